Background: an optimization exercise with open tools, aiming at small area, a short achievable clock period and few clock cycles. Do not read the settings as production practice.
Where RTL was checked, it was by simulation tests only, not by an equivalence proof against the original.
Order is by start time. A run may have started before the one above it ended, and the first run may already hold edits.
The series may have gaps, and a smaller design here may also do less where the tests do not look.
For run 3, only the layout was checked, not whether the RTL still works.
Power figures rest on the tool's default switching activity, not on a simulated workload.

==> design.v <==
module s_mem (
	input  [7:0] address,
	input        clock,
	input  [7:0] data,
	input        wren,
	output [7:0] q);
	reg [7:0] mem [0:255];
	reg [7:0] address_r;
	always @(posedge clock) begin
		if (wren)
			mem[address] <= data;
		address_r <= address;
	end
	assign q = mem[address_r];
endmodule
module pt_mem (
	input  [7:0] address,
	input        clock,
	input  [7:0] data,
	input        wren,
	output [7:0] q);
	reg [7:0] mem [0:255];
	reg [7:0] address_r;
	always @(posedge clock) begin
		if (wren)
			mem[address] <= data;
		address_r <= address;
	end
	assign q = mem[address_r];
endmodule
module init(input logic clk, input logic rst_n,
            input logic en, output logic rdy,
            output logic [7:0] addr, output logic [7:0] wrdata, output logic wren);
logic [1:0] state;  
logic [7:0] i;
logic load;         
    counter c(clk, rst_n & en, i, load);
    statemachine_mooremachine mooremachine(clk, state, i, en);
    statemachine_combinational combinational(state, load,
                                            rdy,
                                            addr, wrdata, wren, i);
endmodule
module counter(input logic clk, input logic rst_n,              
            output logic [7:0] i, input logic load);
            always_ff @(posedge clk) begin
            if (rst_n == 1'b0)
                i <= 8'b00000000;
            else if (load == 1'b1)
                i <= i + 8'b00000001;
            else
                i <= i;
        end
endmodule
module statemachine_mooremachine(input logic clk,
                                output logic [1:0] state, input logic [7:0] i,
                                input logic en);
    logic [1:0] present_state;  
    always @(posedge clk) begin
        if (en == 1'b0) begin  
            present_state = 2'b00;
        end else begin
            case(present_state)
                2'b00: present_state = 2'b01;
                2'b01: present_state = 2'b10;
                2'b10: if (i == 8'b11111111) begin
                    present_state = 2'b11;  
                    end
                    else begin
                    present_state = 2'b10;  
                    end
                2'b11: present_state = 2'b11;
                default: present_state = 2'bxx;
            endcase           
        end
        state <= present_state;  
    end
endmodule
module statemachine_combinational(input logic [1:0] state, output logic load,
                                output logic rdy,
                                output logic [7:0] addr, output logic [7:0] wrdata, output logic wren,
                                input logic [7:0] i);
    always @(state or i) begin
        case(state)
        2'b00: begin
            load = 1'b0;             
            addr = 8'b00000000;
            wrdata = 8'b00000000;
            wren = 1'b0;
            rdy = 1'b0;           
        end
        2'b01: begin
            load = 1'b1;             
            addr = i;
            wrdata = i;
            wren = 1'b1;
            rdy = 1'b0;     
        end        
        2'b10: begin
            load = 1'b1;
            addr = i;
            wrdata = i;
            wren = 1'b1;
            rdy = 1'b0;     
        end     
        2'b11: begin
            load = 1'b0;
            addr = 8'b00000000;
            wrdata = 8'b00000000;
            wren = 1'b0;
            rdy = 1'b1;      
        end
        default: begin
            load = 1'bx; 
            addr = 8'bxxxxxxxx;
            wrdata = 8'bxxxxxxxx;
            wren = 1'bx;
            rdy = 1'bx;  
        end
        endcase   
    end
endmodule
module ksa(input logic clk, input logic rst_n,
           input logic en, output logic rdy,
           input logic [23:0] key,
           output logic [7:0] addr, input logic [7:0] rddata, output logic [7:0] wrdata, output logic wren);
logic [4:0] state;
logic [8:0] i;
logic load_i;
logic [7:0] j;
logic load_j;
logic [7:0] store_i;
logic load_store_i;
logic [7:0] store_j;
logic load_store_j;
    counter_i_ksa ci_ksa(clk, en, i, load_i);
    counter_j_ksa cj_ksa(clk, en, j, load_j, rddata, key, i);
    register_store_i st_i(clk, en, rddata, store_i, load_store_i);
    register_store_j st_j(clk, en, rddata, store_j, load_store_j);
    statemachine_mooremachine_ksa mooremachine_ksa(clk, en, state, i);
    statemachine_combinational_ksa combinational_ksa(state, rdy, key, addr, rddata, wrdata, wren,
                                                    i, j, store_i, store_j, load_i, load_j,
                                                    load_store_i, load_store_j);
endmodule
module counter_i_ksa(input logic clk, input logic en,              
            output logic [8:0] i, input logic load_i);
            always_ff @(posedge clk) begin
            if (en == 1'b0)
                i <= 9'b000000000;
            else if (load_i == 1'b1)
                i <= i + 9'b000000001;
            else
                i <= i;
        end
endmodule
module counter_j_ksa(input logic clk, input logic en,              
            output logic [7:0] j, input logic load_j,
            input logic [7:0] rddata, input logic [23:0] key, input logic [8:0] i);
            always_ff @(posedge clk) begin
            if (en == 1'b0)
                j <= 8'b00000000;
            else if ((load_j == 1'b1) && (i % 3 == 0))
                j <= ((j + rddata + key[23:16]) % 256);
            else if ((load_j == 1'b1) && (i % 3 == 1))
                j <= ((j + rddata + key[15:8]) % 256);
            else if ((load_j == 1'b1) && (i % 3 == 2))
                j <= ((j + rddata + key[7:0]) % 256);
            else
                j <= j;
        end
endmodule
module register_store_i(input logic clk, input logic en, 
                        input logic [7:0] rddata,
                        output logic [7:0] store_i, input logic load_store_i);
            always_ff @(posedge clk) begin
            if (en == 1'b0)
                store_i <= 8'b00000000;
            else if (load_store_i == 1'b1)
                store_i <= rddata;
            else
                store_i <= store_i;
        end
endmodule
module register_store_j(input logic clk, input logic en, 
                        input logic [7:0] rddata,
                        output logic [7:0] store_j, input logic load_store_j);
            always_ff @(posedge clk) begin
            if (en == 1'b0)
                store_j <= 8'b00000000;
            else if (load_store_j == 1'b1)
                store_j <= rddata;
            else
                store_j <= store_j;
        end
endmodule
module statemachine_mooremachine_ksa(input logic clk,
                                     input logic en, output logic [4:0] state,
                                     input logic [8:0] i);
    logic [4:0] present_state;  
    always @(posedge clk) begin
        if (en == 1'b0) begin  
            present_state = 5'b00000;
        end else begin
            case(present_state)
                5'b00000: present_state = 5'b00001;
                5'b00001: if (i == 9'b100000000)
                    present_state = 5'b01100;
                    else begin
                        if (i % 3 == 0)
                        present_state = 5'b00010;
                        else if (i % 3 == 1)
                        present_state = 5'b00011;
                        else if (i % 3 == 2)
                        present_state = 5'b00100;
                        else
                        present_state = 4'bxxxx;
                    end
                5'b00010: present_state = 5'b00101;
                5'b00011: present_state = 5'b00101;
                5'b00100: present_state = 5'b00101;
                5'b00101: present_state = 5'b00110;
                5'b00110: present_state = 5'b01101;
                5'b01101: present_state = 5'b10000;
                5'b10000: present_state = 5'b00111;
                5'b00111: present_state = 5'b01000;
                5'b01000: present_state = 5'b01001;
                5'b01001: present_state = 5'b01010;
                5'b01010: present_state = 5'b01110;
                5'b01110: present_state = 5'b01011;
                5'b01011: present_state = 5'b01111;
                5'b01111: present_state = 5'b00001;
                5'b01100: present_state = 5'b01100;
                default: present_state = 4'bxxxx;
            endcase           
        end
        state <= present_state;  
    end
endmodule
module statemachine_combinational_ksa (input logic [4:0] state, output logic rdy, input logic [23:0] key,
                                        output logic [7:0] addr, input logic [7:0] rddata,
                                        output logic [7:0] wrdata, output logic wren,
                                        input logic [8:0] i, input logic [7:0] j,
                                        input logic [7:0] store_i, input logic [7:0] store_j,
                                        output logic load_i, output logic load_j,
                                        output logic load_store_i, output logic load_store_j);
    always @(state or key or rddata or i or j or store_i or store_j) begin
            case(state)
            5'b00000: begin
                load_i =   1'b0;             
                load_j =   1'b0;
                addr =     8'b00000000;
                wrdata =   8'b00000000;
                load_store_i = 1'b0;
                load_store_j = 1'b0;
                wren =     1'b0;
                rdy =      1'b0;           
            end
            5'b00001: begin
                load_i =   1'b0;
                load_j =   1'b0;
                addr =     i[7:0];
                wrdata =   8'b00000000;  
                load_store_i = 1'b0;
                load_store_j = 1'b0;
                wren =     1'b0;
                rdy =      1'b0;           
            end
            5'b00010: begin
                load_i =   1'b0;
                load_j =   1'b1;
                addr =     i[7:0];
                wrdata =   8'b00000000;  
                load_store_i = 1'b1;
                load_store_j = 1'b0;
                wren =     1'b0;
                rdy =      1'b0;           
            end
            5'b00011: begin
                load_i =   1'b0;
                load_j =   1'b1;
                addr =     i[7:0];
                wrdata =   8'b00000000;  
                load_store_i = 1'b1;
                load_store_j = 1'b0;
                wren =     1'b0;
                rdy =      1'b0;           
            end
            5'b00100: begin
                load_i =   1'b0;
                load_j =   1'b1;
                addr =     i[7:0];
                wrdata =   8'b00000000;  
                load_store_i = 1'b1;                     
                load_store_j = 1'b0;
                wren =     1'b0;
                rdy =      1'b0;           
            end
            5'b00101: begin
                load_i =   1'b0;
                load_j =   1'b0;
                addr =     i[7:0];
                wrdata =   8'b00000000;   
                load_store_i = 1'b0;
                load_store_j = 1'b0;
                wren =     1'b0;
                rdy =      1'b0;           
            end
            5'b00110: begin
                load_i =   1'b0;
                load_j =   1'b0;
                addr =     j;
                wrdata =   8'b00000000;  
                load_store_i = 1'b0;
                load_store_j = 1'b0;
                wren =     1'b0;
                rdy =      1'b0;           
            end
            5'b01101: begin  
                load_i =   1'b0;
                load_j =   1'b0;
                addr =     j;
                wrdata =   8'b00000000;  
                load_store_i = 1'b0;
                load_store_j = 1'b0;
                wren =     1'b0;
                rdy =      1'b0;           
            end
            5'b10000: begin  
                load_i =   1'b0;
                load_j =   1'b0;
                addr =     j;
                wrdata =   8'b00000000;  
                load_store_i = 1'b0;
                load_store_j = 1'b0;
                wren =     1'b0;
                rdy =      1'b0;           
            end
            5'b00111: begin
                load_i =   1'b0;
                load_j =   1'b0;
                addr =     j;
                wrdata =   store_i;      
                load_store_i = 1'b0;
                load_store_j = 1'b1;     
                wren =     1'b0;
                rdy =      1'b0;           
            end
            5'b01000: begin
                load_i =   1'b0;
                load_j =   1'b0;
                addr =     j;
                wrdata =   store_i;       
                load_store_i = 1'b0;
                load_store_j = 1'b0;     
                wren =     1'b1;         
                rdy =      1'b0;           
            end
            5'b01001: begin
                load_i =   1'b0;
                load_j =   1'b0;
                addr =     i[7:0];
                wrdata =   store_j;      
                load_store_i = 1'b0;
                load_store_j = 1'b0;
                wren =     1'b0;
                rdy =      1'b0;           
            end
            5'b01010: begin
                load_i =   1'b0;
                load_j =   1'b0;
                addr =     i[7:0];
                wrdata =   store_j;       
                load_store_i = 1'b0;
                load_store_j = 1'b0;
                wren =     1'b1;         
                rdy =      1'b0;           
            end
            5'b01110: begin
                load_i =   1'b1;
                load_j =   1'b0;
                addr =     i[7:0];
                wrdata =   store_j;       
                load_store_i = 1'b0;
                load_store_j = 1'b0;
                wren =     1'b0;
                rdy =      1'b0;           
            end
            5'b01011: begin            
                load_i =   1'b0;
                load_j =   1'b0;
                addr =     i[7:0];
                wrdata =   store_j;       
                load_store_i = 1'b0;
                load_store_j = 1'b0;
                wren =     1'b0;
                rdy =      1'b0;           
            end
            5'b01111: begin            
                load_i =   1'b0;
                load_j =   1'b0;
                addr =     i[7:0];
                wrdata =   store_j;       
                load_store_i = 1'b0;
                load_store_j = 1'b0;
                wren =     1'b0;
                rdy =      1'b0;           
            end
            5'b01100: begin
                load_i =   1'b0;
                load_j =   1'b0;
                addr =     8'b00000000;
                wrdata =   8'b00000000;
                load_store_i = 1'b0;
                load_store_j = 1'b0;
                wren =     1'b0;
                rdy =      1'b1;           
            end
            default: begin
                load_i =   1'bx;
                load_j =   1'bx;
                addr =     8'bxxxxxxxx;
                wrdata =   8'bxxxxxxxx;
                load_store_i = 1'bx;
                load_store_j = 1'bx;
                wren =     1'bx;
                rdy =      1'bx;           
            end
            endcase
    end
endmodule
module prga(input logic clk, input logic rst_n,
            input logic en, output logic rdy,
            input logic [23:0] key,
            output logic [7:0] s_addr, input logic [7:0] s_rddata, output logic [7:0] s_wrdata, output logic s_wren,
            output logic [7:0] ct_addr, input logic [7:0] ct_rddata,
            output logic [7:0] pt_addr, input logic [7:0] pt_rddata, output logic [7:0] pt_wrdata, output logic pt_wren);
logic [4:0] state;
logic [7:0] i;
logic load_i;
logic [7:0] j;
logic load_j;
logic [7:0] k;
logic load_k_inc;
logic load_k_1;
logic [7:0] store_i;
logic load_store_i;
logic [7:0] store_j;
logic load_store_j;
logic [7:0] math;            
logic [7:0] store_math;
logic load_math;
logic [7:0] message_length;
    counter_i_prga ci_prga(clk, en, i, load_i);
    counter_j_prga cj_prga(clk, en, j, load_j, s_rddata);
    counter_k_prga ck_prga(clk, en, k, load_k_inc, load_k_1);
    register_store_i_prga st_i_prga(clk, en, s_rddata, store_i, load_store_i);
    register_store_j_prga st_j_prga(clk, en, s_rddata, store_j, load_store_j);
    register_math math_prga(clk, en, s_rddata, store_math, load_math);
    register_message message_prga(clk, en, ct_addr, ct_rddata, message_length);
    statemachine_mooremachine_prga mooremachine_prga(clk, en, state, k, message_length);
    statemachine_combinational_prga combinational_prga(state, rdy, 
                                                    s_addr, s_rddata, s_wrdata, s_wren,
                                                    ct_addr, ct_rddata,
                                                    pt_addr, pt_rddata, pt_wrdata, pt_wren,
                                                    i, j, k,
                                                    store_i, store_j, store_math,
                                                    load_i, load_j, load_k_inc, load_k_1,
                                                    load_store_i, load_store_j, load_math, math, message_length);
endmodule
module counter_i_prga(input logic clk, input logic en,              
            output logic [7:0] i, input logic load_i);
            always_ff @(posedge clk) begin
            if (en == 1'b0)
                i <= 8'b00000000;
            else if (load_i == 1'b1)
                i <= ((i + 8'b00000001) % 256);
            else
                i <= i;
        end
endmodule
module counter_j_prga(input logic clk, input logic en,              
            output logic [7:0] j, input logic load_j,
            input logic [7:0] s_rddata);
            always_ff @(posedge clk) begin
            if (en == 1'b0)
                j <= 8'b00000000;
            else if (load_j == 1'b1)
                j <= ((j + s_rddata) % 256);
            else
                j <= j;
        end
endmodule
module counter_k_prga(input logic clk, input logic en,              
            output logic [7:0] k, input logic load_k_inc, input logic load_k_1);
            always_ff @(posedge clk) begin
            if (en == 1'b0 || load_k_1 == 1'b1)
                k <= 8'b00000001;
            else if (load_k_inc == 1'b1)
                k <= k + 8'b00000001;
            else
                k <= k;
        end
endmodule
module register_store_i_prga(input logic clk, input logic en, 
                        input logic [7:0] s_rddata,
                        output logic [7:0] store_i, input logic load_store_i);
            always_ff @(posedge clk) begin
            if (en == 1'b0)
                store_i <= 8'b00000000;
            else if (load_store_i == 1'b1)
                store_i <= s_rddata;
            else
                store_i <= store_i;
        end
endmodule
module register_store_j_prga(input logic clk, input logic en, 
                        input logic [7:0] s_rddata,
                        output logic [7:0] store_j, input logic load_store_j);
            always_ff @(posedge clk) begin
            if (en == 1'b0)
                store_j <= 8'b00000000;
            else if (load_store_j == 1'b1)
                store_j <= s_rddata;
            else
                store_j <= store_j;
        end
endmodule
module register_math(input logic clk, input logic en, 
                        input logic [7:0] s_rddata,
                        output logic [7:0] store_math, input logic load_math);
            always_ff @(posedge clk) begin
            if (en == 1'b0)
                store_math <= 8'b00000000;
            else if (load_math == 1'b1)
                store_math <= s_rddata;
            else
                store_math <= store_math;
        end
endmodule
module register_message(input logic clk, input logic en,
                        input logic [7:0] ct_addr, input logic [7:0] ct_rddata,
                        output logic [7:0] message_length);
            always_ff @(posedge clk) begin
            if (en == 1'b0)
                message_length <= 8'b00000000;
            else if (ct_addr == 8'b00000000)
                message_length <= ct_rddata;                 
            else
                message_length <= message_length;
        end
endmodule
module statemachine_mooremachine_prga(input logic clk,
                                     input logic en, output logic [4:0] state,
                                     input logic [7:0] k, input logic [7:0] message_length);
    logic [4:0] present_state;  
    always @(posedge clk) begin
        if (en == 1'b0) begin  
            present_state = 5'b00000;
        end else begin
            case(present_state)
                5'b00000: present_state = 5'b00001;
                5'b00001: present_state = 5'b00010;
                5'b00010: if (k > message_length)
                    present_state = 5'b10111;
                    else begin
                        present_state = 5'b00011;
                    end
                5'b00011: present_state = 5'b00100;
                5'b00100: present_state = 5'b00101;
                5'b00101: present_state = 5'b00110;
                5'b00110: present_state = 5'b00111;
                5'b00111: present_state = 5'b01000;
                5'b01000: present_state = 5'b01001;
                5'b01001: present_state = 5'b01010;
                5'b01010: present_state = 5'b01011;
                5'b01011: present_state = 5'b01100;
                5'b01100: present_state = 5'b01101;
                5'b01101: present_state = 5'b01110;
                5'b01110: present_state = 5'b01111;
                5'b01111: present_state = 5'b10000;
                5'b10000: present_state = 5'b10001;
                5'b10001: present_state = 5'b10010;
                5'b10010: present_state = 5'b10011;
                5'b10011: present_state = 5'b10100;               
                5'b10100: present_state = 5'b10101;
                5'b10101: present_state = 5'b10110;
                5'b10110: present_state = 5'b00010;
                5'b10111: present_state = 5'b11000;
                5'b11000: if (k > message_length)
                    present_state = 5'b11101;
                    else begin
                        present_state = 5'b11001;
                    end
                5'b11001: present_state = 5'b11110;
                5'b11110: present_state = 5'b11010;
                5'b11010: present_state = 5'b11011;
                5'b11011: present_state = 5'b11100;
                5'b11100: present_state = 5'b11000;
                5'b11101: present_state = 5'b11101;
                default: present_state = 4'bxxxx;
            endcase           
        end
        state <= present_state;  
    end
endmodule
module statemachine_combinational_prga(input logic [4:0] state, output logic rdy, 
                                       output logic [7:0] s_addr, input logic [7:0] s_rddata, output logic [7:0] s_wrdata, output logic s_wren,
                                       output logic [7:0] ct_addr, input logic [7:0] ct_rddata,
                                       output logic [7:0] pt_addr, input logic [7:0] pt_rddata, output logic [7:0] pt_wrdata, output logic pt_wren,
                                       input logic [7:0] i, input logic [7:0] j, input logic [7:0] k,
                                       input logic [7:0] store_i, input logic [7:0] store_j, input logic [7:0] store_math,
                                       output logic load_i, output logic load_j, output logic load_k_inc, output logic load_k_1,
                                       output logic load_store_i, output logic load_store_j, output logic load_math, output logic [7:0] math, input logic [7:0] message_length);
    always @(state or s_rddata or ct_rddata or pt_rddata or i or j or k or store_i or store_j or store_math or message_length or math) begin
            case(state)
            5'b00000: begin
                load_i =         1'b0;
                load_j =         1'b0;
                load_k_inc =     1'b0;
                load_k_1 =       1'b0;
                s_addr =         8'b00000000;
                s_wrdata =       8'b00000000;
                s_wren =         1'b0;
                ct_addr =        8'b00000000;
                pt_addr =        8'b00000000;
                pt_wrdata =      8'b00000000;
                pt_wren =        1'b0;
                load_store_i =   1'b0;
                load_store_j =   1'b0;
                load_math =      1'b0;
                math =      8'b00000000;
                rdy =            1'b0;           
            end
            5'b00001: begin
                load_i =         1'b0;
                load_j =         1'b0;
                load_k_inc =     1'b0;
                load_k_1 =       1'b0;
                s_addr =         8'b00000000;
                s_wrdata =       8'b00000000;
                s_wren =         1'b0;
                ct_addr =        8'b00000000;
                pt_addr =        8'b00000000;
                pt_wrdata =      8'b00000000;
                pt_wren =        1'b0;
                load_store_i =   1'b0;
                load_store_j =   1'b0;
                load_math =      1'b0;
                math =      8'b00000000;
                rdy =            1'b0;           
            end
            5'b00010: begin
                load_i =         1'b0;
                load_j =         1'b0;
                load_k_inc =     1'b0;
                load_k_1 =       1'b0;
                s_addr =         8'b00000000;
                s_wrdata =       8'b00000000;
                s_wren =         1'b0;
                ct_addr =        8'b00000000;
                pt_addr =        8'b00000000;
                pt_wrdata =      8'b00000000;
                pt_wren =        1'b0;
                load_store_i =   1'b0;
                load_store_j =   1'b0;
                load_math =      1'b0;
                math =      8'b00000000;
                rdy =            1'b0;           
            end
            5'b00011: begin
                load_i =         1'b1;               
                load_j =         1'b0;
                load_k_inc =     1'b0;
                load_k_1 =       1'b0;
                s_addr =         8'b00000000;
                s_wrdata =       8'b00000000;
                s_wren =         1'b0;
                ct_addr =        8'b00000000;
                pt_addr =        8'b00000000;
                pt_wrdata =      8'b00000000;
                pt_wren =        1'b0;
                load_store_i =   1'b0;
                load_store_j =   1'b0;
                load_math =      1'b0;
                math =      8'b00000000;
                rdy =            1'b0;           
            end
            5'b00100: begin
                load_i =         1'b0;
                load_j =         1'b0;
                load_k_inc =     1'b0;
                load_k_1 =       1'b0;
                s_addr =         i;                  
                s_wrdata =       8'b00000000;
                s_wren =         1'b0;
                ct_addr =        8'b00000000;
                pt_addr =        8'b00000000;
                pt_wrdata =      8'b00000000;
                pt_wren =        1'b0;
                load_store_i =   1'b0;
                load_store_j =   1'b0;
                load_math =      1'b0;
                math =      8'b00000000;
                rdy =            1'b0;           
            end
            5'b00101: begin
                load_i =         1'b0;
                load_j =         1'b0;
                load_k_inc =     1'b0;
                load_k_1 =       1'b0;
                s_addr =         i;                  
                s_wrdata =       8'b00000000;
                s_wren =         1'b0;
                ct_addr =        8'b00000000;
                pt_addr =        8'b00000000;
                pt_wrdata =      8'b00000000;
                pt_wren =        1'b0;
                load_store_i =   1'b0;
                load_store_j =   1'b0;
                load_math =      1'b0;
                math =      8'b00000000;
                rdy =            1'b0;           
            end
            5'b00110: begin
                load_i =         1'b0;
                load_j =         1'b1;               
                load_k_inc =     1'b0;
                load_k_1 =       1'b0;
                s_addr =         i;                  
                s_wrdata =       8'b00000000;
                s_wren =         1'b0;
                ct_addr =        8'b00000000;
                pt_addr =        8'b00000000;
                pt_wrdata =      8'b00000000;
                pt_wren =        1'b0;
                load_store_i =   1'b1;               
                load_store_j =   1'b0;
                load_math =      1'b0;
                math =      8'b00000000;
                rdy =            1'b0;           
            end
            5'b00111: begin
                load_i =         1'b0;
                load_j =         1'b0;
                load_k_inc =     1'b0;
                load_k_1 =       1'b0;
                s_addr =         j;
                s_wrdata =       8'b00000000;
                s_wren =         1'b0;
                ct_addr =        8'b00000000;
                pt_addr =        8'b00000000;
                pt_wrdata =      8'b00000000;
                pt_wren =        1'b0;
                load_store_i =   1'b0;               
                load_store_j =   1'b0;
                load_math =      1'b0;
                math =      8'b00000000;
                rdy =            1'b0;           
            end
            5'b01000: begin
                load_i =         1'b0;
                load_j =         1'b0;
                load_k_inc =     1'b0;
                load_k_1 =       1'b0;
                s_addr =         j;                  
                s_wrdata =       8'b00000000;
                s_wren =         1'b0;
                ct_addr =        8'b00000000;
                pt_addr =        8'b00000000;
                pt_wrdata =      8'b00000000;
                pt_wren =        1'b0;
                load_store_i =   1'b0;               
                load_store_j =   1'b0;
                load_math =      1'b0;
                math =      8'b00000000;
                rdy =            1'b0;           
            end
            5'b01001: begin
                load_i =         1'b0;
                load_j =         1'b0;
                load_k_inc =     1'b0;
                load_k_1 =       1'b0;
                s_addr =         j;                  
                s_wrdata =       8'b00000000;
                s_wren =         1'b0;
                ct_addr =        8'b00000000;
                pt_addr =        8'b00000000;
                pt_wrdata =      8'b00000000;
                pt_wren =        1'b0;
                load_store_i =   1'b0;
                load_store_j =   1'b1;
                load_math =      1'b0;
                math =      8'b00000000;
                rdy =            1'b0;           
            end
            5'b01010: begin
                load_i =         1'b0;
                load_j =         1'b0;
                load_k_inc =     1'b0;
                load_k_1 =       1'b0;
                s_addr =         j;                  
                s_wrdata =       store_i;
                s_wren =         1'b1;               
                ct_addr =        8'b00000000;
                pt_addr =        8'b00000000;
                pt_wrdata =      8'b00000000;
                pt_wren =        1'b0;
                load_store_i =   1'b0;
                load_store_j =   1'b0;               
                load_math =      1'b0;
                math =      8'b00000000;
                rdy =            1'b0;           
            end
            5'b01011: begin
                load_i =         1'b0;
                load_j =         1'b0;
                load_k_inc =     1'b0;
                load_k_1 =       1'b0;
                s_addr =         i;                  
                s_wrdata =       8'b00000000;
                s_wren =         1'b0;
                ct_addr =        8'b00000000;
                pt_addr =        8'b00000000;
                pt_wrdata =      8'b00000000;
                pt_wren =        1'b0;
                load_store_i =   1'b0;
                load_store_j =   1'b0;
                load_math =      1'b0;
                math =      8'b00000000;
                rdy =            1'b0;           
            end
            5'b01100: begin
                load_i =         1'b0;
                load_j =         1'b0;
                load_k_inc =     1'b0;
                load_k_1 =       1'b0;
                s_addr =         i;                  
                s_wrdata =       8'b00000000;
                s_wren =         1'b0;
                ct_addr =        8'b00000000;
                pt_addr =        8'b00000000;
                pt_wrdata =      8'b00000000;
                pt_wren =        1'b0;
                load_store_i =   1'b0;
                load_store_j =   1'b0;
                load_math =      1'b0;
                math =      8'b00000000;
                rdy =            1'b0;           
            end
            5'b01101: begin
                load_i =         1'b0;
                load_j =         1'b0;
                load_k_inc =     1'b0;
                load_k_1 =       1'b0;
                s_addr =         i;                  
                s_wrdata =       store_j;
                s_wren =         1'b1;               
                ct_addr =        8'b00000000;
                pt_addr =        8'b00000000;
                pt_wrdata =      8'b00000000;
                pt_wren =        1'b0;
                load_store_i =   1'b0;
                load_store_j =   1'b0;
                load_math =      1'b0;
                math =      8'b00000000;
                rdy =            1'b0;           
            end
            5'b01110: begin
                load_i =         1'b0;
                load_j =         1'b0;
                load_k_inc =     1'b0;
                load_k_1 =       1'b0;
                s_addr =         i;              
                s_wrdata =       8'b00000000;
                s_wren =         1'b0;
                ct_addr =        8'b00000000;
                pt_addr =        8'b00000000;
                pt_wrdata =      8'b00000000;
                pt_wren =        1'b0;
                load_store_i =   1'b0;
                load_store_j =   1'b0;
                load_math =      1'b0;
                math =      ((store_i + store_j) % 256);     
                rdy =            1'b0;           
            end
            5'b01111: begin
                load_i =         1'b0;
                load_j =         1'b0;
                load_k_inc =     1'b0;
                load_k_1 =       1'b0;
                s_addr =         math;    
                s_wrdata =       8'b00000000;
                s_wren =         1'b0;
                ct_addr =        8'b00000000;
                pt_addr =        8'b00000000;
                pt_wrdata =      8'b00000000;
                pt_wren =        1'b0;
                load_store_i =   1'b0;
                load_store_j =   1'b0;
                load_math =      1'b0;
                math =      ((store_i + store_j) % 256);
                rdy =            1'b0;           
            end
            5'b10000: begin
                load_i =         1'b0;
                load_j =         1'b0;
                load_k_inc =     1'b0;
                load_k_1 =       1'b0;
                s_addr =         math;    
                s_wrdata =       8'b00000000;
                s_wren =         1'b0;
                ct_addr =        8'b00000000;
                pt_addr =        8'b00000000;
                pt_wrdata =      8'b00000000;
                pt_wren =        1'b0;
                load_store_i =   1'b0;
                load_store_j =   1'b0;
                load_math =      1'b0;
                math =      ((store_i + store_j) % 256);
                rdy =            1'b0;           
            end
            5'b10001: begin
                load_i =         1'b0;
                load_j =         1'b0;
                load_k_inc =     1'b0;
                load_k_1 =       1'b0;
                s_addr =         math;    
                s_wrdata =       8'b00000000;
                s_wren =         1'b0;
                ct_addr =        8'b00000000;
                pt_addr =        8'b00000000;
                pt_wrdata =      8'b00000000;
                pt_wren =        1'b0;
                load_store_i =   1'b0;
                load_store_j =   1'b0;
                load_math =      1'b1;                       
                math =      ((store_i + store_j) % 256);
                rdy =            1'b0;           
            end
            5'b10010: begin
                load_i =         1'b0;
                load_j =         1'b0;
                load_k_inc =     1'b0;
                load_k_1 =       1'b0;
                s_addr =         k;                          
                s_wrdata =       8'b00000000;
                s_wren =         1'b0;
                ct_addr =        8'b00000000;
                pt_addr =        k;
                pt_wrdata =      8'b00000000;
                pt_wren =        1'b0;
                load_store_i =   1'b0;
                load_store_j =   1'b0;
                load_math =      1'b0;                       
                math =      ((store_i + store_j) % 256);
                rdy =            1'b0;           
            end
            5'b10011: begin
                load_i =         1'b0;
                load_j =         1'b0;
                load_k_inc =     1'b0;
                load_k_1 =       1'b0;
                s_addr =         k;                          
                s_wrdata =       8'b00000000;
                s_wren =         1'b0;
                ct_addr =        8'b00000000;
                pt_addr =        k;
                pt_wrdata =      8'b00000000;
                pt_wren =        1'b0;
                load_store_i =   1'b0;
                load_store_j =   1'b0;
                load_math =      1'b0;
                math =      ((store_i + store_j) % 256);
                rdy =            1'b0;           
            end
            5'b10100: begin
                load_i =         1'b0;
                load_j =         1'b0;
                load_k_inc =     1'b0;
                load_k_1 =       1'b0;
                s_addr =         k;                          
                s_wrdata =       8'b00000000;
                s_wren =         1'b0;                       
                ct_addr =        8'b00000000;
                pt_addr =        k;
                pt_wrdata =      store_math;
                pt_wren =        1'b1;
                load_store_i =   1'b0;
                load_store_j =   1'b0;
                load_math =      1'b0;
                math =      ((store_i + store_j) % 256);
                rdy =            1'b0;           
            end
            5'b10101: begin
                load_i =         1'b0;
                load_j =         1'b0;
                load_k_inc =     1'b1;                       
                load_k_1 =       1'b0;
                s_addr =         k;
                s_wrdata =       store_math;
                s_wren =         1'b0;                       
                ct_addr =        8'b00000000;
                pt_addr =        8'b00000000;
                pt_wrdata =      8'b00000000;
                pt_wren =        1'b0;
                load_store_i =   1'b0;
                load_store_j =   1'b0;
                load_math =      1'b0;
                math =      ((store_i + store_j) % 256);
                rdy =            1'b0;           
            end
            5'b10110: begin
                load_i =         1'b0;
                load_j =         1'b0;
                load_k_inc =     1'b0;                       
                load_k_1 =       1'b0;
                s_addr =         k;
                s_wrdata =       store_math;
                s_wren =         1'b0;
                ct_addr =        8'b00000000;
                pt_addr =        8'b00000000;
                pt_wrdata =      8'b00000000;
                pt_wren =        1'b0;
                load_store_i =   1'b0;
                load_store_j =   1'b0;
                load_math =      1'b0;
                math =      ((store_i + store_j) % 256);
                rdy =            1'b0;           
            end
            5'b10111: begin
                load_i =         1'b0;
                load_j =         1'b0;
                load_k_inc =     1'b0;
                load_k_1 =       1'b1;               
                s_addr =         k;
                s_wrdata =       8'b00000000;
                s_wren =         1'b0;
                ct_addr =        8'b00000000;
                pt_addr =        8'b00000000;
                pt_wrdata =      message_length;     
                pt_wren =        1'b1;               
                load_store_i =   1'b0;
                load_store_j =   1'b0;
                load_math =      1'b0;
                math =      8'b00000000;
                rdy =            1'b0;           
            end
            5'b11000: begin
                load_i =         1'b0;
                load_j =         1'b0;
                load_k_inc =     1'b0;
                load_k_1 =       1'b0;               
                s_addr =         k;                  
                s_wrdata =       8'b00000000;
                s_wren =         1'b0;
                ct_addr =        k;                  
                pt_addr =        k;                  
                pt_wrdata =      message_length;
                pt_wren =        1'b0;
                load_store_i =   1'b0;
                load_store_j =   1'b0;
                load_math =      1'b0;
                math =      8'b00000000;
                rdy =            1'b0;           
            end
            5'b11001: begin
                load_i =         1'b0;
                load_j =         1'b0;
                load_k_inc =     1'b0;
                load_k_1 =       1'b0;
                s_addr =         k;                  
                s_wrdata =       8'b00000000;
                s_wren =         1'b0;
                ct_addr =        k;                  
                pt_addr =        k;                  
                pt_wrdata =      message_length;
                pt_wren =        1'b0;
                load_store_i =   1'b0;
                load_store_j =   1'b0;
                load_math =      1'b0;
                math =      8'b00000000;
                rdy =            1'b0;           
            end
            5'b11110: begin
                load_i =         1'b0;
                load_j =         1'b0;
                load_k_inc =     1'b0;
                load_k_1 =       1'b0;
                s_addr =         k;                  
                s_wrdata =       8'b00000000;
                s_wren =         1'b0;
                ct_addr =        k;                  
                pt_addr =        k;                  
                pt_wrdata =      message_length;
                pt_wren =        1'b0;
                load_store_i =   1'b0;
                load_store_j =   1'b0;
                load_math =      1'b0;
                math =      8'b00000000;
                rdy =            1'b0;           
            end
            5'b11010: begin
                load_i =         1'b0;
                load_j =         1'b0;
                load_k_inc =     1'b0;
                load_k_1 =       1'b0;
                s_addr =         k;                  
                s_wrdata =       8'b00000000;
                s_wren =         1'b0;
                ct_addr =        k;                  
                pt_addr =        k;                  
                pt_wrdata =      pt_rddata ^ ct_rddata;                       
                pt_wren =        1'b1;               
                load_store_i =   1'b0;
                load_store_j =   1'b0;
                load_math =      1'b0;
                math =      8'b00000000;
                rdy =            1'b0;           
            end
            5'b11011: begin
                load_i =         1'b0;
                load_j =         1'b0;
                load_k_inc =     1'b1;               
                load_k_1 =       1'b0;
                s_addr =         k;
                s_wrdata =       8'b00000000;
                s_wren =         1'b0;
                ct_addr =        k;
                pt_addr =        k;
                pt_wrdata =      s_rddata ^ ct_rddata;
                pt_wren =        1'b0;               
                load_store_i =   1'b0;
                load_store_j =   1'b0;
                load_math =      1'b0;
                math =      8'b00000000;
                rdy =            1'b0;           
            end
            5'b11100: begin
                load_i =         1'b0;
                load_j =         1'b0;
                load_k_inc =     1'b0;               
                load_k_1 =       1'b0;
                s_addr =         k;
                s_wrdata =       8'b00000000;
                s_wren =         1'b0;
                ct_addr =        k;
                pt_addr =        k;
                pt_wrdata =      s_rddata ^ ct_rddata;
                pt_wren =        1'b0;
                load_store_i =   1'b0;
                load_store_j =   1'b0;
                load_math =      1'b0;
                math =      8'b00000000;
                rdy =            1'b0;           
            end
            5'b11101: begin
                load_i =         1'b0;
                load_j =         1'b0;
                load_k_inc =     1'b0;
                load_k_1 =       1'b0;
                s_addr =         8'b00000000;
                s_wrdata =       8'b00000000;
                s_wren =         1'b0;
                ct_addr =        8'b00000000;
                pt_addr =        8'b00000000;
                pt_wrdata =      8'b00000000;
                pt_wren =        1'b0;
                load_store_i =   1'b0;
                load_store_j =   1'b0;
                load_math =      1'b0;
                math =      8'b00000000;
                rdy =            1'b1;           
            end
            default: begin
                load_i =         1'bx;
                load_j =         1'bx;
                load_k_inc =     1'bx;
                load_k_1 =       1'bx;
                s_addr =         8'bxxxxxxxx;
                s_wrdata =       8'bxxxxxxxx;
                s_wren =         1'bx;
                ct_addr =        8'bxxxxxxxx;
                pt_addr =        8'bxxxxxxxx;
                pt_wrdata =      8'bxxxxxxxx;
                pt_wren =        1'bx;
                load_store_i =   1'bx;
                load_store_j =   1'bx;
                load_math =      1'bx;
                math =      8'bxxxxxxxx;
                rdy =            1'bx;           
            end
            endcase
    end
endmodule
module arc4(input logic clk, input logic rst_n,
            input logic en, output logic rdy,
            input logic [23:0] key,
            output logic [7:0] ct_addr, input logic [7:0] ct_rddata,
            output logic [7:0] pt_addr, input logic [7:0] pt_rddata, output logic [7:0] pt_wrdata, output logic pt_wren);
    logic	[7:0]  address_init;  
    logic	[7:0]  address_ksa;  
    logic	[7:0]  address_prga;  
	logic	[7:0]  data_init;  
    logic	[7:0]  data_ksa;  
    logic	[7:0]  data_prga;  
	logic	wren_init;  
	logic	wren_ksa;   
	logic	wren_prga;   
    logic	[7:0]  address;  
	logic	[7:0]  data;  
	logic	wren;  
	logic	[7:0]  data_out;  
    logic en_init;   
    logic rdy_init;  
    logic en_ksa;   
    logic rdy_ksa;  
    logic en_prga;   
    logic rdy_prga;  
    init i(.clk(clk), .rst_n(rst_n),
            .en(en_init), .rdy(rdy_init),
            .addr(address_init), .wrdata(data_init), .wren(wren_init));
    ksa k(.clk(clk), .rst_n(rst_n),
            .en(en_ksa), .rdy(rdy_ksa),
            .key(key),
            .addr(address_ksa), .rddata(data_out), .wrdata(data_ksa), .wren(wren_ksa));
    s_mem s(.address(address),
	.clock(clk),
	.data(data),
	.wren(wren),
	.q(data_out));
    prga p(.clk(clk), .rst_n(rst_n),
            .en(en_prga), .rdy(rdy_prga),
            .key(key),
            .s_addr(address_prga), .s_rddata(data_out), .s_wrdata(data_prga), .s_wren(wren_prga),
            .ct_addr(ct_addr), .ct_rddata(ct_rddata),
            .pt_addr(pt_addr), .pt_rddata(pt_rddata), .pt_wrdata(pt_wrdata), .pt_wren(pt_wren));
    logic [2:0] state;
    statemachine_mooremachine_arc4 arc4_mm(clk, en, state, rdy_init, rdy_ksa, rdy_prga);
    statemachine_combinational_arc4 arc4_cl(state,
                                        address_init, address_ksa, address_prga,
                                        data_init, data_ksa, data_prga,
                                        wren_init, wren_ksa, wren_prga,
                                        address,
                                        data,
                                        wren,
                                        en_init, en_ksa, en_prga,
                                        rdy);
endmodule
module statemachine_mooremachine_arc4(input logic clk, input logic en,
                                        output logic [2:0] state, 
                                        input logic rdy_init, input logic rdy_ksa, input logic rdy_prga);
    logic [2:0] present_state;
    always @(posedge clk) begin
        if (en == 1'b0) begin  
            present_state = 3'b000;
        end else begin
            case(present_state)
                3'b000: present_state = 3'b001;  
                3'b001: present_state = 3'b010;
                3'b010: if (rdy_init == 1'b1)
                            present_state = 3'b011;  
                            else
                            present_state = 3'b010;
                3'b011: if (rdy_ksa == 1'b1)
                            present_state = 3'b100;
                            else
                            present_state = 3'b011;
                3'b100: present_state = 3'b101;
                3'b101: if (rdy_prga == 1'b1)
                            present_state = 3'b110;
                            else
                            present_state = 3'b101;
                3'b110: present_state = 3'b110;
                default: present_state = 3'bxxx;
            endcase
        end
        state <= present_state;
    end
endmodule
module statemachine_combinational_arc4(input logic [2:0] state,
                                        input logic [7:0] address_init, input logic [7:0] address_ksa, input logic [7:0] address_prga,  
                                        input logic [7:0] data_init, input logic [7:0] data_ksa, input logic [7:0] data_prga, 
                                        input logic wren_init, input logic wren_ksa, input logic wren_prga,
                                        output logic [7:0] address,
                                        output logic [7:0] data,
                                        output logic wren,
                                        output logic en_init, output logic en_ksa, output logic en_prga,
                                        output logic rdy);
     always @(state or 
            address_init or address_ksa or address_prga or
            data_init or data_ksa or data_prga or
            wren_init or wren_ksa or wren_prga) begin
            case(state)
            3'b000: begin
                address <= address_init;
                data <= data_init;
                wren <= wren_init;
                en_init <= 1'b0;
                en_ksa <= 1'b0;
                en_prga <= 1'b0;
                rdy <= 1'b0;
            end
            3'b001: begin
                address <= address_init;
                data <= data_init;
                wren <= wren_init;
                en_init <= 1'b1;
                en_ksa <= 1'b0;
                en_prga <= 1'b0;
                rdy <= 1'b0;
            end
            3'b010: begin
                address <= address_init;
                data <= data_init;
                wren <= wren_init;
                en_init <= 1'b1;
                en_ksa <= 1'b0;
                en_prga <= 1'b0;
                rdy <= 1'b0;
            end
            3'b011: begin
                address <= address_ksa;
                data <= data_ksa;
                wren <= wren_ksa;
                en_init <= 1'b0;
                en_ksa <= 1'b1;
                en_prga <= 1'b0;
                rdy <= 1'b0;
            end
            3'b100: begin
                address <= address_ksa;
                data <= data_ksa;
                wren <= wren_ksa;
                en_init <= 1'b0;
                en_ksa <= 1'b0;
                en_prga <= 1'b0;
                rdy <= 1'b0;
            end
            3'b101: begin
                address <= address_prga;
                data <= data_prga;
                wren <= wren_prga;
                en_init <= 1'b0;
                en_ksa <= 1'b0;
                en_prga <= 1'b1;
                rdy <= 1'b0;
            end
            3'b110: begin
                address <= address_prga;
                data <= data_prga;
                wren <= wren_prga;
                en_init <= 1'b0;
                en_ksa <= 1'b0;
                en_prga <= 1'b0;
                rdy <= 1'b1;
            end
            default: begin
                address <= 8'bxxxxxxxx;
                data <= 8'bxxxxxxxx;
                wren <= 1'bx;
                en_init <= 1'bx;
                en_ksa <= 1'bx;
                en_prga <= 1'bx;
                rdy <= 1'bx;
            end
            endcase
    end
endmodule
module crack(input logic clk, input logic rst_n,
             input logic en, output logic rdy,
             output logic [23:0] key, output logic key_valid,
             output logic [7:0] ct_addr, input logic [7:0] ct_rddata,
             input logic flag     
          );
    logic [23:0] key_test;  
    logic load_key;         
    logic [7:0] pt_addr;
    logic [7:0] pt_rddata;  
    logic [7:0] pt_wrdata; 
    logic pt_wren;  
    logic en_arc4;
    logic rdy_arc4;
    logic [7:0] i;           
    logic load_i;
    logic reset_i;
    logic [7:0] message_length;
    logic [7:0] address;
    pt_mem pt(.address(address),
	.clock(clk),
	.data(pt_wrdata),
	.wren(pt_wren),
	.q(pt_rddata));
    arc4 a4(.clk(clk), .rst_n(rst_n),
            .en(en_arc4), .rdy(rdy_arc4),
            .key(key_test),
            .ct_addr(ct_addr), .ct_rddata(ct_rddata),
            .pt_addr(pt_addr), .pt_rddata(pt_rddata), .pt_wrdata(pt_wrdata), .pt_wren(pt_wren));
    logic [4:0] state;
    counter_key_test5 ckt5(clk, en, key_test, load_key, flag);
    counter_i_crack5 cic5(clk, en, i, load_i, reset_i);
    register_message_crack5 message_crack5(clk, en, ct_addr, ct_rddata, message_length);
    statemachine_mooremachine_crack5 crack_mm5(clk, en, state, rdy_arc4, key_test, i, pt_rddata, message_length);
    statemachine_combinational_crack5 crack_cl5(state, rdy, key, key_test, key_valid,
                                              address,
                                              pt_addr, i,
                                              en_arc4, load_i, reset_i, load_key,
                                              message_length);
endmodule
module counter_key_test5(input logic clk, input logic en,              
            output logic [23:0] key_test, input logic load_key, input logic flag);
            always_ff @(posedge clk) begin
            if ((en == 1'b0) && (flag == 1'b0))
                key_test <= 24'b000000000000000000000000;
            else if ((en == 1'b0) && (flag == 1'b1))
                key_test <= 24'b000000000000000000000001;
            else if (load_key == 1'b1)
                key_test <= key_test + 24'b000000000000000000000010;
            else
                key_test <= key_test;
        end
endmodule
module counter_i_crack5(input logic clk, input logic en,              
            output logic [7:0] i, input logic load_i, input logic reset_i);
            always_ff @(posedge clk) begin
            if (en == 1'b0 || reset_i == 1'b1)
                i <= 8'b00000000;
            else if (load_i == 1'b1)
                i <= i + 8'b00000001;
            else
                i <= i;
        end
endmodule
module register_message_crack5(input logic clk, input logic en,
                        input logic [7:0] ct_addr, input logic [7:0] ct_rddata,
                        output logic [7:0] message_length);
            always_ff @(posedge clk) begin
            if (en == 1'b0)
                message_length <= 8'b00000000;
            else if (ct_addr == 8'b00000000)
                message_length <= ct_rddata;                 
            else
                message_length <= message_length;
        end
endmodule
module statemachine_mooremachine_crack5(input logic clk, input logic en,
                                       output logic [4:0] state,
                                       input logic rdy_arc4,
                                       input logic [23:0] key_test,
                                       input logic [7:0] i,
                                       input logic [7:0] pt_rddata,
                                       input logic [7:0] message_length);
    logic [4:0] present_state;
    always @(posedge clk) begin
        if (en == 1'b0) begin  
            present_state = 5'b00000;
        end else begin
            case(present_state)
             5'b00000: present_state = 5'b00001;
             5'b00001: if (key_test <= 24'b111111111111111111111111)  
                            present_state = 5'b00010;
                            else
                            present_state = 5'b01111;
            5'b00010: if (rdy_arc4 == 1'b1)
                            present_state = 5'b00011;
                            else
                            present_state = 5'b00010;
            5'b00011: present_state = 5'b00100;
            5'b00100: present_state = 5'b00101;
            5'b00101: present_state = 5'b00110;
            5'b00110: if (i <= message_length)
                            present_state = 5'b00111;
                            else
                            present_state = 5'b10000;
            5'b00111: present_state = 5'b01000;
            5'b01000: if ((pt_rddata >= 8'b00100000) && (pt_rddata <= 8'b01111110))
                            present_state = 5'b01001;  
                            else
                            present_state = 5'b01011;  
            5'b01001: present_state = 5'b01010;
            5'b01010: present_state = 5'b00110;
            5'b01011: present_state = 5'b01100;
            5'b01100: present_state = 5'b01101;
            5'b01101: present_state = 5'b01110;
            5'b01110: present_state = 5'b00001;
            5'b01111: present_state = 5'b01111;  
            5'b10000: present_state = 5'b10000;  
            default: present_state = 5'bxxxxx;
            endcase
        end
        state <= present_state;
    end
endmodule
module statemachine_combinational_crack5(input logic [4:0] state, output logic rdy,
                                        output logic [23:0] key,
                                        input logic [23:0] key_test,
                                        output logic key_valid,
                                        output logic [7:0] address,
                                        input logic [7:0] pt_addr,
                                        input logic [7:0] i,
                                        output logic en_arc4,
                                        output logic load_i,
                                        output logic reset_i,
                                        output logic load_key,
                                        input logic [7:0] message_length);
    always @(state or key_test or pt_addr or i or message_length) begin
        case(state)
        5'b00000: begin
                key <=            24'b000000000000000000000000;
                key_valid <=      1'b0;
                rdy <=            1'b0;
                address <=        pt_addr;
                en_arc4 <=        1'b0;
                load_i <=         1'b0;
                reset_i <=        1'b0;
                load_key <=       1'b0;
            end
            5'b00001: begin
                key <=            24'b000000000000000000000000;
                key_valid <=      1'b0;
                rdy <=            1'b0;
                address <=        pt_addr;
                en_arc4 <=        1'b0;
                load_i <=         1'b0;
                reset_i <=        1'b0;
                load_key <=       1'b0;
            end
            5'b00010: begin
                key <=            24'b000000000000000000000000;
                key_valid <=      1'b0;
                rdy <=            1'b0;
                address <=        pt_addr;
                en_arc4 <=        1'b1;
                load_i <=         1'b0;
                reset_i <=        1'b0;
                load_key <=       1'b0;
            end
            5'b00011: begin
                key <=            24'b000000000000000000000000;
                key_valid <=      1'b0;
                rdy <=            1'b0;
                address <=        pt_addr;
                en_arc4 <=        1'b0;
                load_i <=         1'b0;
                reset_i <=        1'b0;
                load_key <=       1'b0;
            end
            5'b00100: begin
                key <=            24'b000000000000000000000000;
                key_valid <=      1'b0;
                rdy <=            1'b0;
                address <=        i;
                en_arc4 <=        1'b0;
                load_i <=         1'b0;
                reset_i <=        1'b0;
                load_key <=       1'b0;
            end
            5'b00101: begin
                key <=            24'b000000000000000000000000;
                key_valid <=      1'b0;
                rdy <=            1'b0;
                address <=        i;
                en_arc4 <=        1'b0;
                load_i <=         1'b0;
                reset_i <=        1'b0;
                load_key <=       1'b0;
            end
            5'b00110: begin
                key <=            24'b000000000000000000000000;
                key_valid <=      1'b0;
                rdy <=            1'b0;
                address <=        i;
                en_arc4 <=        1'b0;
                load_i <=         1'b0;
                reset_i <=        1'b0;
                load_key <=       1'b0;
            end
            5'b00111: begin
                key <=            24'b000000000000000000000000;
                key_valid <=      1'b0;
                rdy <=            1'b0;
                address <=        i;
                en_arc4 <=        1'b0;
                load_i <=         1'b0;
                reset_i <=        1'b0;
                load_key <=       1'b0;
            end
            5'b01000: begin
                key <=            24'b000000000000000000000000;
                key_valid <=      1'b0;
                rdy <=            1'b0;
                address <=        i;
                en_arc4 <=        1'b0;
                load_i <=         1'b0;
                reset_i <=        1'b0;
                load_key <=       1'b0;
            end
            5'b01001: begin
                key <=            24'b000000000000000000000000;
                key_valid <=      1'b0;
                rdy <=            1'b0;
                address <=        i;
                en_arc4 <=        1'b0;
                load_i <=         1'b1;
                reset_i <=        1'b0;
                load_key <=       1'b0;
            end
            5'b01010: begin
                key <=            24'b000000000000000000000000;
                key_valid <=      1'b0;
                rdy <=            1'b0;
                address <=        i;
                en_arc4 <=        1'b0;
                load_i <=         1'b0;
                reset_i <=        1'b0;
                load_key <=       1'b0;
            end
            5'b01011: begin
                key <=            24'b000000000000000000000000;
                key_valid <=      1'b0;
                rdy <=            1'b0;
                address <=        i;
                en_arc4 <=        1'b0;
                load_i <=         1'b0;
                reset_i <=        1'b1;
                load_key <=       1'b0;
            end
            5'b01100: begin
                key <=            24'b000000000000000000000000;
                key_valid <=      1'b0;
                rdy <=            1'b0;
                address <=        pt_addr;
                en_arc4 <=        1'b0;
                load_i <=         1'b0;
                reset_i <=        1'b0;
                load_key <=       1'b0;
            end
            5'b01101: begin
                key <=            24'b000000000000000000000000;
                key_valid <=      1'b0;
                rdy <=            1'b0;
                address <=        pt_addr;
                en_arc4 <=        1'b0;
                load_i <=         1'b0;
                reset_i <=        1'b0;
                load_key <=       1'b1;
            end
            5'b01110: begin
                key <=            24'b000000000000000000000000;
                key_valid <=      1'b0;
                rdy <=            1'b0;
                address <=        pt_addr;
                en_arc4 <=        1'b0;
                load_i <=         1'b0;
                reset_i <=        1'b0;
                load_key <=       1'b0;
            end
            5'b01111: begin
                key <=            24'b000000000000000000000000;
                key_valid <=      1'b0;
                rdy <=            1'b1;
                address <=        pt_addr;
                en_arc4 <=        1'b0;
                load_i <=         1'b0;
                reset_i <=        1'b0;
                load_key <=       1'b0;
            end
            5'b10000: begin
                key <=            key_test;
                key_valid <=      1'b1;
                rdy <=            1'b1;
                address <=        pt_addr;
                en_arc4 <=        1'b0;
                load_i <=         1'b0;
                reset_i <=        1'b0;
                load_key <=       1'b0;
            end
            default: begin
                key <=            24'bxxxxxxxxxxxxxxxxxxxxxxxx;
                key_valid <=      1'bx;
                rdy <=            1'bx;
                address <=        8'bxxxxxxxx;
                en_arc4 <=        1'bx;
                load_i <=         1'bx;
                reset_i <=        1'bx;
                load_key <=       1'bx;
            end
        endcase
    end
endmodule
==> run.sh <==
#!/bin/bash
# synth_recipe.tcl (not shown) runs the flow's synth.tcl, then flattens the netlist and writes it again
# the make line also repeats each setting of config.mk as NAME=value (left out here)
make -C /OpenROAD-flow-scripts/flow DESIGN_CONFIG=/design/flow/config.mk WORK_HOME=/design/flow/orfs CLKGATE_MAP_FILE= SYNTH_SCRIPT=/design/flow/synth_recipe.tcl finish
==> config.mk <==
export PLATFORM = sky130hd
export DESIGN_NAME = crack
export DESIGN_NICKNAME = crack
export VERILOG_FILES = /design/flow/design.v
export SDC_FILE = /design/flow/constraint.sdc
export NUM_CORES = 4
export LEC_CHECK = 0
export CAP_MARGIN = 20
export CORE_MARGIN = 2
export CORE_UTILIZATION = 45
export PLACE_DENSITY = 0.6
export SLEW_MARGIN = 20
==> constraint.sdc <==
create_clock -name core_clock -period 10.0 [get_ports {clk}]
set_input_delay 2.0000 -clock core_clock [delete_from_list [all_inputs] [get_ports {clk}]]
set_output_delay 2.0000 -clock core_clock [all_outputs]
set_load 0.01 [all_outputs]
==> results of run 1 <==
[tightest hold or removal path, delay by kind of cell, from the launching register on]
family / cells / cell delay [ps]
DFF: 1 / 330
muxes: 1 / 70
and+or+nand+nor: 1 / 70
[cells in the final DEF, fill, tap and decap left out, types with 96 or more instances in the layout]
cell	n
edfxtp_1	4096
mux4_2	1360
nor2_1	705
clkbuf_16	442
nand2_1	186
dfxtp_1	161
buf_4	111
a21oi_1	108
clkbuf_1	99
clkinv_1	96
[cell usage after synthesis (4+ instances only)]
| cell | number |
|---|---|
| a211o_1 | 6 |
| a211oi_1 | 10 |
| a21boi_0 | 9 |
| a21o_1 | 13 |
| a21oi_1 | 108 |
| a221oi_1 | 5 |
| a222oi_1 | 5 |
| a22o_1 | 6 |
| a22oi_1 | 35 |
| a31oi_1 | 9 |
| and2_1 | 63 |
| and3_1 | 20 |
| and4_1 | 5 |
| buf_1 | 127 |
| buf_2 | 9 |
| clkbuf_1 | 312 |
| dfxtp_1 | 173 |
| edfxtp_1 | 4096 |
| fa_1 | 4 |
| ha_1 | 58 |
| inv_1 | 59 |
| mux2i_1 | 48 |
| mux4_2 | 1360 |
| nand2_1 | 187 |
| nand2b_1 | 13 |
| nand3_1 | 52 |
| nand3b_1 | 5 |
| nand4_1 | 24 |
| nor2_1 | 706 |
| nor2b_1 | 20 |
| nor3_1 | 26 |
| nor3b_1 | 5 |
| nor4_1 | 7 |
| o211ai_1 | 5 |
| o21a_1 | 6 |
| o21ai_0 | 92 |
| o21ai_1 | 10 |
| o21bai_1 | 13 |
| o221ai_1 | 20 |
| o22ai_1 | 5 |
| or3_1 | 14 |
| xnor2_1 | 50 |
| xor2_1 | 42 |
[final cells by class]
class | count | area [um2]
fill | 29300 | 185000
timing repair buffer | 191 | 1980
inverter | 62 | 233
clock inverter | 244 | 2280
sequential | 4269 | 126000
tap | 4994 | 6250
multi-input combinational | 3145 | 40800
clock buffer | 547 | 11500
antenna | 3 | 7.51
[registers in the layout (all words and copies together), names as in the netlist, 8 cells and up, named ones only]
register and cells:
a4.p.st_j_prga.store_j 8, a4.p.math_prga.store_math 8, cic5.i 8, a4.p.st_i_prga.store_i 8, a4.k.st_i.store_i 8, message_crack5.message_length 8, a4.k.ci_ksa.i 9, a4.k.st_j.store_j 8
ckt5.key_test 24, a4.p.ci_prga.i 8, a4.p.cj_prga.j 8, a4.s.mem 2048, a4.p.message_prga.message_length 8, a4.k.cj_ksa.j 8, a4.p.ck_prga.k 8, pt.mem 2048
a4.i.c.i 8
[path summary, 6_finish.rpt]
kind,endpoint,depth (start not counted)
worst max-delay path,a4.k.cj_ksa.j[7],31
worst min-delay path,a4.k.st_j.store_j[7],2
worst max register to register,a4.k.cj_ksa.j[7],31
worst min register to register,a4.k.st_j.store_j[7],2
[layer usage]
| layer | GRT usage [%] | vias to the layer above |
|---|---|---|
| met5 | 0 | - |
| met4 | 6.28 | 0 |
| met3 | 2.62 | 619 |
| met2 | 33.8 | 2823 |
| met1 | 28.8 | 43000 |
| li1 | - | 33400 |
[through the flow]
step                      setup WS, ps  setup TNS (ps)  std cells  hold slack (ps)
after floorplan                   -720        -1470450       7926              461
after global placement            1730               0      12700              475
after detailed placement          1580               0      12700              489
after CTS                         1500               0      13500              502
after global routing               727               0      13500              531
final                             1330               0      13500              501
[kinds of logic after synthesis]
logic type	after synthesis	share of synthesized area, %
AND/OR/NAND/NOR	1177	3.05
multiplexers	1412	18.4
adder cells (fa/ha/maj)	64	0.489
AO/OA/AOI/OAI	398	1.52
XOR/XNOR	94	0.503
buffers and inverters	512	1.15
flip-flops	4269	74.9
==> flow_summary.toml, run 1 <==
[detailed_routing]
wl_met1_um = 163000
drtPass1Iterations = 9
vias = 79800
met3WireLength_um = 23100
wl_um = 394000
drc = 0
wl_per_cell_um = 29.3
top_layer = "met4"
first_iter_violations = 8436
antenna_left = 0
met2_length_um = 195000
viasPerCell = 5.93

[critical_path]
worstSetupStartpoint = "a4.k.ci_ksa.i[8]"
worst_ep_required_time_ps = 10770
cp_top_family = "compound AO/OA/AOI/OAI gates"
cp.arrival_ps = 9440
slowest_stage = "dfxtp_1"
max_stage_delay_ps = 790
path_common_cell = "ha_1"
end_kind = "flop"
critical_path_buf_inv_count = 1
r2r-start = "a4.k.ci_ksa.i[8]"
startpoint_type = "flop"
critical_path_class = "reg -> reg"
cp_max_fo = 23
r2r_slack_ps = 1330

[logic_synthesis]
synth_top_area_share_pct = 72.8
synth_cell_types = 92
ys_seq_area_share_pct = 74.9
ys.flop_type = "edfxtp_1"
synth.avg_cell_area_um2 = 21.3
synthDominantAreaCellType = "edfxtp_1"
synth_warnings = 27
synth_edf_count = 4096
ys_ff_latch = 4269
async_flop_share_pct = 0
synth.area.top_cells = "edfxtp_1 73%, mux4_2 18%, dfxtp_1 2.0%"
synthCells = 7926
syn_area_mm2 = 0.169

[clock_network]
ctsHoldBuffers = 0
post_cts_buffers = 0
clock_path_buffers = 4
ctsHtreeMaxLevel = 5
clk_pin_slew_worst_paths_ps = 70
cts-buffers-inserted = 430
cts_resized = 0
cts_tree = "done"
root_buffer = "clkbuf_16"
clock_sinks = 4269
clk_latency_ps = 960

[timing]
hold_violations = 0
setup_viol = 0
slew_headroom_pct = 16.5
rsz0062_at_grt = "no"
fin_crit_ps = 8670
fin_worst_skew_ps = 86.1
worst_pin_slew_ps = 1250
drv_slew = 0
fmax_mhz = 115
finalCritPeriodShare_pct = 86.7

[global_routing]
grt_pass1_wl_um = 576000
gr-total-overflow = 0
grt_pass1_vias = 80900
grt_max_degree = 209
antenna_found_initial = 6
grtUsageTotal_pct = 20.5

[final_layout]
design_area_mm2 = 0.190
fin_util_pct = 50.6
final_layout_size_suffix_gt1_share_pct = 25.6
syn_to_final_growth_pct = 12.2
fin_nets = 8173

[hold_path]
hold_path.class = "reg -> reg"
worstHoldStart = "a4.k.st_j.store_j[7]"

[floorplanning]
initial_core_util_pct = 45.1
die-width_um = 617
ioPinCount = 46
num_rows = 225
die_area_mm2 = 0.380
die_y_um = 617
core_mm2 = 0.375

[place]
placed_area_mm2 = 0.176
hpwlAfterDp_um = 240000
gp_congestion = 0.818
portBuffers = 45

[run_status]
status = "no timing/DRC/antenna violations"

[flow_run]
max-cap-violations = 0
Testbench counts, summed over its fixed seeds: cycles 640,226.
Power of run 1 is not shown: the default activity estimate is doubtful for this run.
==> inputs of run 2 (changes only) <==
==> design.v (replaced) <==
module crack(input logic clk, input logic rst_n,
             input logic en, output logic rdy,
             output logic [23:0] key, output logic key_valid,
             output logic [7:0] ct_addr, input logic [7:0] ct_rddata,
             input logic flag);
    localparam logic [2:0] S_IDLE = 3'd0, S_INIT = 3'd1, S_KSA = 3'd2,
                           S_P1 = 3'd3, S_P2 = 3'd4, S_DONE = 3'd5;
    logic [2:0]  st;
    logic [23:0] kt;           
    logic [7:0]  ka, kb, kc;   
    logic [6:0]  cnt;          
    logic [7:0]  jr;           
    logic [7:0]  ir;           
    logic [7:0]  tr;           
    logic [7:0]  si;           
    logic [7:0]  off;          
    logic [7:0]  n;            
    logic [7:0]  len;          
    logic        lok;          
    logic        first;        
    logic [2047:0] q;          
    logic [2047:0] d;          
    wire init = (st == S_INIT);
    wire ksa  = (st == S_KSA);
    wire p1   = (st == S_P1);
    wire [7:0] A = q[7:0]  ^ 8'hFE;
    wire [7:0] B = q[15:8] ^ 8'hFF;
    wire [7:0] j1r = jr + A + ka;
    wire       e1  = (j1r == 8'd1);
    wire [7:0] Bp  = e1 ? A : B;              
    wire [7:0] j2r = j1r + Bp + kb;
    wire       e12 = (j2r == j1r);
    wire       e20 = (j2r == 8'd0);
    wire [7:0] jnr = jr + si;                 
    wire [7:0] a1 = ksa ? j1r : (p1 ? jnr : tr);
    wire [7:0] a2 = ksa ? j2r : (p1 ? ir : ir + 8'd1);
    logic [15:0] h1, l1, h2, l2;
    logic [255:0] w1, w2, hold;
    always_comb begin
        for (int k = 0; k < 16; k++) begin
            h1[k] = !init && (a1[7:4] == k[3:0]);
            l1[k] = (a1[3:0] == k[3:0]);
            h2[k] = !init && (a2[7:4] == k[3:0]);
            l2[k] = (a2[3:0] == k[3:0]);
        end
        for (int x = 0; x < 256; x++) begin
            w1[x] = h1[x / 16] & l1[x % 16];
            w2[x] = h2[x / 16] & l2[x % 16];
            hold[x] = !(w1[x] | w2[x] | init);
        end
    end
    logic [7:0] r1, r2;
    always_comb begin
        r1 = 8'd0;
        r2 = 8'd0;
        for (int x = 0; x < 256; x++) begin
            r1 = r1 | ({8{w1[x]}} & (q[8*x +: 8] ^ 8'(x - 2)));
            r2 = r2 | ({8{w2[x]}} & (q[8*x +: 8] ^ 8'(x - 2)));
        end
    end
    wire [7:0] R2 = e12 ? A : (e20 ? r1 : r2);
    wire [7:0] b1 = ksa ? (e12 ? Bp : A) : (p1 ? si : r1);
    wire [7:0] b2 = ksa ? Bp : (p1 ? r1 : r2);
    genvar p, b;
    generate
        for (p = 0; p < 254; p++) begin : g_ent
            localparam int X = p + 2;
            localparam logic [7:0] PP = 8'(p - 2);    
            localparam logic [7:0] PX = 8'(p);        
            for (b = 0; b < 8; b++) begin : g_bit
                if (PP[b] != PX[b]) begin : g_inv
                    assign d[8*p + b] = ~((w1[X] & (b1[b] ^ ~PP[b])) |
                                          (w2[X] & (b2[b] ^ ~PP[b])) |
                                          (hold[X] & q[8*X + b]));
                end else begin : g_buf
                    assign d[8*p + b] =  ((w1[X] & (b1[b] ^ PP[b])) |
                                          (w2[X] & (b2[b] ^ PP[b])) |
                                          (hold[X] & q[8*X + b]));
                end
            end
        end
    endgenerate
    wire [7:0] n0 = ({8{w1[0]}} & b1) | ({8{w2[0]}} & b2) | ({8{hold[0]}} & A);
    wire [7:0] n1 = ({8{w1[1]}} & b1) | ({8{w2[1]}} & b2) | ({8{hold[1]}} & B);
    wire [7:0] v254 = init ? 8'd254 : (ksa ? (e20 ? Bp : r1) : n0);
    wire [7:0] v255 = init ? 8'd255 : (ksa ? R2 : n1);
    assign d[8*254 +: 8] = v254 ^ 8'd252;
    assign d[8*255 +: 8] = v255 ^ 8'd253;
    always_ff @(posedge clk) q <= d;
    wire [7:0] pt = r1 ^ ct_rddata;
    wire ok = lok && (pt >= 8'h20) && (pt <= 8'h7E);
    wire cok = (ct_rddata >= 8'h20) && (ct_rddata <= 8'h7E);
    always_ff @(posedge clk) begin
        off <= off + 8'd2;
        if (!rst_n || !en) begin
            st    <= S_IDLE;
            kt    <= {23'd0, flag};
            n     <= 8'd0;
            first <= 1'b1;
        end else begin
            case (st)
                S_IDLE: st <= S_INIT;
                S_INIT: begin
                    st  <= S_KSA;
                    cnt <= 7'd0;
                    jr  <= 8'd0;
                    off <= 8'd0;
                    ka  <= kt[23:16];
                    kb  <= kt[15:8];
                    kc  <= kt[7:0];
                    n   <= 8'd1;
                    if (first) begin
                        len   <= ct_rddata;
                        lok   <= cok;
                        first <= 1'b0;
                    end
                end
                S_KSA: begin
                    cnt <= cnt + 7'd1;
                    ka  <= kc;
                    kb  <= ka;
                    kc  <= kb;
                    jr  <= j2r - 8'd2;
                    if (cnt == 7'd127) begin
                        st <= S_P1;
                        jr <= 8'd0;
                        ir <= 8'd1;
                        si <= d[15:8] ^ 8'hFF;
                    end
                end
                S_P1: begin
                    st <= S_P2;
                    jr <= jnr - 8'd2;
                    ir <= ir - 8'd2;
                    tr <= si + r1 - off - 8'd2;
                end
                S_P2: begin
                    jr <= jr - 8'd2;
                    ir <= ir - 8'd1;
                    si <= r2;
                    if (!ok) begin
                        st <= S_INIT;
                        kt <= kt + 24'd2;
                        n  <= 8'd1;
                    end else if (n == len) begin
                        st <= S_DONE;
                    end else begin
                        st <= S_P1;
                        n  <= n + 8'd1;
                    end
                end
                default: ;
            endcase
        end
    end
    assign rdy       = (st == S_DONE);
    assign key_valid = rdy;
    assign key       = kt;
    assign ct_addr   = n;
endmodule
==> run 2 against run 1 <==
- the flow now stops in global routing (5_1_grt)
- area after synthesis fell by 31%
- synthesized cell count rose by 77%
==> flow_summary.toml, run 2 <==
[global_routing]
grt_pass1_vias = 186000
grtUsageTotal_pct = 119
grt_max_degree = 82
grt_pass1_wl_um = 2090000
gr-total-overflow = 59300

[floorplanning]
num_rows = 186
initial_core_util_pct = 45.2
die-width_um = 512
die_y_um = 512
ioPinCount = 46

[logic_synthesis]
ys_seq_area_share_pct = 37.9
synth_warnings = 1
yosys.area_share.simple_pct = 16.9
synth-compound-area-share_pct = 36.9
synthDominantAreaCellType = "dfxtp_1"
synth_top_area_share_pct = 36.0
synthCells = 14000
synth.avg_cell_area_um2 = 8.30
async_flop_share_pct = 0
synth_top_cells_by_count = "2090 x dfxtp_1, 1514 x o21ai_0, 1474 x a22oi_1, 847 x nor2_1, 841 x clkbuf_1"
syn_area_mm2 = 0.116
ys.flop_type = "dfxtp_1"
ys_ff_latch = 2163
muxShareOfSynthArea_pct = 0.990
synth_most_common_cell = "dfxtp_1"
synth.area.top_cells = "dfxtp_1 36%, a22oi_1 9.5%, o21ai_0 6.5%"
synth_edf_count = 73
synth_cell_types = 113
synthAdderAreaFrac_pct = 0.877
synthXorXnorAreaFrac_pct = 0.543
synth_top_family_by_area = "compound AO/OA/AOI/OAI gates"

[place]
hpwlAfterDp_um = 1080000
portBuffers = 45
dp.cells = 18000
gp_congestion = 2.40

[run_status]
status = "did not finish"
lastStage = "global routing (5_1_grt)"
error = "[ERROR GRT-0116] Global routing finished with congestion. Check the congestion regions in the DRC Viewer."

[clock_network]
ctsHtreeMaxLevel = 4
ctsHoldBuffers = 0
root_buffer = "clkbuf_16"
cts-buffers-inserted = 221
clock_path_buffers = 3
clock_sinks = 2163
## run 2: cell types whose count changed after synthesis, moves of 291 or more
cell | previous run | this run
a21oi_1 | 108 | 444
a222oi_1 | 5 | 466
a22oi_1 | 35 | 1474
clkbuf_1 | 312 | 841
dfxtp_1 | 173 | 2090
edfxtp_1 | 4096 | 73
mux4_2 | 1360 | 0
nand2_1 | 187 | 773
nand3_1 | 52 | 571
nand4_1 | 24 | 315
nor3_1 | 26 | 755
o21ai_0 | 92 | 1514
o22ai_1 | 5 | 404
## run 2: stage by stage
| step | setup slack (ps) | hold slack [ps] | power (mW) | area, um2 | utilization (%) |
|---|---|---|---|---|---|
| 2_1_floorplan | 1210 | 415 | 14.0 | 116000 | - |
| 3_5_place_dp | -1110 | 437 | 20.7 | 133000 | 51.8 |
| 4_1_cts | 0.512 | 448 | 29.4 | 141000 | 55.1 |
| 3_3_place_gp | -1820 | 427 | 20.7 | 133000 | 51.7 |
## run 2: logic make-up after synthesis
kind of cell               after synthesis
AOI/OAI and AO/OA                     6043
xor gates and xnor gates                72
adders and majority gates               67
buffers and inverters                 1573
DFF                                   2163
muxes                                  110
other                                    1
and+or+nand+nor                       3963
## run 2: power by group through the flow
| stage | sequential [mW] | clock [mW] | combinational (mW) |
|---|---|---|---|
| CTS | 13.4 | 8.62 | 7.32 |
| detailed placement | 13.6 | 0 | 7.15 |
| global placement | 13.6 | 0 | 7.04 |
| floorplan | 10.7 | 0 | 3.27 |
## run 2: worst min-delay path by stage
stage,endpoint,slack [ps],cells after the start
floorplan,first,420,2
global placement,first,430,2
detailed placement,first,440,2
CTS,first,450,2
## run 2: timing repair
| action | CTS |
|---|---|
| buffers inserted | 17 |
| cloned | 7 |
| resized for setup | 108 |
| setup endpoints to repair | 2054 |
| pin swaps | 18 |
## run 2: routing by layer
| layer | overflow | global-route usage, % |
|---|---|---|
| met4 | 5023 | 103 |
| met3 | 5254 | 97.4 |
| met5 | 666 | 89.8 |
| met1 | 17600 | 117 |
| met2 | 30800 | 149 |
Testbench counts for the RTL of run 2, summed over its fixed seeds: cycles 18,296.
==> inputs of run 3 (changes only) <==
--- a/design.v
+++ b/design.v
@@ -3,16 +3,43 @@
              output logic [23:0] key, output logic key_valid,
              output logic [7:0] ct_addr, input logic [7:0] ct_rddata,
              input logic flag);
+    function automatic logic [7:0] add2(input logic [7:0] a, input logic [7:0] b);
+        logic [7:0] p, g, p1, g1, p2, g2, g3;
+        p = a ^ b;
+        g = a & b;
+        for (int k = 0; k < 8; k++) begin
+            g1[k] = (k >= 1) ? (g[k] | (p[k] & g[k-1])) : g[k];
+            p1[k] = (k >= 1) ? (p[k] & p[k-1]) : p[k];
+        end
+        for (int k = 0; k < 8; k++) begin
+            g2[k] = (k >= 2) ? (g1[k] | (p1[k] & g1[k-2])) : g1[k];
+            p2[k] = (k >= 2) ? (p1[k] & p1[k-2]) : p1[k];
+        end
+        for (int k = 0; k < 8; k++)
+            g3[k] = (k >= 4) ? (g2[k] | (p2[k] & g2[k-4])) : g2[k];
+        add2 = p ^ {g3[6:0], 1'b0};
+    endfunction
+    function automatic logic [7:0] add3(input logic [7:0] a, input logic [7:0] b,
+                                        input logic [7:0] c);
+        logic [7:0] s, cy;
+        s  = a ^ b ^ c;
+        cy = (a & b) | (a & c) | (b & c);
+        add3 = add2(s, {cy[6:0], 1'b0});
+    endfunction
     localparam logic [2:0] S_IDLE = 3'd0, S_INIT = 3'd1, S_KSA = 3'd2,
                            S_P1 = 3'd3, S_P2 = 3'd4, S_DONE = 3'd5;
     logic [2:0]  st;
     logic [23:0] kt;           
     logic [7:0]  ka, kb, kc;   
     logic [6:0]  cnt;          
+    logic [7:0]  jk;           
+    logic [7:0]  jkk;          
+    logic [7:0]  u1;           
     logic [7:0]  jr;           
     logic [7:0]  ir;           
     logic [7:0]  tr;           
     logic [7:0]  si;           
+    logic [7:0]  sj;           
     logic [7:0]  off;          
     logic [7:0]  n;            
     logic [7:0]  len;          
@@ -25,15 +52,18 @@
     wire p1   = (st == S_P1);
     wire [7:0] A = q[7:0]  ^ 8'hFE;
     wire [7:0] B = q[15:8] ^ 8'hFF;
-    wire [7:0] j1r = jr + A + ka;
-    wire       e1  = (j1r == 8'd1);
-    wire [7:0] Bp  = e1 ? A : B;              
-    wire [7:0] j2r = j1r + Bp + kb;
-    wire       e12 = (j2r == j1r);
-    wire       e20 = (j2r == 8'd0);
-    wire [7:0] jnr = jr + si;                 
-    wire [7:0] a1 = ksa ? j1r : (p1 ? jnr : tr);
-    wire [7:0] a2 = ksa ? j2r : (p1 ? ir : ir + 8'd1);
+    wire [7:0] j1r = add2(jk, A);              
+    wire       e1  = (A == u1);                
+    wire [7:0] Bp  = e1 ? A : B;               
+    wire [7:0] j2a = add2(jkk, {A[6:0], 1'b0});
+    wire [7:0] j2b = add3(jkk, A, B);
+    wire [7:0] j2r = e1 ? j2a : j2b;           
+    wire [7:0] nkb = 8'd0 - kb;
+    wire       e12 = e1 ? (A == nkb) : (B == nkb);   
+    wire       e20 = (j2r == 8'd0);                  
+    wire [7:0] jnr = jr + si;                  
+    wire [7:0] a1 = ksa ? j1r : (p1 ? jnr : ir);
+    wire [7:0] a2 = ksa ? j2r : (p1 ? ir + 8'd1 : tr);
     logic [15:0] h1, l1, h2, l2;
     logic [255:0] w1, w2, hold;
     always_comb begin
@@ -46,7 +76,7 @@
         for (int x = 0; x < 256; x++) begin
             w1[x] = h1[x / 16] & l1[x % 16];
             w2[x] = h2[x / 16] & l2[x % 16];
-            hold[x] = !(w1[x] | w2[x] | init);
+            hold[x] = !(init | w1[x] | (w2[x] & ksa));
         end
     end
     logic [7:0] r1, r2;
@@ -59,8 +89,11 @@
         end
     end
     wire [7:0] R2 = e12 ? A : (e20 ? r1 : r2);
-    wire [7:0] b1 = ksa ? (e12 ? Bp : A) : (p1 ? si : r1);
-    wire [7:0] b2 = ksa ? Bp : (p1 ? r1 : r2);
+    wire [7:0] b1  = ksa ? (e12 ? Bp : A) : (p1 ? si : sj);
+    wire [7:0] b1t = b1;
+    wire [7:0] b1f = ~b1;
+    wire [7:0] b2t = {8{ksa}} & Bp;
+    wire [7:0] b2f = {8{ksa}} & ~Bp;
     genvar p, b;
     generate
         for (p = 0; p < 254; p++) begin : g_ent
@@ -69,27 +102,27 @@
             localparam logic [7:0] PX = 8'(p);        
             for (b = 0; b < 8; b++) begin : g_bit
                 if (PP[b] != PX[b]) begin : g_inv
-                    assign d[8*p + b] = ~((w1[X] & (b1[b] ^ ~PP[b])) |
-                                          (w2[X] & (b2[b] ^ ~PP[b])) |
+                    assign d[8*p + b] = ~((w1[X] & (PP[b] ? b1t[b] : b1f[b])) |
+                                          (w2[X] & (PP[b] ? b2t[b] : b2f[b])) |
                                           (hold[X] & q[8*X + b]));
                 end else begin : g_buf
-                    assign d[8*p + b] =  ((w1[X] & (b1[b] ^ PP[b])) |
-                                          (w2[X] & (b2[b] ^ PP[b])) |
+                    assign d[8*p + b] =  ((w1[X] & (PP[b] ? b1f[b] : b1t[b])) |
+                                          (w2[X] & (PP[b] ? b2f[b] : b2t[b])) |
                                           (hold[X] & q[8*X + b]));
                 end
             end
         end
     endgenerate
-    wire [7:0] n0 = ({8{w1[0]}} & b1) | ({8{w2[0]}} & b2) | ({8{hold[0]}} & A);
-    wire [7:0] n1 = ({8{w1[1]}} & b1) | ({8{w2[1]}} & b2) | ({8{hold[1]}} & B);
-    wire [7:0] v254 = init ? 8'd254 : (ksa ? (e20 ? Bp : r1) : n0);
-    wire [7:0] v255 = init ? 8'd255 : (ksa ? R2 : n1);
+    wire [7:0] v254 = init ? 8'd254 : (ksa ? (e20 ? Bp : r1) : (w1[0] ? b1 : A));
+    wire [7:0] v255 = init ? 8'd255 : (ksa ? R2 : (w1[1] ? b1 : B));
     assign d[8*254 +: 8] = v254 ^ 8'd252;
     assign d[8*255 +: 8] = v255 ^ 8'd253;
     always_ff @(posedge clk) q <= d;
-    wire [7:0] pt = r1 ^ ct_rddata;
-    wire ok = lok && (pt >= 8'h20) && (pt <= 8'h7E);
+    wire [7:0] ks = (tr == ir) ? sj : r2;
+    wire [7:0] pt = ks ^ ct_rddata;
+    wire ok  = lok && (pt >= 8'h20) && (pt <= 8'h7E);
     wire cok = (ct_rddata >= 8'h20) && (ct_rddata <= 8'h7E);
+    wire [7:0] j2m = j2r - 8'd2;
     always_ff @(posedge clk) begin
         off <= off + 8'd2;
         if (!rst_n || !en) begin
@@ -103,11 +136,13 @@
                 S_INIT: begin
                     st  <= S_KSA;
                     cnt <= 7'd0;
-                    jr  <= 8'd0;
                     off <= 8'd0;
                     ka  <= kt[23:16];
                     kb  <= kt[15:8];
                     kc  <= kt[7:0];
+                    jk  <= kt[23:16];
+                    jkk <= kt[23:16] + kt[15:8];
+                    u1  <= 8'd1 - kt[23:16];
                     n   <= 8'd1;
                     if (first) begin
                         len   <= ct_rddata;
@@ -120,7 +155,9 @@
                     ka  <= kc;
                     kb  <= ka;
                     kc  <= kb;
-                    jr  <= j2r - 8'd2;
+                    jk  <= j2m + kc;
+                    jkk <= j2m + kc + ka;
+                    u1  <= 8'd3 - j2r - kc;
                     if (cnt == 7'd127) begin
                         st <= S_P1;
                         jr <= 8'd0;
@@ -130,14 +167,15 @@
                 end
                 S_P1: begin
                     st <= S_P2;
+                    sj <= r1;
+                    si <= (jnr == ir + 8'd1) ? si : r2;
+                    tr <= si + r1 - off - 8'd2;
                     jr <= jnr - 8'd2;
                     ir <= ir - 8'd2;
-                    tr <= si + r1 - off - 8'd2;
                 end
                 S_P2: begin
                     jr <= jr - 8'd2;
                     ir <= ir - 8'd1;
-                    si <= r2;
                     if (!ok) begin
                         st <= S_INIT;
                         kt <= kt + 24'd2;
--- a/config.mk
+++ b/config.mk
@@ -7,6 +7,6 @@
 export LEC_CHECK = 0
 export CAP_MARGIN = 20
 export CORE_MARGIN = 2
-export CORE_UTILIZATION = 45
-export PLACE_DENSITY = 0.6
+export CORE_UTILIZATION = 28
+export PLACE_DENSITY = 0.45
 export SLEW_MARGIN = 20
==> run 3 against run 2 <==
- synthesized cell count grew 3.3%
- the run again fails in global routing (5_1_grt)
- area after synthesis up 0.71%
==> flow_summary.toml, run 3 <==
[run_status]
status = "did not finish"
lastStage = "global routing (5_1_grt)"
error = "[ERROR GRT-0116] Global routing finished with congestion. Check the congestion regions in the DRC Viewer."

[logic_synthesis]
synthCells = 14500
ys_ff_latch = 2195
synth.avg_cell_area_um2 = 8.09
ys_seq_area_share_pct = 38.5
synth_most_common_cell = "nand2_1"
ys.flop_type = "dfxtp_1"
synth_cell_types = 111
synth_top_area_share_pct = 35.8
synth.area.top_cells = "dfxtp_1 36%, o221ai_1 8.7%, nand2_1 6.8%"
async_flop_share_pct = 0
synth_top_cells_by_count = "2108 x nand2_1, 2090 x dfxtp_1, 1162 x o221ai_1, 1112 x clkbuf_1, 976 x nor2_1"
synth_warnings = 1
syn_area_mm2 = 0.117
synthDominantAreaCellType = "dfxtp_1"
synth_edf_count = 105

[floorplanning]
die_y_um = 650
num_rows = 237
die-width_um = 650
initial_core_util_pct = 28.1
ioPinCount = 46

[global_routing]
grt_max_degree = 85
grt_pass1_vias = 218000
grtUsageTotal_pct = 107
gr-total-overflow = 35800
grt_pass1_wl_um = 3010000

[place]
dp.cells = 20700
placed_area_mm2 = 0.140
dpl_worst_slack_ps = 135
gp_congestion = 1.61
portBuffers = 45
hpwlAfterDp_um = 1750000

[clock_network]
ctsHtreeMaxLevel = 5
clock_path_buffers = 4
ctsHoldBuffers = 0
root_buffer = "clkbuf_16"
post_cts_buffers = 0
clock_sinks = 2195
cts_resized = 0
cts-buffers-inserted = 274
==> run 3: layer usage <==
metal  GRT overflow  global-route usage, %
met1           4457                    101
met2          21600                    122
met3           3616                   98.9
met4           5712                    105
met5            351                   91.3
==> run 3: per-stage QoR <==
| stage | power (mW) | hold WS (ps) | utilization (%) |
|---|---|---|---|
| floorplan | 13.6 | 415 | - |
| global placement | 21.1 | 425 | 33.5 |
| detailed placement | 21.1 | 435 | 33.7 |
| CTS | 31.7 | 444 | 35.9 |
==> run 3: how the worst max path moves through the flow <==
stage | from | to | cells past startpoint
floorplan | jr[1] | tr[7] | 30
detailed placement | q[1] | n[5] | 29
global placement | q[1] | tr[7] | 31
CTS | q[1] | n[5] | 29
==> run 3: logic make-up after synthesis <==
logic type               synth area share, %
AO/OA/AOI/OAI                           35.1
XOR/XNOR                                1.06
adder cells (fa/ha/maj)                 1.30
buffers and inverters                   5.50
flip-flops                              38.5
multiplexers                           0.530
other                                0.00321
AND/OR/NAND/NOR                         18.0
==> run 3: power groups by stage <==
stage                     sequential [mW]  combinational, mW  clock (mW)
after detailed placement             13.8               7.30           0
after CTS                            13.7               7.33        10.7
after global placement               13.9               7.26           0
after floorplan                      10.7               2.90           0
==> inputs of run 4 (changes only) <==
==> design.v (replaced) <==
module crack(input logic clk, input logic rst_n,
             input logic en, output logic rdy,
             output logic [23:0] key, output logic key_valid,
             output logic [7:0] ct_addr, input logic [7:0] ct_rddata,
             input logic flag);
    function automatic logic [7:0] ff(input logic [7:0] v);
        ff = v ^ (v[1] ? 8'hFD : 8'h00);
    endfunction
    function automatic logic [7:0] add2(input logic [7:0] a, input logic [7:0] b);
        logic [7:0] p, g, p1, g1, p2, g2, g3;
        p = a ^ b;
        g = a & b;
        for (int k = 0; k < 8; k++) begin
            g1[k] = (k >= 1) ? (g[k] | (p[k] & g[k-1])) : g[k];
            p1[k] = (k >= 1) ? (p[k] & p[k-1]) : p[k];
        end
        for (int k = 0; k < 8; k++) begin
            g2[k] = (k >= 2) ? (g1[k] | (p1[k] & g1[k-2])) : g1[k];
            p2[k] = (k >= 2) ? (p1[k] & p1[k-2]) : p1[k];
        end
        for (int k = 0; k < 8; k++)
            g3[k] = (k >= 4) ? (g2[k] | (p2[k] & g2[k-4])) : g2[k];
        add2 = p ^ {g3[6:0], 1'b0};
    endfunction
    function automatic logic [7:0] add3(input logic [7:0] a, input logic [7:0] b,
                                        input logic [7:0] c);
        logic [7:0] s, cy;
        s  = a ^ b ^ c;
        cy = (a & b) | (a & c) | (b & c);
        add3 = add2(s, {cy[6:0], 1'b0});
    endfunction
    function automatic logic eq2(input logic [7:0] a, input logic [7:0] b,
                                 input logic [7:0] k);
        logic [7:0] cy;
        cy = (a & b) | ((a | b) & ~k);
        eq2 = ((a ^ b ^ k) == {cy[6:0], 1'b0});
    endfunction
    function automatic logic eq3(input logic [7:0] a, input logic [7:0] b,
                                 input logic [7:0] c, input logic [7:0] k);
        logic [7:0] s, cy;
        s  = a ^ b ^ c;
        cy = (a & b) | (a & c) | (b & c);
        eq3 = eq2(s, {cy[6:0], 1'b0}, k);
    endfunction
    localparam logic [2:0] S_IDLE = 3'd0, S_KSA = 3'd2,
                           S_E = 3'd3, S_O = 3'd4, S_TR = 3'd5, S_CHK = 3'd6,
                           S_DONE = 3'd7;
    logic [2:0]  st;
    logic [23:0] kt;           
    logic [7:0]  ka, kb, kc;   
    logic [6:0]  cnt;          
    logic [7:0]  jk;           
    logic [7:0]  jkk;          
    logic [7:0]  sc, sca;      
    logic [7:0]  ad1, ad2;     
    logic [7:0]  va, vb;       
    logic [7:0]  wb1;          
    logic        fe12, fe20;   
    logic        f2, f3;       
    logic [7:0]  fv2, fv3;     
    logic [7:0]  jl;           
    logic        m1;           
    logic [7:0]  si;           
    logic [7:0]  si1;          
    logic [7:0]  sj;           
    logic [7:0]  pf;           
    logic        tv;           
    logic [7:0]  ksf, ctr;     
    logic        pv;           
    logic [7:0]  off;          
    logic [7:0]  n;            
    logic [7:0]  len;          
    logic        lok;          
    logic        first;        
    wire init;                 
    wire ksa  = (st == S_KSA);
    wire pe   = (st == S_E) || (st == S_TR);
    wire po   = (st == S_O);
    wire [7:0] V2 = ff(q[23:16] ^ ff(8'd0));
    wire [7:0] V3 = ff(q[31:24] ^ ff(8'd1));
    wire [7:0] A = f2 ? fv2 : V2;
    wire [7:0] B = f3 ? fv3 : V3;
    wire [7:0] fA = ff(A);
    wire [7:0] fB = ff(B);
    wire [7:0] j1r = add2(jk, A);
    wire [7:0] u1  = 8'd1 - jk;
    wire       e1  = (A == u1);                  
    wire [7:0] Bp  = e1 ? A : B;
    wire [7:0] j2a = add2(jkk, {A[6:0], 1'b0});
    wire [7:0] j2b = add3(jkk, A, B);
    wire [7:0] j2r = e1 ? j2a : j2b;
    wire [7:0] nkb = 8'd0 - kb;
    wire       e1b = (B == nkb);
    wire       e12 = e1 ? (A == nkb) : e1b;      
    wire       e20 = e1 ? eq2(jkk, {A[6:0], 1'b0}, 8'd0) : eq3(jkk, A, B, 8'd0);
    wire       e22 = e1 ? eq2(jkk, {A[6:0], 1'b0}, 8'd2) : eq3(jkk, A, B, 8'd2);
    wire       e23 = e1 ? eq2(jkk, {A[6:0], 1'b0}, 8'd3) : eq3(jkk, A, B, 8'd3);
    wire       e12a = eq2(jk, A, 8'd2);
    wire       e13a = eq2(jk, A, 8'd3);
    wire [7:0] xk  = add2(jkk, sc);
    wire [7:0] xkk = add2(jkk, sca);
    wire [7:0] jk_n  = e1 ? add2(xk,  {A[6:0], 1'b0}) : add3(xk,  A, B);
    wire [7:0] jkk_n = e1 ? add2(xkk, {A[6:0], 1'b0}) : add3(xkk, A, B);
    logic [15:0] h1, l1, h2, l2;
    always_comb begin
        for (int k = 0; k < 16; k++) begin
            h1[k] = (ad1[7:4] == k[3:0]);
            l1[k] = (ad1[3:0] == k[3:0]);
            h2[k] = (ad2[7:4] == k[3:0]);
            l2[k] = (ad2[3:0] == k[3:0]);
        end
    end
    wire [7:0] b1t = {8{!init}} & wb1;
    wire [7:0] b1f = {8{!init}} & ~wb1;
    wire [7:0] b2t = {8{ksa}} & vb;
    wire [7:0] b2f = {8{ksa}} & ~vb;
    logic [2047:0] q;          
    logic [31:0]   d0;         
    logic [7:0]    r1, r2;
    logic [7:0]    r1p [16];
    logic [7:0]    r2p [16];
    logic [15:0]   ov;
    genvar g;
    generate
        for (g = 0; g < 16; g++) begin : g_grp
            logic [31:0] dlo;
            sgrp #(.G(g)) u (
                .clk(clk), .init(init), .ksa(ksa),
                .h1(h1[g]), .h2(h2[g]), .h1n(h1[(g + 1) % 16]), .h2n(h2[(g + 1) % 16]),
                .l1(l1), .l2(l2),
                .b1t(b1t), .b1f(b1f), .b2t(b2t), .b2f(b2f),
                .qn(q[128 * ((g + 1) % 16) +: 16]),
                .ovr(ksa), .ov(ov),
                .q(q[128 * g +: 128]), .dlo(dlo),
                .r1p(r1p[g]), .r2p(r2p[g]));
            if (g == 0) begin : g_d0
                assign d0 = dlo;
            end
        end
    endgenerate
    always_comb begin
        r1 = 8'd0;
        r2 = 8'd0;
        for (int k = 0; k < 16; k++) begin
            r1 = r1 | r1p[k];
            r2 = r2 | r2p[k];
        end
    end
    wire [7:0] R2 = fe12 ? va : (fe20 ? r1 : r2);    
    wire [7:0] v254 = fe20 ? vb : r1;
    wire [7:0] v255 = R2;
    assign ov = {v255 ^ ff(8'd253), v254 ^ ff(8'd252)};
    wire [7:0] s1f = d0[15:8] ^ ff(8'd255);
    wire [7:0] s1  = ff(s1f);
    wire [7:0] s2f = d0[23:16] ^ ff(8'd0);
    wire [7:0] pt  = ff(ksf) ^ ctr;
    wire       ok  = lok && (pt >= 8'h20) && (pt <= 8'h7E);
    wire       cok = (ct_rddata >= 8'h20) && (ct_rddata <= 8'h7E);
    wire       fail = (po && pv && !ok) || (st == S_CHK && !ok);
    assign init = (st == S_IDLE) || fail;
    wire [7:0] s1n = m1 ? si : ff(pf);
    wire [23:0] kt2 = kt + 24'd2;
    always_ff @(posedge clk) begin
        off <= off + 8'd2;
        pv  <= 1'b0;
        if (!rst_n || !en) begin
            st    <= S_IDLE;
            kt    <= {23'd0, flag};
            ka    <= 8'd0;
            kb    <= 8'd0;
            kc    <= {7'd0, flag};
            sc    <= {7'd0, flag} - 8'd2;
            sca   <= {7'd0, flag} - 8'd2;
            jk    <= 8'd0;
            jkk   <= 8'd0;
            f2  <= 1'b1;
            f3  <= 1'b1;
            fv2 <= 8'd0;
            fv3 <= 8'd1;
            n     <= 8'd0;
            first <= 1'b1;
            ad1   <= j1r;
            ad2   <= j2r;
        end else begin
            ad1 <= j1r;
            ad2 <= j2r;
            if (pe || po || st == S_CHK) begin
                ka  <= kt2[23:16];
                kb  <= kt2[15:8];
                kc  <= kt2[7:0];
                sc  <= kt2[7:0] - 8'd2;
                sca <= kt2[7:0] + kt2[23:16] - 8'd2;
                jk  <= kt2[23:16];
                jkk <= kt2[23:16] + kt2[15:8];
                f2  <= 1'b1;
                f3  <= 1'b1;
                fv2 <= 8'd0;
                fv3 <= 8'd1;
            end
            case (st)
                S_IDLE: begin
                    st  <= S_KSA;
                    cnt <= 7'd0;
                    off <= 8'd0;
                    n   <= 8'd1;
                end
                S_KSA: begin
                    cnt <= cnt + 7'd1;
                    tv  <= 1'b0;
                    if (first) begin
                        len   <= ct_rddata;
                        lok   <= cok;
                        first <= 1'b0;
                    end
                    if (cnt == 7'd127) begin
                        st  <= S_E;
                        si  <= s1;
                        jl  <= s1;
                        m1  <= (s1 == 8'd2);
                        pf  <= s2f;
                        ad1 <= s1;
                        wb1 <= s1f;
                    end
                end
                S_E, S_TR: begin
                    sj  <= r1;
                    wb1 <= r1;
                    ksf <= r2;
                    ctr <= ct_rddata;
                    pv  <= tv;
                    si1 <= s1n;
                    jl  <= jl + s1n;
                    ad1 <= n - off - 8'd2;             
                    ad2 <= n - off;                    
                    st  <= (st == S_TR) ? S_CHK : S_O;
                end
                S_O: begin
                    pf  <= r2;
                    si  <= si1;
                    wb1 <= ff(si1);
                    tv  <= 1'b1;
                    ad1 <= jl - off - 8'd2;            
                    m1  <= (jl == n + 8'd2);
                    ad2 <= si + ff(sj) - off - 8'd2;   
                    if (n == len) begin
                        st <= S_TR;
                    end else begin
                        st <= S_E;
                        n  <= n + 8'd1;
                    end
                end
                S_CHK: st <= S_DONE;
                default: ;
            endcase
            if (fail) begin
                st  <= S_KSA;
                kt  <= kt2;
                cnt <= 7'd0;
                off <= 8'd0;
                n   <= 8'd1;
            end
            if (init || (ksa && cnt != 7'd127)) begin
                ka   <= kc;
                kb   <= ka;
                kc   <= kb;
                sc   <= kb - 8'd2;
                sca  <= kb + kc - 8'd2;
                jk   <= jk_n;
                jkk  <= jkk_n;
                ad1  <= j1r;
                ad2  <= j2r;
                va   <= fA;
                vb   <= e1 ? fA : fB;
                wb1  <= (!e1 && e1b) ? fB : fA;
                fe12 <= e12;
                fe20 <= e20;
                f2   <= e12a || e22;
                f3   <= e13a || e23;
                fv2  <= e22 ? Bp : A;
                fv3  <= e23 ? Bp : A;
            end
        end
    end
    assign rdy       = (st == S_DONE);
    assign key_valid = rdy;
    assign key       = kt;
    assign ct_addr   = n;
endmodule
module sgrp #(parameter int G = 0) (
    input  logic         clk,
    input  logic         init,
    input  logic         ksa,
    input  logic         h1, h2,       
    input  logic         h1n, h2n,     
    input  logic [15:0]  l1, l2,       
    input  logic [7:0]   b1t, b1f, b2t, b2f,
    input  logic [15:0]  qn,           
    input  logic         ovr,          
    input  logic [15:0]  ov,
    output logic [127:0] q,
    output logic [31:0]  dlo,          
    output logic [7:0]   r1p, r2p);
    function automatic logic [7:0] ff(input logic [7:0] v);
        ff = v ^ (v[1] ? 8'hFD : 8'h00);
    endfunction
    logic [17:0] w1, w2, hold;
    logic [143:0] qx;                  
    logic [127:0] d;
    assign qx = {qn, q};
    always_comb begin
        for (int e = 0; e < 18; e++) begin
            w1[e] = (e < 16 ? h1 : h1n) & l1[e % 16];
            w2[e] = (e < 16 ? h2 : h2n) & l2[e % 16];
            hold[e] = !(init | w1[e] | (w2[e] & ksa));
        end
    end
    always_comb begin
        r1p = 8'd0;
        r2p = 8'd0;
        for (int e = 0; e < 16; e++) begin
            r1p = r1p | ({8{w1[e]}} & (q[8*e +: 8] ^ ff(8'(16 * G + e - 2))));
            r2p = r2p | ({8{w2[e]}} & (q[8*e +: 8] ^ ff(8'(16 * G + e - 2))));
        end
    end
    genvar e, b;
    generate
        for (e = 0; e < 16; e++) begin : g_ent
            localparam int P = 16 * G + e;
            localparam logic [7:0] P0 = 8'(P - 2);
            localparam logic [7:0] P2 = 8'(P);
            localparam logic [7:0] PP = P0 ^ (P0[1] ? 8'hFD : 8'h00);
            localparam logic [7:0] PX = P2 ^ (P2[1] ? 8'hFD : 8'h00);
            logic [7:0] dn;
            for (b = 0; b < 8; b++) begin : g_bit
                if (PP[b] != PX[b]) begin : g_inv
                    assign dn[b] = ~((w1[e+2] & (PP[b] ? b1t[b] : b1f[b])) |
                                     (w2[e+2] & (PP[b] ? b2t[b] : b2f[b])) |
                                     (hold[e+2] & qx[8*(e+2) + b]));
                end else begin : g_buf
                    assign dn[b] =  ((w1[e+2] & (PP[b] ? b1f[b] : b1t[b])) |
                                     (w2[e+2] & (PP[b] ? b2f[b] : b2t[b])) |
                                     (hold[e+2] & qx[8*(e+2) + b]));
                end
            end
            if (G == 15 && e >= 14) begin : g_ov
                assign d[8*e +: 8] = ovr ? ov[8*(e-14) +: 8] : dn;
            end else begin : g_nov
                assign d[8*e +: 8] = dn;
            end
        end
    endgenerate
    assign dlo = d[31:0];
    always_ff @(posedge clk) q <= d;
endmodule
--- a/config.mk
+++ b/config.mk
@@ -6,7 +6,11 @@
 export NUM_CORES = 4
 export LEC_CHECK = 0
 export CAP_MARGIN = 20
+export CELL_PAD_IN_SITES_DETAIL_PLACEMENT = 1
+export CELL_PAD_IN_SITES_GLOBAL_PLACEMENT = 1
 export CORE_MARGIN = 2
-export CORE_UTILIZATION = 28
-export PLACE_DENSITY = 0.45
+export CORE_UTILIZATION = 35
+export PLACE_DENSITY = 0.6
+export SETUP_SLACK_MARGIN = 5
 export SLEW_MARGIN = 20
+export SYNTH_HIERARCHICAL = 1
==> run 4 against run 3 <==
- now clean on timing, DRC and antenna
- synthesized cell count fell by 13%
- area after synthesis grew 3.8%
==> flow_summary.toml, run 4 <==
[run_status]
status = "no timing/DRC/antenna violations"

[power_and_ir_drop]
p_int_mw = 19.9
p_switching_mw = 14.5
power_density_mw_per_mm2 = 257
p_sw_share_pct = 42.2
clockPowerShare_pct = 31.3
ir_worst_vdd_mv = 0.219
p_leak_nw = 47.3
total_power_mw = 34.4
seq_power_share_pct = 34.5
combPwrFrac_pct = 34.2

[place]
dpl_worst_slack_ps = 4190
placed_area_mm2 = 0.124
gp_congestion = 1.04
portBuffers = 45
hpwlAfterDp_um = 514000

[detailed_routing]
vias = 132000
met2_length_um = 333000
drtPass1Iterations = 17
antenna_left = 0
wl_per_cell_um = 47.9
drc = 0
wl_met1_um = 295000
top_layer = "met5"
wl_um = 799000
met3WireLength_um = 109000
viasPerCell = 7.90
first_iter_violations = 31200

[logic_synthesis]
synth.avg_cell_area_um2 = 9.65
synthCells = 12600
synth_warnings = 25
syn_area_mm2 = 0.121

[floorplanning]
num_rows = 216
initial_core_util_pct = 35.1
ioPinCount = 46
core_mm2 = 0.346
die-width_um = 593
die_area_mm2 = 0.352
die_y_um = 593

[critical_path]
r2r_end = "g_grp[15].u.q[121]"
max_stage_delay_ps = 670
critical_path_buf_inv_count = 2
cp.arrival_ps = 6050
r2r_slack_ps = 4790
startpoint_type = "flop"
critical_path_class = "reg -> reg"
cp_max_fo = 37
slowest_stage = "nor4_4"
worst_ep_required_time_ps = 10840
reg2reg_depth = 12
r2r-start = "ad2[0]"
end_kind = "flop"
cp_top_family = "compound AO/OA/AOI/OAI gates"
worstPathCellList = "nor4_4 > buf_4 > buf_4 > nand2b_1 > o2111ai_1 > o31ai_1 > o2111ai_1 > nor4_4 > nand4_1 > mux2i_1 > o21ai_0 > a22o_1"

[clock_network]
cts-buffers-inserted = 279
ctsHtreeMaxLevel = 5
cts_tree = "done"
root_buffer = "clkbuf_16"
clk_pin_slew_worst_paths_ps = 60
clk_latency_ps = 980
clock_sinks = 2281
ctsHoldBuffers = 0
clock_path_buffers = 4

[hold_path]
hold_depth = 2
whs_endpoint = "first"
hold_path.class = "reg -> reg"
worstHoldStart = "first"

[timing]
worst_pin_slew_ps = 1420
drv_slew = 0
hold_violations = 0
setup_viol = 0
slew_headroom_pct = 5.20
layout_setup_ws_ps = 4790
fin_worst_skew_ps = 65.8
rsz0062_at_grt = "yes"
fin_crit_ps = 5210
fmax_mhz = 192
finalCritPeriodShare_pct = 52.1
finalSetupTns_ps = 0

[final_layout]
fillers = 38100
regMostFlops = "g_grp.u.q"
syn_to_final_growth_pct = 10.4
largest_registers = "g_grp.u.q x2048, kt x24"
fin_nets = 12100
design_area_mm2 = 0.134
largest_reg_flops = 2048
final_layout_size_suffix_gt1_share_pct = 10.5
final_common_cell = "dfxtp_1"
mostFrequentLayoutCells = "2157 x dfxtp_1, 2036 x a222oi_1, 1136 x nand2_1"

[global_routing]
antenna_found_initial = 47
grt_max_degree = 98
gr-total-overflow = 0
grt_pass1_wl_um = 1080000
grtUsageTotal_pct = 43.4
grt_pass1_vias = 128000

[flow_run]
max-cap-violations = 0
==> run 4: area by class of cell <==
| class | count | area (um2) | area share, % |
|---|---|---|---|
| clock buffers | 388 | 8030 | 5.99 |
| inverters | 781 | 2950 | 2.20 |
| clock inverters | 103 | 1330 | 0.996 |
| well taps | 4578 | 5730 | 4.28 |
| multi-input cells | 8152 | 65600 | 49.0 |
| repair buffers | 373 | 3380 | 2.53 |
| diodes | 25 | 62.6 | 0.0467 |
| flip-flops and latches | 2281 | 46800 | 35.0 |
==> run 4: metal layers <==
layer,track usage (%),up-vias
met3,12.7,3199
met1,55.1,66800
met5,0,-
met4,29.0,22
li1,-,49300
met2,63.5,12400
==> run 4: power by group through the flow <==
stage	logic, mW	registers (mW)	clock network (mW)
after detailed placement	10.8	11.9	0
after CTS	11.1	11.7	10.8
after floorplan	6.19	10.9	0
final	11.8	11.9	10.8
after global placement	10.6	11.9	0
after global routing	11.9	11.8	11.1
==> run 4: how the worst max path moves through the flow <==
stage | startpoint | end | slack [ps] | cells after the start
CTS | ad2[0] | g_grp[15].u.q[121] | 5020 | 14
finish | ad2[0] | g_grp[15].u.q[121] | 4790 | 12
global placement | ad1[0] | wb1[6] | 4160 | 15
global route | ksf[0] | pf[4] | 4960 | 11
floorplan | ad2[2] | g_grp[15].u.q[120] | 4990 | 12
detailed placement | ad1[0] | wb1[6] | 4190 | 15
==> run 4: worst min-delay path, delay by kind of cell, from the launching register on <==
kind / cells / cell delay, ps
flops: 1 / 300
simple gates: 2 / 100
==> run 4: per-stage QoR <==
stage | util (%) | hold WS [ps] | std cells
6_report | 38.8 | 447 | 16700
5_1_grt | 38.7 | 478 | 16700
4_1_cts | 38.7 | 449 | 16600
3_5_place_dp | 35.8 | 440 | 16100
3_3_place_gp | 35.8 | 431 | 16100
2_1_floorplan | - | 415 | 12600
==> run 4: repair_timing <==
item	CTS	global route
gates cloned	2	1
setup buffers	14	7
setup endpoints to repair	72	40
pin swaps	13	10
resized for setup	44	37
endpoints found under the hold margin	0	0
Testbench counts for the RTL of run 4, summed over its fixed seeds: cycles 18,406.
==> inputs of run 5 (changes only) <==
--- a/config.mk
+++ b/config.mk
@@ -9,8 +9,8 @@
 export CELL_PAD_IN_SITES_DETAIL_PLACEMENT = 1
 export CELL_PAD_IN_SITES_GLOBAL_PLACEMENT = 1
 export CORE_MARGIN = 2
-export CORE_UTILIZATION = 35
-export PLACE_DENSITY = 0.6
+export CORE_UTILIZATION = 30
+export PLACE_DENSITY = 0.45
 export SETUP_SLACK_MARGIN = 5
 export SLEW_MARGIN = 20
 export SYNTH_HIERARCHICAL = 1
==> run 5 against run 4 <==
- design area grew 1.7%
- sequential share of layout area shrank 0.59 points
- via count shrank 2.5%
- critical path depth grew 2
- largest power group is now combinational cells
- sequential power is essentially flat
- first-iteration DRC count shrank 11%
- cell count grew 5.3%
- fmax grew 1.7%
- area after synthesis is the same
==> flow_summary.toml, run 5 <==
[clock_network]
cts_tree = "done"
cts-buffers-inserted = 293
clk_pin_slew_worst_paths_ps = 60
clock_path_buffers = 4
root_buffer = "clkbuf_16"
ctsHoldBuffers = 0
clock_sinks = 2281
clk_latency_ps = 990
ctsHtreeMaxLevel = 5

[final_layout]
largest_reg_flops = 2048
seqCellArea_mm2 = 0.0468
final_common_cell = "dfxtp_1"
regMostFlops = "g_grp.u.q"
mostFrequentLayoutCells = "2160 x dfxtp_1, 2036 x a222oi_1, 1138 x nand2_1"
syn_to_final_growth_pct = 12.3
fillers = 44800
fin_nets = 12100
design_area_mm2 = 0.136
multi_input_area_mm2 = 0.0657
fin_util_pct = 33.8
final_layout_size_suffix_gt1_share_pct = 10.8
largest_registers = "g_grp.u.q x2048, kt x24"

[critical_path]
reg2reg_depth = 14
worst_ep_required_time_ps = 10660
r2r_slack_ps = 4880
end_kind = "flop"
cp.arrival_ps = 5780
r2r-start = "ad1[2]"
startpoint_type = "flop"
critical_path_class = "reg -> reg"
r2r_end = "wb1[1]"
cp_max_fo = 15

[power_and_ir_drop]
p_int_mw = 20.7
seq_power_share_pct = 33.4
power_density_mw_per_mm2 = 262
p_sw_share_pct = 41.9
ir_worst_vdd_mv = 0.241
p_leak_nw = 48.0
p_switching_mw = 14.9
clockPowerShare_pct = 32.8
combPwrFrac_pct = 33.8

[detailed_routing]
vias = 128000
antenna_left = 0
wl_met1_um = 328000
drc = 0
top_layer = "met5"
viasPerCell = 7.31
drtPass1Iterations = 14
wl_um = 848000
first_iter_violations = 27700
met3WireLength_um = 90600
wl_per_cell_um = 48.3
met2_length_um = 368000

[global_routing]
gr-total-overflow = 0
grt_max_degree = 98
grt_pass1_vias = 127000
grtUsageTotal_pct = 39.5
grt_pass1_wl_um = 1130000
antenna_found_initial = 62

[timing]
hold_violations = 0
rsz0062_at_grt = "yes"
fin_crit_ps = 5120
drv_slew = 0
layout_setup_ws_ps = 4880
finalCritPeriodShare_pct = 51.2
fin_worst_skew_ps = 61.8
holdWs_ps = 450
setup_viol = 0
worst_pin_slew_ps = 1220
slew_headroom_pct = 18.6
finalSetupTns_ps = 0
fmax_mhz = 195

[hold_path]
worstHoldStart = "first"
hold_path.class = "reg -> reg"
whs_endpoint = "first"
hold_depth = 2

[logic_synthesis]
syn_area_mm2 = 0.121
synth_warnings = 25
synthCells = 12600
synth.avg_cell_area_um2 = 9.65

[place]
placed_area_mm2 = 0.125
portBuffers = 45
dpl_worst_slack_ps = 4300
hpwlAfterDp_um = 560000
gp_congestion = 0.980

[floorplanning]
num_rows = 233
die_area_mm2 = 0.410
die-width_um = 640
initial_core_util_pct = 30.1
ioPinCount = 46
die_y_um = 640
core_mm2 = 0.403

[flow_run]
max-cap-violations = 0

[run_status]
status = "no timing/DRC/antenna violations"
## run 5: power groups by stage
| stage | combinational [mW] | clock [mW] | sequential [mW] |
|---|---|---|---|
| floorplan | 6.19 | 0 | 10.9 |
| global placement | 11.1 | 0 | 12.0 |
| detailed placement | 11.2 | 0 | 11.9 |
| CTS | 11.5 | 11.8 | 11.8 |
| global route | 12.3 | 12.1 | 11.9 |
| finish | 12.0 | 11.7 | 11.9 |
## run 5: routing by layer
| metal | vias up | global-route usage (%) |
|---|---|---|
| met3 | 2627 | 9.22 |
| li1 | 49500 | - |
| met1 | 66200 | 49.9 |
| met4 | 20 | 24.3 |
| met2 | 10200 | 60.8 |
| met5 | - | 0 |
## run 5: timing repair
action | 4_1_cts | 5_1_grt
endpoints found under the setup margin | 162 | 24
setup buffers | 21 | 2
resized for setup | 28 | 30
pin swaps | 23 | 9
## run 5: layout make-up
class | count | share of cell area, %
clock inverter | 111 | 1.17
multi-input combinational | 8149 | 48.2
tap | 5405 | 4.96
sequential | 2281 | 34.4
clock buffer | 413 | 6.42
inverter | 781 | 2.17
antenna | 35 | 0.0643
timing repair buffer | 390 | 2.65
## run 5: worst max-delay path by stage
| stage | end | start | slack (ps) |
|---|---|---|---|
| after CTS | g_grp[15].u.q[124] | ad2[3] | 5000 |
| final | wb1[1] | ad1[2] | 4880 |
| after floorplan | g_grp[15].u.q[120] | ad2[2] | 4990 |
| after global routing | wb1[1] | ad1[2] | 4900 |
| after global placement | wb1[4] | ad1[0] | 3200 |
| after detailed placement | g_grp[15].u.q[122] | ad2[0] | 4300 |
## run 5: stage by stage
| step | power [mW] | cells |
|---|---|---|
| finish | 35.7 | 17600 |
| global route | 36.3 | 17500 |
| CTS | 35.1 | 17500 |
| detailed placement | 23.2 | 17000 |
| global placement | 23.1 | 17000 |
| floorplan | 17.1 | 12600 |
## run 5: worst max-delay path: stages (launching register included)
cell and delay, ps:
dfxtp_1 440, nand2_1 360, nor3_4 190, buf_4 290
buf_4 290, inv_1 280, o221ai_1 230, o31ai_2 480
o2111ai_1 380, nor4_4 900, nand4_1 180, buf_4 240
a221o_1 320, nand2_1 90, o21ai_0 100

## what the ideal ports hide
Ports are ideal in the flow. The routed layouts listed here were re-timed in OpenROAD. Step 1 sets driving cells, clkbuf_16 on the clock port and buf_2 on the other inputs (assumed; they add their load-dependent delay and slew). Step 2 moves the port delays by t, midway between the first and last clock arrival at a register: inputs arrive t later, outputs are due t later. That takes back most of the time a late clock gives input paths. a / b / c = ideal ports / drivers / drivers and shift; a / b = the first two.
| run | t (ns) | setup slack, ns | worst setup path after step 2 | latest minus earliest clock arrival (ns) | worst register clock-pin slew, ns |
|---|---|---|---|---|---|
| run 1 | 1.024 | 1.327 / 1.327 / 1.327 | register to register | 0.087 / 0.087 | 0.07 / 0.07 |
| run 4 | 1.066 | 4.792 / 4.792 / 4.688 | input to register | 0.067 / 0.067 | 0.07 / 0.07 |
| run 5 | 1.066 | 4.879 / 4.879 / 4.819 | input to register | 0.069 / 0.069 | 0.07 / 0.07 |
After both steps setup and hold are still met in every run listed. For run 4, which loses most, drivers alone change the setup slack by 0.000 ns; drivers and shift together by -0.104 ns.
